Background: an optimization exercise with open tools, aiming at small area and a short achievable clock period. Do not read the settings as production practice.
RTL that was checked went through simulation tests only; none was proved equivalent to the original.
Order is by start time. A run may have started before the one above it ended, and the first run may already hold edits.
Not every run is shown, and edits may drop behaviour that the tests do not exercise.
Only the layout flow was run in run 2; the RTL was not checked for function there.
Power and IR drop assume default switching activity.

==> run.sh <==
#!/bin/bash
# synth_recipe.tcl (not shown) runs the flow's synth.tcl, then flattens the netlist and writes it again
# the make line also repeats each setting of config.mk as NAME=value (left out here)
make -C /OpenROAD-flow-scripts/flow DESIGN_CONFIG=/design/flow/config.mk WORK_HOME=/design/flow/orfs CLKGATE_MAP_FILE= SYNTH_SCRIPT=/design/flow/synth_recipe.tcl finish
==> config.mk <==
export PLATFORM = sky130hd
export DESIGN_NAME = core
export DESIGN_NICKNAME = core
export VERILOG_FILES = /design/flow/design.v
export SDC_FILE = /design/flow/constraint.sdc
export NUM_CORES = 4
export LEC_CHECK = 0
export CAP_MARGIN = 20
export CORE_MARGIN = 2
export CORE_UTILIZATION = 40
export SLEW_MARGIN = 20
==> constraint.sdc <==
create_clock -name core_clock -period 16.0 [get_ports {clk}]
set_input_delay 3.2000 -clock core_clock [delete_from_list [all_inputs] [get_ports {clk}]]
set_output_delay 3.2000 -clock core_clock [all_outputs]
set_load 0.01 [all_outputs]
==> design.v <==
module alu
  #(
    parameter N = 32
    )
   (
    input logic [N-1:0]  src1, src2,
    input logic [3:0]    op,
    output logic [N-1:0] res,
    output logic [3:0]   flags
    );
   logic                 carry_out;
   logic [N:0]           temp;
   assign temp = src1 - src2;
   logic signed [31:0]   temp1, temp2;
   always_comb begin : alu_results
           temp1 = src1;
           temp2 = src2;
      case (op)
        'b0000 : {carry_out, res} = src1 + src2;
        'b0001 : {carry_out, res} = temp;
        'b0010 : {carry_out, res} = {1'b0, src1} & {1'b0, src2};
        'b0011 : {carry_out, res} = {1'b0, src1} | {1'b0, src2};
        'b0101 : begin
           if(temp1 < temp2) {carry_out, res} = 1;
           else {carry_out, res} = 0;
        end
        'b1001 : begin
           if(src1 < src2) {carry_out, res} = 1;
           else {carry_out, res} = 0;
        end
        'b0100 : {carry_out, res} = {1'b0, src1} ^ {1'b0, src2};
        'b0110 : {carry_out, res} = {1'b0, $signed(src1) >>> src2[4:0]};
        'b0111 : {carry_out, res} = {1'b0, src1 >> src2[4:0]};
        'b1000 : {carry_out, res} = {1'b0, src1 << src2[4:0]};
        default : {carry_out, res} = src1 + src2;
      endcase  
   end
   assign flags[0] = & (~res);
   assign flags[1] = res[N-1];
   assign flags[2] = carry_out && (~op[1]);
   assign flags[3] = (~op[1]) && (temp[N-1] ^ src1[N-1]) && (~(~(op[0] ^ src1[N-1]) ^ src2[N-1]));
endmodule  
module register_file
  # (
     parameter N = 32,
     parameter A = $clog2(N)
     )
   (
    input logic          clk, we3, rst,
    input logic [A-1:0]  addr1, addr2, addr3,
    output logic [N-1:0] rd1, rd2,
    input logic [N-1:0]  wd3,
    output logic [N-1:0] x14
    );
   logic [N-1:0]         regs [0:31];
   always_ff @(posedge clk, posedge rst) begin
      if(rst) begin
         for(integer i = 0; i < 32; i = i + 1) begin
            regs[i] <= 32'b0;
         end
      end
      else if(we3) begin
         regs[addr3] <= wd3;
         regs[0] <= 0;
      end
   end
   assign x14 = regs[14];
   assign rd1 = regs[addr1];
   assign rd2 = regs[addr2];
endmodule  
module core
  (
   input clk, rst,
   output [31:0] imem_addr,
   input [31:0] imem_rdata,
   output [31:0] dmem_addr,
   output [31:0] dmem_wdata,
   output dmem_we,
   input [31:0] dmem_rdata,
   output logic [31:0] io_o,
   output [31:0] test
   );
   localparam N = 32;
   localparam A = 5;
   logic [N-1:0] pc, pc_next, pc_plus_4, pc_target;
   logic [N-1:0] instr;
   logic [A-1:0] ra1, ra2, wa3;
   logic [N-1:0] rd1, rd2, wd3;
   logic [N-1:0] result, immExt;
   logic [N-1:0] srcA, srcB, aluResult;
   logic [3:0]   _flags;
   logic [N-1:0] readData, writeData;
   logic         regWrite, pcSrc, memWrite, aluSrc, zero, branch_, jump, io_s;
   logic [3:0]   aluControl;
   logic [2:0]   immSrc;
   logic [3:0]   resultSrc;
   logic [1:0]   aluOp;
   logic [1:0]   writeSrc;
   logic [6:0]   op;
   logic [2:0]   funct3;
   logic         funct7;
    logic [31:0] io;
   assign imem_addr = pc;
   assign instr = imem_rdata;
   register_file regs(
                      .clk(clk),
                      .rst(rst),
                      .we3(regWrite),
                      .addr1(ra1),
                      .addr2(ra2),
                      .rd1(rd1),
                      .rd2(rd2),
                      .addr3(wa3),
                      .wd3(wd3),
                      .x14(test)
                      );
   alu alu(
           .src1(srcA),
           .src2(srcB),
           .op(aluControl),
           .res(aluResult),
           .flags(_flags)
           );
   assign dmem_addr = aluResult;
   assign dmem_wdata = writeData;
   assign dmem_we = memWrite;
   assign readData = dmem_rdata;
    always_ff @(posedge clk or posedge rst) begin
        if(rst) {io_o} <= 32'b0;
        else io_o <= io;
    end
    always_comb begin
        if(io_s == 1'b1) io = writeData;
        else io = io_o;
    end
   always_ff @(posedge rst or posedge clk) begin  
      if(rst) pc <= 0;
      else begin
         pc <= pc_next;
      end
   end
always @* begin
        pc_plus_4 = pc + 4;
        pc_target = (op[4:2] == 3'b001) ? {aluResult[N-1:1], 1'b0} : pc + immExt;
        pc_next = (pcSrc == 1'b1) ? pc_target : pc_plus_4;
   end
   assign ra1 = instr[19:15];
   assign ra2 = instr[24:20];
   assign wa3 = instr[11:7];
   assign wd3 = result;
   assign srcA = rd1;
   assign srcB = (aluSrc == 1'b1) ? immExt : rd2;
   always_comb begin
      case(writeSrc)
        2'b00: writeData = rd2;
        2'b01: writeData = {16'b0, rd2[15:0]};
        2'b10: writeData = {24'b0, rd2[7:0]};
        default: writeData = rd2;
      endcase  
   end
   always_comb begin
      case(immSrc)
        'b000: immExt = {{20{instr[31]}}, instr[31:20]};
        'b001: immExt = {{20{instr[31]}}, instr[31:25], instr[11:7]};
        'b010: immExt = {{20{instr[31]}}, instr[7], instr[30:25], instr[11:8], 1'b0};
        'b011: immExt = {{12{instr[31]}}, instr[19:12], instr[20], instr[30:21], 1'b0};
        'b100: immExt = {instr[31:12], 12'b0};
        default: immExt = {{20{instr[31]}}, instr[31:20]};
      endcase  
   end
   always_comb begin
      case(resultSrc)
        4'b000 : result = aluResult;
        4'b001 : result = readData;
        4'b010 : result = pc_plus_4;
        4'b011 : result = immExt;
        4'b100 : result = pc_target;
        4'b101 : result = {{16{readData[15]}}, readData[15:0]};
        4'b110 : result = {{24{readData[7]}}, readData[7:0]};
        4'b111 : result = {16'b0, readData[15:0]};
        4'b1000: result = {24'b0, readData[7:0]};
        4'b1001: result = io_o;
        default : result = aluResult;
      endcase  
   end
   assign op = instr[6:0];
   assign funct3 = instr[14:12];
   assign funct7 = instr[30];
   assign zero = _flags[0];
   always_comb begin
        io_s = 1'b0;
      case (op)
        7'b0000011: begin    
           regWrite = 1'b1;
           immSrc = 3'b000;
           aluSrc = 1'b1;
           memWrite = 1'b0;
           case(funct3)
             3'b000: resultSrc = 4'b0110;
             3'b001: resultSrc = 4'b0101;
             3'b010: resultSrc = 4'b0001;
             3'b101: resultSrc = 4'b0111;
             3'b100: resultSrc = 4'b1000;
             default: resultSrc = 4'b0001;
           endcase  
            if(aluResult[31] == 1'b0) begin
              resultSrc = 4'b1001;
           end
           branch_ = 1'b0;
           aluOp = 2'b00;
           jump = 1'b0;
           writeSrc = 2'b00;
        end
        7'b0100011: begin     
           regWrite = 1'b0;
           immSrc = 3'b001;
           aluSrc = 1'b1;
            if(aluResult[31] == 0) begin
              io_s = 1'b1;
              memWrite = 1'b0;
           end
           else begin
              memWrite = 1'b1;
              io_s = 1'b0;
           end
           resultSrc = 4'bxxx;
           branch_ = 1'b0;
           aluOp = 2'b00;
           jump = 1'b0;
           case (funct3)
             3'b000: writeSrc = 2'b10;
             3'b001: writeSrc = 2'b01;
             3'b010: writeSrc = 2'b00;
             default: writeSrc = 2'b00;
           endcase  
        end
        7'b0110011: begin    
           regWrite = 1'b1;
           immSrc = 3'bxxx;
           aluSrc = 1'b0;
           memWrite = 1'b0;
           resultSrc = 4'b000;
           branch_ = 1'b0;
           aluOp = 2'b10;
           jump = 1'b0;
           writeSrc = 2'b00;
        end
        7'b1100011: begin   
           regWrite = 1'b0;
           immSrc = 3'b010;
           aluSrc = 1'b0;
           memWrite = 1'b0;
           resultSrc = 4'bxxx;
           branch_ = 1'b1;
           if(funct3 == 3'b000 || funct3 == 3'b001) aluOp = 2'b01;
           else aluOp = 2'b11;
           jump = 1'b0;
           writeSrc = 2'b00;
        end
        7'b0010011: begin  
           regWrite = 1'b1;
           immSrc = 3'b000;
           aluSrc = 1'b1;
           memWrite = 1'b0;
           resultSrc = 4'b000;
           branch_ = 1'b0;
           aluOp = 2'b10;
           jump = 1'b0;
           writeSrc = 2'b00;
        end
        7'b1101111: begin  
           regWrite = 1'b1;
           immSrc = 3'b011;
           aluSrc = 1'bx;
           memWrite = 1'b0;
           resultSrc = 4'b010;
           branch_ = 1'b0;
           aluOp = 2'bxx;
           jump = 1'b1;
           writeSrc = 2'b00;
        end
        7'b1100111: begin  
           regWrite = 1'b1;
           immSrc = 3'b000;
           aluSrc = 1'b1;
           memWrite = 1'b0;
           resultSrc = 4'b010;
           branch_ = 1'b0;
           aluOp = 2'b00;
           jump = 1'b1;
           writeSrc = 2'b00;
        end
        7'b0110111: begin  
           regWrite = 1'b1;
           immSrc = 3'b100;
           aluSrc = 1'bx;
           memWrite = 1'b0;
           resultSrc = 4'b011;
           branch_ = 1'b0;
           aluOp = 2'bxx;
           jump = 1'b0;
           writeSrc = 2'b00;
        end
        7'b0010111: begin  
           regWrite = 1'b1;
           immSrc = 3'b100;
           aluSrc = 1'bx;
           memWrite = 1'b0;
           resultSrc = 4'b100;
           branch_ = 1'b0;
           aluOp = 2'bxx;
           jump = 1'b0;
           writeSrc = 2'b00;
        end
        default: begin
           regWrite = 1'b0;
           immSrc = 3'bxxx;
           aluSrc = 1'bx;
           memWrite = 1'b0;
           resultSrc = 4'bxxx;
           branch_ = 1'b0;
           aluOp = 2'bxx;
           jump = 1'b0;
           writeSrc = 2'b00;
        end
      endcase  
   end  
   always_comb begin
      case(funct3)
        3'b000: pcSrc = (zero && branch_) || jump;
        3'b001: pcSrc = (~zero && branch_) || jump;
        3'b100: pcSrc = (~zero && branch_) || jump;
        3'b101: pcSrc = (zero && branch_) || jump;
        3'b110: pcSrc = (~zero && branch_) || jump;
        3'b111: pcSrc = (zero && branch_) || jump;
        default: pcSrc =  branch_ || jump;
      endcase  
   end
   always_comb begin
      case (aluOp)
        2'b00: aluControl = 4'b0000;
        2'b01: aluControl = 4'b0001;
        2'b10: begin
           case (funct3)
             3'b000: begin
                if({op[5], funct7} == 2'b11) aluControl = 4'b0001;
                else aluControl = 4'b0000;
             end
             3'b001: aluControl = 4'b1000;
             3'b010: aluControl = 4'b0101;
             3'b011: aluControl = 4'b1001;
             3'b100: aluControl = 4'b0100;
             3'b101: begin
                if(funct7 == 1'b1) aluControl = 4'b0110;
                else aluControl = 4'b0111;
             end
             3'b110: aluControl = 4'b0011;
             3'b111: aluControl = 4'b0010;
             default: aluControl = 4'b0000;
           endcase  
        end  
        2'b11: begin
           case(funct3)
             3'b100: aluControl = 4'b0101;
             3'b101: aluControl = 4'b0101;
             3'b110: aluControl = 4'b1001;
             3'b111: aluControl = 4'b1001;
             default: aluControl = 4'b0001;
           endcase  
        end
        default: aluControl = 4'b0000;
      endcase  
   end  
endmodule  
==> reports/metrics.yaml, run 1 <==
antenna_found_initial: 43
holdPathStages: 2
yosysTopAreaCell: "dfrtp_1"
post_cts_resized: 0
slew_viol_final: 0
maxCapViolations: 0
min_period_ns: 15.42
rsz0062_at_grt: "false"
grt_max_degree: 163
max-vdd-ir-drop_mv: 0.09543
rr_worst_depth: 25
power.leakage_nw: 33.80
endpoint_kind: "primary output"
synthTopCellsByArea: "dfrtp_1, o21ai_0, nand2_1"
finalNonFillerCells: 9905
syn_inst: 7643
clkTransAtPathRegs_ns: 0.06
dieArea_sq_um: 166200
grt_pass1_wl_microns: 556500
wirelength_met1_microns: 145600
cts_tree: "yes"
synthArstFlopShare: 1.000
finalSetupViolCount: 0
p_int_mw: 5.081
vias: 71700
drive_above_1_share: 0.1155
fp-row-count: 148
start_util: 0.4015
vias_per_cell: 7.238
cp_slowest_cell: "clkdlybuf4s50_1"
yosysUniqueCellTypes: 102
place_inst: 9646
clockBufferDepth: 3
synth_area_per_cell_sq_um: 8.530
dieHeight_microns: 407.7
maxUsedRoutingLayer: "met5"
die_w_microns: 407.7
synth_most_common_cell: "nand2_1"
worstSetupStartpointType: "primary input"
root_buffer: "clkbuf_16"
ctsHoldBuffers: 0
status: "timing/DRC/antenna clean"
io_buffer_count: 226
drc: 0
grt_pass1_vias: 66530
ys_seq_elements: 1056
clock_sinks: 1056
worst_ep_arrival_time_ns: 12.22
worstSkewPairLatency_ns: 0.81
finalCritPeriodShare: 0.9639
cp_data_required_time_ns: 12.80
swShare: 0.3674
cts_buffers: 115
met3_length_microns: 56910
final_nets: 7789
cp_top_family: "simple AND/OR/NAND/NOR gates"
path_class: "primary input to primary output"
finClkSkew_ns: 0.07809
grt_overflow: 0
core-area_sq_um: 162400
syn_area_sq_um: 65200
yosysWarnings: 4
antenna_left: 0
wl_per_cell_microns: 41.38
drt_wl_total_microns: 409900
met2WireLength_microns: 165300
hold_viol_final: 0
hpwl_microns: 279600
globalplace.congestion: 1.062
max_slew_margin: 0.09484
powerDensity_nw_per_um2: 107.3
hp-class: "flip-flop to flip-flop"
tightest_slew_ns: 1.356
path_buf_inv: 5
p_comb_frac: 0.273
yosysTopAreaCellShare: 0.4053
io_pins: 227
synthToLayoutAreaGrowth_pct: 14.80
postCtsSetupRepairBufs: 0
cpPeakStageDelay_ns: 1.02
post-place-ws_ns: 1.067
synthTopCellsByCount: "nand2_1, dfrtp_1, o21ai_0"
synth_edf_count: 0
synth-main-ff-cell: "dfrtp_1"
worstSetupPathDepth: 26
drtPass1Iterations: 10
cp_max_fo: 15
worst_slack_ns: 0.5777
drt_iter0_markers: 13340
htree_levels: 3
p_seq_frac: 0.370
switchingPower_mw: 2.951
grt_usage: 0.4766
ys_seq_area_frac: 0.4053
clock.fmax_ghz: 0.06484
clock_power_share: 0.358
cell type report:
cell class	count	area, sq um
multi-input combinational	5745	36360
inverter	126	476.7
timing repair buffer	546	4733
tap	2175	2721
sequential	1056	26430
fill	15910	87550
antenna	39	97.59
clock inverter	55	679.4
clock buffer	163	3349
final timing paths:
path / to / slack [ns] / startpoint
min in group asynchronous: regs.regs[19][3] / 3.03 / rst
worst max-delay path: dmem_addr[30] / 0.58 / imem_rdata[23]
worst min-delay path: regs.regs[3][1] / 0.50 / regs.regs[3][1]
worst max register to register: regs.regs[26][19] / 6.05 / regs.regs[28][1]
worst min register to register: regs.regs[3][1] / 0.50 / regs.regs[3][1]
max in group asynchronous: regs.regs[23][28] / 9.72 / rst
through the flow:
step	hold WS, ns	TNS, ns	cell area (sq um)	util	power [mW]
2_1_floorplan	0.4553	-1860.18	65200	-	4.067
4_1_cts	0.5006	0	74710	0.4600	7.932
3_3_place_gp	0.4795	0	70650	0.4350	5.090
3_5_place_dp	0.4871	0	70680	0.4352	5.095
5_1_grt	0.5307	0	74770	0.4604	8.221
6_report	0.5010	0	74850	0.4609	8.032
metal layers:
layer / global-route usage / vias up
met5: 0.01494 / -
met4: 0.3864 / 30
met3: 0.1876 / 2152
met2: 0.6760 / 6466
met1: 0.5684 / 34790
li1: - / 28260
kinds of logic after synthesis:
logic type                 after synthesis  synth area share
and+or+nand+nor                       2757            0.2082
AOI/OAI and AO/OA                     2497            0.2512
DFF                                   1056            0.4053
buffers and inverters                  842           0.05055
muxes                                  288           0.04946
adders and majority gates              133           0.02587
xor gates and xnor gates                70          0.009404
tightest hold or removal path: stages, from the launching register on:
cell and delay, ns:
dfrtp_1 0.36, nand2_1 0.05, o21ai_0 0.06
power by group through the flow:
stage	Combinational, mW	Sequential, mW	Clock (mW)
after floorplan	1.11	2.95	0
after global placement	2.08	3.01	0
after detailed placement	2.09	3.01	0
after CTS	2.10	2.96	2.88
after global routing	2.27	2.97	2.98
final	2.19	2.97	2.87
registers in the layout, indices dropped and copies added, names as in the netlist:
register,count
io_o,32
pc,32
regs.regs,992
cell usage in the layout, fill, tap and decap left out, types with 121 or more instances in the layout:
cell type,Yosys,final
a22oi_1,478,478
o21ai_0,1053,1037
nand3_1,153,148
and3_1,513,512
inv_1,122,121
a21oi_1,179,174
nor2_1,292,229
buf_4,6,312
clkdlybuf4s50_1,0,220
ha_1,130,130
dfrtp_1,1056,1056
nand2_1,1227,1205
mux2_2,163,163
a2111oi_0,139,138
==> run 2: changes to the inputs <==
==> design.v (replaced) <==
module alu
  (
   input  logic [31:0] a, b,
   input  logic        sub,
   output logic [31:0] s,
   output logic        lt, ltu, eq
   );
   logic [32:0] t;
   assign t   = {1'b0, a} + {1'b0, b ^ {32{sub}}} + {32'b0, sub};
   assign s   = t[31:0];
   assign ltu = ~t[32];
   assign lt  = (a[31] ^ b[31]) ? a[31] : t[31];
   assign eq  = ~|t[31:0];
endmodule
module shifter
  (
   input  logic [31:0] x,
   input  logic [4:0]  n,
   input  logic        left, arith,
   output logic [31:0] y
   );
   logic [31:0] xr, r;
   logic        fill;
   always_comb begin
      for (integer i = 0; i < 32; i = i + 1) xr[i] = left ? x[31-i] : x[i];
   end
   assign fill = arith & ~left & x[31];
   assign r = $signed({fill, xr}) >>> n;
   always_comb begin
      for (integer i = 0; i < 32; i = i + 1) y[i] = left ? r[31-i] : r[i];
   end
endmodule
module register_file
  (
   input  logic        clk, rst, we3,
   input  logic [4:0]  addr1, addr2, addr3,
   output logic [31:0] rd1, rd2,
   input  logic [31:0] wd3,
   output logic [31:0] x14
   );
   logic [31:0] regs [1:31];
   logic [31:1] valid;
   always_ff @(posedge clk) begin
      if (we3) begin
         for (integer i = 1; i < 32; i = i + 1)
           if (i != 14 && addr3 == i[4:0]) regs[i] <= wd3;
      end
   end
   always_ff @(posedge clk, posedge rst) begin
      if (rst) regs[14] <= 32'b0;
      else if (we3 && addr3 == 5'd14) regs[14] <= wd3;
   end
   always_ff @(posedge clk, posedge rst) begin
      if (rst) valid <= '0;
      else if (we3) begin
         for (integer i = 1; i < 32; i = i + 1)
           if (i != 14 && addr3 == i[4:0]) valid[i] <= 1'b1;
      end
   end
   assign x14 = regs[14];
   always_comb begin
      rd1 = 32'b0;
      rd2 = 32'b0;
      for (integer i = 1; i < 32; i = i + 1) begin
         rd1 = rd1 | (regs[i] & {32{addr1 == i[4:0] && (i == 14 || valid[i])}});
         rd2 = rd2 | (regs[i] & {32{addr2 == i[4:0] && (i == 14 || valid[i])}});
      end
   end
endmodule
module core
  (
   input clk, rst,
   output [31:0] imem_addr,
   input [31:0] imem_rdata,
   output [31:0] dmem_addr,
   output [31:0] dmem_wdata,
   output dmem_we,
   input [31:0] dmem_rdata,
   output logic [31:0] io_o,
   output [31:0] test
   );
   logic [31:0] pc;
   logic [31:0] instr;
   assign instr = imem_rdata;
   assign imem_addr = pc;
   logic [6:0] op;
   logic [2:0] f3;
   assign op = instr[6:0];
   assign f3 = instr[14:12];
   logic is_load, is_store, is_r, is_i, is_br, is_jal, is_jalr, is_lui, is_auipc;
   assign is_load  = op == 7'b0000011;
   assign is_store = op == 7'b0100011;
   assign is_r     = op == 7'b0110011;
   assign is_i     = op == 7'b0010011;
   assign is_br    = op == 7'b1100011;
   assign is_jal   = op == 7'b1101111;
   assign is_jalr  = op == 7'b1100111;
   assign is_lui   = op == 7'b0110111;
   assign is_auipc = op == 7'b0010111;
   logic [31:0] immI, immS, immB, immJ, immU, immA, immP;
   assign immI = {{20{instr[31]}}, instr[31:20]};
   assign immS = {{20{instr[31]}}, instr[31:25], instr[11:7]};
   assign immB = {{20{instr[31]}}, instr[7], instr[30:25], instr[11:8], 1'b0};
   assign immJ = {{12{instr[31]}}, instr[19:12], instr[20], instr[30:21], 1'b0};
   assign immU = {instr[31:12], 12'b0};
   assign immA = is_store ? immS : immI;
   assign immP = is_jal ? immJ : (is_br ? immB : immU);
   logic [31:0] rd1, rd2, wd;
   logic        we;
   register_file regs(.clk(clk), .rst(rst), .we3(we),
                      .addr1(instr[19:15]), .addr2(instr[24:20]), .addr3(instr[11:7]),
                      .rd1(rd1), .rd2(rd2), .wd3(wd), .x14(test));
   logic use_imm, sub;
   assign use_imm = ~(is_r | is_br);
   assign sub = is_br | ((is_r | is_i) & ((f3 == 3'b000 & is_r & instr[30]) | f3 == 3'b010 | f3 == 3'b011));
   logic [31:0] opb, sum;
   logic        lt, ltu, eq;
   assign opb = use_imm ? immA : rd2;
   alu alu(.a(rd1), .b(opb), .sub(sub), .s(sum), .lt(lt), .ltu(ltu), .eq(eq));
   logic [31:0] sh;
   shifter shifter(.x(rd1), .n(opb[4:0]), .left(~f3[2]), .arith(instr[30]), .y(sh));
   logic [31:0] wdata;
   assign wdata = (f3 == 3'b000) ? {24'b0, rd2[7:0]} :
                  (f3 == 3'b001) ? {16'b0, rd2[15:0]} : rd2;
   assign dmem_addr  = sum;
   assign dmem_wdata = wdata;
   assign dmem_we    = is_store & sum[31];
   always_ff @(posedge clk or posedge rst) begin
      if (rst) io_o <= 32'b0;
      else if (is_store & ~sum[31]) io_o <= wdata;
   end
   logic [31:0] pc4, pct;
   assign pc4 = pc + 32'd4;
   assign pct = pc + immP;
   logic taken;
   always_comb begin
      case (f3)
        3'b000: taken = eq;
        3'b001: taken = ~eq;
        3'b100: taken = lt;
        3'b101: taken = ~lt;
        3'b110: taken = ltu;
        3'b111: taken = ~ltu;
        default: taken = 1'b1;
      endcase
   end
   always_ff @(posedge clk or posedge rst) begin
      if (rst) pc <= 32'b0;
      else if (is_jalr) pc <= {sum[31:1], 1'b0};
      else if (is_jal | (is_br & taken)) pc <= pct;
      else pc <= pc4;
   end
   logic [31:0] alu_res, ld;
   always_comb begin
      case (f3)
        3'b000: alu_res = sum;
        3'b001: alu_res = sh;
        3'b010: alu_res = {31'b0, lt};
        3'b011: alu_res = {31'b0, ltu};
        3'b100: alu_res = rd1 ^ opb;
        3'b101: alu_res = sh;
        3'b110: alu_res = rd1 | opb;
        default: alu_res = rd1 & opb;
      endcase
   end
   always_comb begin
      if (~sum[31]) ld = io_o;
      else case (f3)
        3'b000: ld = {{24{dmem_rdata[7]}}, dmem_rdata[7:0]};
        3'b001: ld = {{16{dmem_rdata[15]}}, dmem_rdata[15:0]};
        3'b100: ld = {24'b0, dmem_rdata[7:0]};
        3'b101: ld = {16'b0, dmem_rdata[15:0]};
        default: ld = dmem_rdata;
      endcase
   end
   assign we = is_load | is_r | is_i | is_jal | is_jalr | is_lui | is_auipc;
   assign wd = is_load ? ld :
               (is_jal | is_jalr) ? pc4 :
               is_lui ? immU :
               is_auipc ? pct : alu_res;
endmodule
==> run 2 against run 1 <==
Hold slack got worse by 0.0034 ns. Critical path depth shrank 4. First-iteration DRC count grew 2.7%. Combinational power fell by 41%. Cell count is 30% lower. Cell area decreased by 13%. Via count is 25% lower. Register-to-register slack gained 0.22 ns. Synthesized cell count is 38% lower. Wire length fell by 17%. Clock skew decreased by 0.0066 ns. Global-route usage is 1.7 points lower. Critical endpoint is now dmem_addr[21].
==> reports/metrics.yaml, run 2 <==
status: "timing/DRC/antenna clean"
yosysTopAreaCell: "edfxtp_1"
core-area_sq_um: 139400
rsz0062_at_grt: "false"
finalCritPeriodShare: 0.9074
finalPower_mw: 7.243
cp_max_fo: 22
finalHoldWorstSlack_ns: 0.4976
synthArstFlopShare: 0.08832
die_w_microns: 378.4
switchingPower_mw: 2.170
synth_most_common_cell: "edfxtp_1"
grt_overflow: 0
largest_register: "regs.regs"
syn_area_sq_um: 56080
crit_top_cell: "a21o_1"
hold_path.startpoint: "regs.valid[1]"
grt_use_met3: 0.2142
synth-main-ff-cell: "edfxtp_1"
post-place-ws_ns: 1.920
final_area_sq_um: 65170
antenna_left: 0
antenna_found_initial: 46
yosysTopAreaCellShare: 0.5140
postCtsSetupRepairBufs: 0
io_pins: 227
wl_per_cell_microns: 48.59
max-vdd-ir-drop_mv: 0.1016
largest_register_ffs: 960
power.leakage_nw: 23.85
drtPass1Iterations: 13
r2r_start: "regs.valid[4]"
ys_seq_elements: 1053
clock.fmax_ghz: 0.06887
final_nets: 5136
syn_inst: 4763
worstSetupPathDepth: 22
worstSkewPairLatency_ns: 0.81
top_regs: "regs.regs (960), io_o (32), pc (31)"
synth_area_per_cell_sq_um: 11.77
finClkSkew_ns: 0.07151
dieArea_sq_um: 143200
ctsHoldBuffers: 0
clockBufferDepth: 3
yosysWarnings: 68
hold_viol_final: 0
cts_tree: "yes"
finalSetupViolCount: 0
start_util: 0.4024
vias_per_cell: 7.749
cp_slowest_cell: "clkdlybuf4s50_1"
synthTopCellsByArea: "edfxtp_1, a22oi_1, dfrtp_1"
htree_levels: 3
dieHeight_microns: 378.4
p_int_mw: 5.073
grt_max_degree: 59
hp-class: "flip-flop to flip-flop"
worstSetupStartpointType: "primary input"
powerDensity_nw_per_um2: 111.1
yosysUniqueCellTypes: 101
worst_ep_arrival_time_ns: 11.32
drive_above_1_share: 0.1390
cp_top_family: "buffers and inverters"
path_class: "primary input to primary output"
drt_iter0_markers: 13690
synthToLayoutAreaGrowth_pct: 16.20
drt_wl_total_microns: 338500
cts_buffers: 111
endpoint_kind: "primary output"
p_comb_frac: 0.178
cpPeakStageDelay_ns: 1.10
holdPathStages: 1
maxCapViolations: 0
grt_pass1_vias: 49480
multi_input_area_sq_um: 23470
fill_cells: 12570
swShare: 0.2996
min_period_ns: 14.52
clock_sinks: 1053
p_seq_frac: 0.446
root_buffer: "clkbuf_16"
cp-startpoint: "imem_rdata[23]"
clkTransAtPathRegs_ns: 0.06
hpwl_microns: 216900
grt_most_used_layer: "met2"
layout_common_cells: "edfxtp_1, a22oi_1, buf_4"
vias: 53980
grt_usage: 0.4595
seq_area_sq_um: 31150
setup_tns_ns: 0
io_buffer_count: 193
post_cts_resized: 0
slew_viol_final: 0
synthTopCellsByCount: "edfxtp_1, a22oi_1, clkbuf_1"
rr_worst_depth: 25
tightest_slew_ns: 1.327
path_buf_inv: 4
grt_pass1_wl_microns: 442100
grt_util_met2: 0.6374
cp_data_required_time_ns: 12.80
grtUsageMet1: 0.5404
synth_edf_count: 960
ys_seq_area_frac: 0.5555
globalplace.congestion: 1.096
drc: 0
final_common_cell: "edfxtp_1"
fp-row-count: 137
dpl_cell_area_sq_um: 61170
clock_power_share: 0.376
worst_slack_ns: 1.481
max_slew_margin: 0.1154
cp_cell_sequence: "clkdlybuf4s50_1 -> nor3b_1 -> buf_4 -> and2_2 -> buf_4 -> a222oi_1 -> nand3_1 -> nor4_1 -> a21oi_1 -> a21oi_1 -> xnor2_1 -> ha_1 -> a21o_1 -> a21o_1 -> a21o_1 -> nor2b_1 -> nand3_1 -> o21ai_1 -> o21a_2 -> o21bai_1 -> xor2_1 -> clkdlybuf4s50_1"
==> run 2: changes by cell type in the layout (fill, tap and decap cells not counted), sizes merged, moves of 99 or more <==
cell / before / now
nand3: 153 / 252
and3: 513 / 181
nand2: 1228 / 224
edfxtp: 0 / 960
a2111oi: 141 / 39
o21ai: 1057 / 124
mux2: 171 / 32
dfrtp: 1056 / 93
nor2: 292 / 160
==> run 2: layer usage <==
layer | wire length (microns) | vias to the layer above
li1 | - | 19570
met1 | 111100 | 26050
met2 | 134800 | 6356
met3 | 56860 | 1976
met4 | 35070 | 24
met5 | 673 | -
==> run 2: kinds of logic (layout without fill, tap and decap cells) <==
group | Yosys count | after routing | share of synthesized area
flops | 1053 | 1053 | 0.5555
compound gates | 1477 | 1477 | 0.1951
buf+inv | 519 | 759 | 0.03828
mux | 171 | 171 | 0.03799
simple gates | 1300 | 1300 | 0.1263
fa+ha+maj | 128 | 128 | 0.02883
xor+xnor | 114 | 114 | 0.01794
other cells | 1 | 88 | 0.00006687
==> run 2: cell type report <==
class                           count  area share
Sequential cell                  1053      0.4781
Multi-Input combinational cell   3223      0.3602
Tap cell                         1876     0.03602
Inverter                           95    0.005510
Clock buffer                      128     0.04424
Antenna cell                       55    0.002112
Timing Repair Buffer              458     0.06015
Clock inverter                     78     0.01375
==> run 2: power groups by stage <==
stage               Sequential [mW]  Clock (mW)  Combinational, mW
finish                         3.23        2.72               1.29
global route                   3.23        2.82               1.33
CTS                            3.22        2.71               1.24
detailed placement             3.28           0               1.23
global placement               3.28           0               1.23
floorplan                      3.25           0              0.637
==> run 2: worst register-to-register path, cell delays in order (launching register included) <==
cell and delay [ns]:
dfrtp_1 0.43, nor3b_1 0.87, and2_2 1.00, buf_4 0.51, a22o_1 0.20, a221oi_1 0.06
and3_1 0.25, nand3_1 0.49, o21ai_2 0.21, xnor2_1 0.18, ha_1 0.44, o2111ai_1 0.22
a31oi_1 0.38, a22oi_1 0.19, o311a_1 0.41, o31ai_1 0.24, a21oi_1 0.14, o21ai_0 0.68
mux2i_1 0.24, o21ai_0 0.19, a211oi_1 0.64, nand4bb_1 0.43, o221ai_4 0.15, buf_4 0.53
mux2_1 0.43, a21oi_1 0.14
==> run 2: final timing paths <==
check | endpoint | slack, ns
setup / recovery | dmem_addr[21] | 1.48
hold / removal | regs.valid[1] | 0.50
setup reg to reg | pc[2] | 6.27
hold reg to reg | regs.valid[1] | 0.50
max in group asynchronous | regs.valid[8] | 11.78
min in group asynchronous | pc[12] | 2.87
==> run 2: stage by stage <==
| stage | util | instances |
|---|---|---|
| final | 0.4676 | 6966 |
| after global routing | 0.4668 | 6919 |
| after CTS | 0.4660 | 6905 |
| after detailed placement | 0.4389 | 6699 |
| after global placement | 0.4387 | 6697 |
| after floorplan | - | 4795 |
==> run 3: changes to the inputs <==
--- a/design.v
+++ b/design.v
@@ -46,9 +46,10 @@
            if (i != 14 && addr3 == i[4:0]) regs[i] <= wd3;
       end
    end
+   logic [31:0] r14;
    always_ff @(posedge clk, posedge rst) begin
-      if (rst) regs[14] <= 32'b0;
-      else if (we3 && addr3 == 5'd14) regs[14] <= wd3;
+      if (rst) r14 <= 32'b0;
+      else if (we3 && addr3 == 5'd14) r14 <= wd3;
    end
    always_ff @(posedge clk, posedge rst) begin
       if (rst) valid <= '0;
@@ -57,13 +58,19 @@
            if (i != 14 && addr3 == i[4:0]) valid[i] <= 1'b1;
       end
    end
-   assign x14 = regs[14];
+   assign x14 = r14;
    always_comb begin
       rd1 = 32'b0;
       rd2 = 32'b0;
       for (integer i = 1; i < 32; i = i + 1) begin
-         rd1 = rd1 | (regs[i] & {32{addr1 == i[4:0] && (i == 14 || valid[i])}});
-         rd2 = rd2 | (regs[i] & {32{addr2 == i[4:0] && (i == 14 || valid[i])}});
+         if (i == 14) begin
+            rd1 = rd1 | (r14 & {32{addr1 == 5'd14}});
+            rd2 = rd2 | (r14 & {32{addr2 == 5'd14}});
+         end
+         else begin
+            rd1 = rd1 | (regs[i] & {32{addr1 == i[4:0] && valid[i]}});
+            rd2 = rd2 | (regs[i] & {32{addr2 == i[4:0] && valid[i]}});
+         end
       end
    end
 endmodule
@@ -113,21 +120,22 @@
    logic use_imm, sub;
    assign use_imm = ~(is_r | is_br);
    assign sub = is_br | ((is_r | is_i) & ((f3 == 3'b000 & is_r & instr[30]) | f3 == 3'b010 | f3 == 3'b011));
-   logic [31:0] opb, sum;
+   logic [31:0] opb, sum, addr;
    logic        lt, ltu, eq;
-   assign opb = use_imm ? immA : rd2;
+   assign opb = use_imm ? immI : rd2;
    alu alu(.a(rd1), .b(opb), .sub(sub), .s(sum), .lt(lt), .ltu(ltu), .eq(eq));
+   assign addr = rd1 + immA;
    logic [31:0] sh;
    shifter shifter(.x(rd1), .n(opb[4:0]), .left(~f3[2]), .arith(instr[30]), .y(sh));
    logic [31:0] wdata;
    assign wdata = (f3 == 3'b000) ? {24'b0, rd2[7:0]} :
                   (f3 == 3'b001) ? {16'b0, rd2[15:0]} : rd2;
-   assign dmem_addr  = sum;
+   assign dmem_addr  = addr;
    assign dmem_wdata = wdata;
-   assign dmem_we    = is_store & sum[31];
+   assign dmem_we    = is_store & addr[31];
    always_ff @(posedge clk or posedge rst) begin
       if (rst) io_o <= 32'b0;
-      else if (is_store & ~sum[31]) io_o <= wdata;
+      else if (is_store & ~addr[31]) io_o <= wdata;
    end
    logic [31:0] pc4, pct;
    assign pc4 = pc + 32'd4;
@@ -146,7 +154,7 @@
    end
    always_ff @(posedge clk or posedge rst) begin
       if (rst) pc <= 32'b0;
-      else if (is_jalr) pc <= {sum[31:1], 1'b0};
+      else if (is_jalr) pc <= {addr[31:1], 1'b0};
       else if (is_jal | (is_br & taken)) pc <= pct;
       else pc <= pc4;
    end
@@ -164,7 +172,7 @@
       endcase
    end
    always_comb begin
-      if (~sum[31]) ld = io_o;
+      if (~addr[31]) ld = io_o;
       else case (f3)
         3'b000: ld = {{24{dmem_rdata[7]}}, dmem_rdata[7:0]};
         3'b001: ld = {{16{dmem_rdata[15]}}, dmem_rdata[15:0]};
--- a/config.mk
+++ b/config.mk
@@ -8,4 +8,6 @@
 export CAP_MARGIN = 20
 export CORE_MARGIN = 2
 export CORE_UTILIZATION = 40
+export SETUP_SLACK_MARGIN = 5
 export SLEW_MARGIN = 20
+export TNS_END_PERCENT = 10
==> run 3 against run 2 <==
Critical path type unchanged. First-iteration DRC count down 13%. Sequential share of layout area down 2.7 points. Cell area up 8.7%. Core utilization up 1.9 points. Power up 5.7%. Count of clock-buffer cells in the layout up 14. Flip-flop and latch count up 32. Wire length up 1.4%. Clock skew up 0.016 ns. Sequential power up 2%. Register-to-register slack better by 1.6 ns. Largest cell class unchanged. Maximum frequency up 31%.
==> reports/metrics.yaml, run 3 <==
layout.core_utilization: 0.4865
io_pins: 227
synthToLayoutAreaGrowth_pct: 20.75
yosysTopAreaCellShare: 0.4915
clock.fmax_ghz: 0.09053
top_regs: "regs.regs (960), io_o (32), regs.r14 (32)"
largest_register: "regs.regs"
cts_tree: "yes"
swShare: 0.3075
clockBufferDepth: 3
cp_slowest_cell: "a31oi_1"
drive_above_1_share: 0.1804
core-area_sq_um: 145600
cts_buffers: 114
grt_max_degree: 80
switchingPower_mw: 2.355
clkTransAtPathRegs_ns: 0.07
maxCapViolations: 0
crit_path_end: "dmem_wdata[17]"
finalCritPeriodShare: 0.6903
r2r_start: "regs.valid[8]"
max-vdd-ir-drop_mv: 0.08726
dieArea_sq_um: 149700
path_class: "primary input to primary output"
tightest_slew_ns: 1.192
final_nets: 5711
endpoint_kind: "primary output"
layout_common_cells: "edfxtp_1, a22oi_1, nand2_1"
synth_most_common_cell: "edfxtp_1"
cp_max_fo: 33
rsz0062_at_grt: "true"
drt_wl_total_microns: 343100
final_common_cell: "edfxtp_1"
multi_input_area_sq_um: 26420
yosysWarnings: 4
fp-row-count: 140
synthTopCellsByArea: "edfxtp_1, a22oi_1, dfrtp_1"
syn_area_sq_um: 58650
ys_seq_elements: 1085
p_int_mw: 5.303
synth-main-ff-cell: "edfxtp_1"
finClkSkew_ns: 0.08767
synth_compound_area_frac: 0.2009
powerDensity_nw_per_um2: 108.1
setup_tns_ns: 0
rr_endpoint: "regs.r14[29]"
synth_edf_count: 960
yosysUniqueCellTypes: 94
fill_cells: 13100
io_buffer_count: 225
p_seq_frac: 0.433
start_util: 0.4029
worstSkewPairLatency_ns: 0.79
finalSetupViolCount: 0
cp-startpoint: "imem_rdata[23]"
rr_worst_depth: 25
wl_per_cell_microns: 45.63
synth_top_family_by_area: "compound AO/OA/AOI/OAI gates"
synth_area_per_cell_sq_um: 11.44
slew_viol_final: 0
grt_usage: 0.4426
hold_viol_final: 0
clock_sinks: 1085
cpPeakStageDelay_ns: 0.91
grt_pass1_vias: 51990
cp_data_required_time_ns: 12.80
max_slew_margin: 0.2053
drt_iter0_markers: 11920
holdPathStages: 1
min_period_ns: 11.05
muxShareOfSynthArea: 0.04642
synthTopCellsByCount: "edfxtp_1, a22oi_1, nand2_1"
grt_pass1_wl_microns: 455400
hold_path.startpoint: "regs.valid[1]"
synthArstFlopShare: 0.1152
drtPass1Iterations: 20
die_w_microns: 386.9
vias_per_cell: 7.420
hpwl_microns: 218500
htree_levels: 3
clock_power_share: 0.372
power.leakage_nw: 26.52
worstSetupStartpointType: "primary input"
p_comb_frac: 0.196
yosysTopAreaCell: "edfxtp_1"
syn_inst: 5129
globalplace.congestion: 1.055
grt_overflow: 0
cp_cell_sequence: "clkdlybuf4s50_1 -> buf_6 -> nor3b_4 -> and2_2 -> buf_4 -> a222oi_1 -> nand2_1 -> nor3_1 -> a31oi_1 -> clkdlybuf4s50_1"
root_buffer: "clkbuf_16"
worst_ep_arrival_time_ns: 7.85
antenna_left: 0
status: "timing/DRC/antenna clean"
dieHeight_microns: 386.9
ys_seq_area_frac: 0.5448
place_inst: 7133
antenna_found_initial: 23
ctsHoldBuffers: 0
finalNonFillerCells: 7519
seq_area_sq_um: 31960
hp-class: "flip-flop to flip-flop"
ff2ff_setup_slack_ns: 7.86
yosys.area_share.adder: 0.03452
drc: 0
synth_xor_area_frac: 0.02061
crit_top_cell: "clkdlybuf4s50_1"
yosys.area_share.simple: 0.1199
largest_register_ffs: 960
vias: 55790
-- run 3: cell count changes in the layout (fill, tap and decap cells not counted), sizes merged, moves of 40 or more --
cell / before / now
a22oi: 484 / 752
nand4: 115 / 74
a221oi: 76 / 33
nor3: 67 / 121
nand2: 224 / 534
buf: 266 / 375
a22o: 87 / 30
and3: 181 / 115
diode: 55 / 15
nand3: 252 / 129
-- run 3: cell families after synthesis --
kind of cell | count (synthesis)
AO/OA/AOI/OAI | 1620
AND/OR/NAND/NOR | 1427
flip-flops | 1085
buffers and inverters | 474
multiplexers | 224
adder cells (fa/ha/maj) | 160
XOR/XNOR | 138
other | 1
-- run 3: cell type report --
class                   instances  area share
diodes                         15   0.0005300
clock buffers                 142     0.04323
clock inverters                76     0.01299
inverters                     114    0.006148
multi-input cells            3576      0.3730
flip-flops and latches       1085      0.4512
well taps                    1917     0.03387
repair buffers                594     0.07899
-- run 3: stage by stage --
step	power, mW	area [sq um]	worst slack (ns)	hold WS [ns]
after floorplan	4.048	58690	5.001	0.4449
after global placement	4.740	64110	2.091	0.4975
after detailed placement	4.745	64130	1.943	0.4968
after CTS	7.574	70110	4.868	0.5126
after global routing	7.809	70790	4.866	0.5391
final	7.658	70820	4.954	0.5277
-- run 3: power by group through the flow --
| stage | combinational, mW | clock [mW] | sequential [mW] |
|---|---|---|---|
| after detailed placement | 1.38 | 0 | 3.36 |
| final | 1.50 | 2.85 | 3.31 |
| after global routing | 1.55 | 2.95 | 3.31 |
| after global placement | 1.38 | 0 | 3.36 |
| after CTS | 1.42 | 2.85 | 3.31 |
| after floorplan | 0.726 | 0 | 3.32 |
-- run 3: worst min-delay path by stage --
stage | slack, ns | to
after floorplan | 0.44 | regs.valid[1]
after global placement | 0.50 | regs.valid[1]
after detailed placement | 0.50 | regs.valid[1]
after CTS | 0.51 | regs.valid[1]
after global routing | 0.54 | regs.valid[1]
final | 0.53 | regs.valid[1]
-- run 3: what timing repair did --
item / in CTS / in global routing
endpoints found under the setup margin: 619 / 492
endpoints found under the hold margin: 0 / 0
pin swaps: 53 / 41
gates resized for setup: 260 / 92
gates cloned: 7 / 2
buffers inserted: 116 / 26
-- run 3: worst max-delay path: cells and delay by family --
family	cells	cell delay, ns
AO/OA/AOI/OAI	2	1.09
AND/OR/NAND/NOR	4	1.43
buffers and inverters	4	2.03
-- run 3: per-layer routing --
layer,vias up,global-route usage,wire (microns)
met4,32,0.3243,32480
met5,-,0.01595,622
met2,5842,0.6344,140300
met1,27160,0.5466,118600
li1,21080,-,-
met3,1679,0.1603,51060
==> run 4: changes to the inputs <==
==> design.v (replaced) <==
module addr_add
  (
   input  logic [31:0] a, b,
   output logic [31:0] s
   );
   assign s = a + b;
endmodule
module rf_readbit
  (
   input  logic [31:1] d,
   input  logic [31:1] s,
   output logic        y
   );
   logic [15:0] n;
   logic [3:0]  m;
   always_comb begin
      n[0] = ~(d[1] & s[1]);
      for (integer k = 1; k < 16; k = k + 1) n[k] = ~((d[2*k] & s[2*k]) | (d[2*k+1] & s[2*k+1]));
      for (integer j = 0; j < 4; j = j + 1) m[j] = ~&n[4*j +: 4];
   end
   assign y = |m;
endmodule
module rf_read
  (
   input  logic [1023:32] q,
   input  logic [31:1]    sel,
   output logic [31:0]    rd
   );
   for (genvar b = 0; b < 32; b = b + 1) begin : g_bit
      logic [31:1] d;
      for (genvar i = 1; i < 32; i = i + 1) begin : g_d
         assign d[i] = q[32*i + b];
      end
      rf_readbit rb (.d(d), .s(sel), .y(rd[b]));
   end
endmodule
module core
  (
   input clk, rst,
   output [31:0] imem_addr,
   input [31:0] imem_rdata,
   output [31:0] dmem_addr,
   output [31:0] dmem_wdata,
   output dmem_we,
   input [31:0] dmem_rdata,
   output logic [31:0] io_o,
   output [31:0] test
   );
   logic [31:0] pc;
   logic [31:0] instr;
   assign instr = imem_rdata;
   assign imem_addr = pc;
   logic [6:0] op;
   logic [2:0] f3;
   logic [4:0] ra1, ra2, wa;
   assign op = instr[6:0];
   assign f3 = instr[14:12];
   assign ra1 = instr[19:15];
   assign ra2 = instr[24:20];
   assign wa  = instr[11:7];
   logic is_load, is_store, is_r, is_i, is_br, is_jal, is_jalr, is_lui, is_auipc;
   assign is_load  = op == 7'b0000011;
   assign is_store = op == 7'b0100011;
   assign is_r     = op == 7'b0110011;
   assign is_i     = op == 7'b0010011;
   assign is_br    = op == 7'b1100011;
   assign is_jal   = op == 7'b1101111;
   assign is_jalr  = op == 7'b1100111;
   assign is_lui   = op == 7'b0110111;
   assign is_auipc = op == 7'b0010111;
   logic [31:0] immI, immS, immB, immJ, immU, immA, immP;
   assign immI = {{20{instr[31]}}, instr[31:20]};
   assign immS = {{20{instr[31]}}, instr[31:25], instr[11:7]};
   assign immB = {{20{instr[31]}}, instr[7], instr[30:25], instr[11:8], 1'b0};
   assign immJ = {{12{instr[31]}}, instr[19:12], instr[20], instr[30:21], 1'b0};
   assign immU = {instr[31:12], 12'b0};
   assign immA = is_store ? immS : immI;
   assign immP = is_jal ? immJ : (is_br ? immB : immU);
   logic [31:0] regs [1:31];
   logic [31:0] r14;
   logic [31:0] valid;
   logic        we;
   logic [31:0] wd;
   always_ff @(posedge clk) begin
      if (we) begin
         for (integer i = 1; i < 32; i = i + 1)
           if (i != 14 && wa == i[4:0]) regs[i] <= wd;
      end
   end
   always_ff @(posedge clk, posedge rst) begin
      if (rst) r14 <= 32'b0;
      else if (we && wa == 5'd14) r14 <= wd;
   end
   always_ff @(posedge clk, posedge rst) begin
      if (rst) valid <= 32'b0;
      else if (we) begin
         for (integer i = 1; i < 32; i = i + 1)
           if (i != 14 && wa == i[4:0]) valid[i] <= 1'b1;
      end
   end
   assign test = r14;
   logic [1023:0] q;
   logic [31:0]   qvalid;
   always_comb begin
      q = '0;
      qvalid = valid;
      qvalid[0] = 1'b0;
      qvalid[14] = 1'b1;
      for (integer i = 1; i < 32; i = i + 1)
        q[32*i +: 32] = (i == 14) ? r14 : regs[i];
   end
   logic [31:0] rd1, rd2;
   logic [31:1] sel1, sel2;
   always_comb begin
      for (integer i = 1; i < 32; i = i + 1) begin
         sel1[i] = ra1 == i[4:0] && qvalid[i];
         sel2[i] = ra2 == i[4:0] && qvalid[i];
      end
   end
   rf_read rp1 (.q(q[1023:32]), .sel(sel1), .rd(rd1));
   rf_read rp2 (.q(q[1023:32]), .sel(sel2), .rd(rd2));
   logic sub;
   assign sub = is_br | ((is_r | is_i) & ((f3 == 3'b000 & is_r & instr[30]) | f3 == 3'b010 | f3 == 3'b011));
   logic [31:0] opb, sum, addr;
   logic [32:0] t;
   assign opb = (is_r | is_br) ? rd2 : immI;
   assign t   = {1'b0, rd1} + {1'b0, opb ^ {32{sub}}} + {32'b0, sub};
   assign sum = t[31:0];
   logic lt, ltu, eq;
   assign ltu = ~t[32];
   assign lt  = (rd1[31] ^ opb[31]) ? rd1[31] : t[31];
   assign eq  = ~|t[31:0];
   addr_add aa(.a(rd1), .b(immA), .s(addr));
   logic [31:0] shx, shr, sh;
   logic        left, fill;
   assign left = ~f3[2];
   assign fill = instr[30] & ~left & rd1[31];
   always_comb for (integer i = 0; i < 32; i = i + 1) shx[i] = left ? rd1[31-i] : rd1[i];
   assign shr = $signed({fill, shx}) >>> opb[4:0];
   always_comb for (integer i = 0; i < 32; i = i + 1) sh[i] = left ? shr[31-i] : shr[i];
   logic [31:0] wdata;
   assign wdata = (f3 == 3'b000) ? {24'b0, rd2[7:0]} :
                  (f3 == 3'b001) ? {16'b0, rd2[15:0]} : rd2;
   assign dmem_addr  = addr;
   assign dmem_wdata = wdata;
   assign dmem_we    = is_store & addr[31];
   always_ff @(posedge clk or posedge rst) begin
      if (rst) io_o <= 32'b0;
      else if (is_store & ~addr[31]) io_o <= wdata;
   end
   logic [31:0] pc4, pct;
   assign pc4 = pc + 32'd4;
   assign pct = pc + immP;
   logic taken;
   always_comb begin
      case (f3)
        3'b000: taken = eq;
        3'b001: taken = ~eq;
        3'b100: taken = lt;
        3'b101: taken = ~lt;
        3'b110: taken = ltu;
        3'b111: taken = ~ltu;
        default: taken = 1'b1;
      endcase
   end
   always_ff @(posedge clk or posedge rst) begin
      if (rst) pc <= 32'b0;
      else if (is_jalr) pc <= {addr[31:1], 1'b0};
      else if (is_jal | (is_br & taken)) pc <= pct;
      else pc <= pc4;
   end
   logic [31:0] alu_res, ld;
   always_comb begin
      case (f3)
        3'b000: alu_res = sum;
        3'b001: alu_res = sh;
        3'b010: alu_res = {31'b0, lt};
        3'b011: alu_res = {31'b0, ltu};
        3'b100: alu_res = rd1 ^ opb;
        3'b101: alu_res = sh;
        3'b110: alu_res = rd1 | opb;
        default: alu_res = rd1 & opb;
      endcase
   end
   always_comb begin
      if (~addr[31]) ld = io_o;
      else case (f3)
        3'b000: ld = {{24{dmem_rdata[7]}}, dmem_rdata[7:0]};
        3'b001: ld = {{16{dmem_rdata[15]}}, dmem_rdata[15:0]};
        3'b100: ld = {24'b0, dmem_rdata[7:0]};
        3'b101: ld = {16'b0, dmem_rdata[15:0]};
        default: ld = dmem_rdata;
      endcase
   end
   assign we = is_load | is_r | is_i | is_jal | is_jalr | is_lui | is_auipc;
   assign wd = is_load ? ld :
               (is_jal | is_jalr) ? pc4 :
               is_lui ? immU :
               is_auipc ? pct : alu_res;
endmodule
--- a/config.mk
+++ b/config.mk
@@ -10,4 +10,5 @@
 export CORE_UTILIZATION = 40
 export SETUP_SLACK_MARGIN = 5
 export SLEW_MARGIN = 20
+export SYNTH_HIERARCHICAL = 1
 export TNS_END_PERCENT = 10
==> run 4 against run 3 <==
Worst setup slack got worse by 0.19 ns. Still clean on timing, DRC and antenna. Maximum frequency fell by 1.7%. Area after synthesis fell by 0.71%. Non-clock buffer count fell by 98.
==> reports/metrics.yaml, run 4 <==
status: "timing/DRC/antenna clean"
drt_iter0_markers: 8810
drc: 0
vias: 52080
synth-main-ff-cell: "edfxtp_1"
yosys.area_share.simple: 0.1052
synth_top_family_by_area: "compound AO/OA/AOI/OAI gates"
ys_seq_elements: 1085
finalHoldWorstSlack_ns: 0.4907
htree_levels: 3
wl_per_cell_microns: 41.70
hp-class: "flip-flop to flip-flop"
grt_overflow: 0
path_class: "primary input to primary output"
clkTransAtPathRegs_ns: 0.06
syn_area_sq_um: 58230
hold_viol_final: 0
io_pins: 227
worstSetupStartpointType: "primary input"
fill_cells: 12940
met3_length_microns: 36640
drtPass1Iterations: 9
slew_viol_final: 0
synthTopCellsByArea: "edfxtp_1, a22oi_1, dfrtp_1"
yosysTopAreaCellShare: 0.4950
clock.fmax_ghz: 0.08902
switchingPower_mw: 2.388
synthArstFlopShare: 0.1152
yosysTopAreaCell: "edfxtp_1"
maxUsedRoutingLayer: "met5"
start_util: 0.4015
grt_pass1_vias: 48220
seq_area_sq_um: 31960
synthToLayoutAreaGrowth_pct: 20.32
synth_area_per_cell_sq_um: 12.04
grt_max_degree: 82
synthTopCellsByCount: "edfxtp_1, a22oi_1, a21oi_1"
swShare: 0.3128
rsz0062_at_grt: "true"
holdPathStages: 1
globalplace.congestion: 1.054
syn_inst: 4837
dieArea_sq_um: 148600
synth_most_common_cell: "edfxtp_1"
yosys.area_share.adder: 0.03519
cts_tree: "yes"
final_nets: 5475
dieHeight_microns: 385.6
drt_wl_total_microns: 303800
muxShareOfSynthArea: 0.03651
grt_pass1_wl_microns: 408900
top_regs: "regs (960), io_o (32), r14 (32)"
cts_buffers: 115
largest_register_ffs: 960
synth_edf_count: 960
powerDensity_nw_per_um2: 109.0
cp_max_fo: 16
endpoint_kind: "primary output"
ys_seq_area_frac: 0.5488
root_buffer: "clkbuf_16"
maxCapViolations: 0
grt_usage: 0.3994
p_comb_frac: 0.208
p_int_mw: 5.246
synth_xor_area_frac: 0.02076
wirelength_met1_microns: 108300
clock_sinks: 1085
min_period_ns: 11.23
layout.core_utilization: 0.4831
drive_above_1_share: 0.1714
multi_input_area_sq_um: 26460
ctsHoldBuffers: 0
yosysWarnings: 9
final_common_cell: "edfxtp_1"
finClkSkew_ns: 0.08709
max_slew_margin: 0.1298
max-vdd-ir-drop_mv: 0.1092
met2WireLength_microns: 128400
setup_tns_ns: 0
worst_ep_arrival_time_ns: 8.03
yosysUniqueCellTypes: 104
finalSetupViolCount: 0
worstSkewPairLatency_ns: 0.82
antenna_left: 0
io_buffer_count: 225
finalCritPeriodShare: 0.7021
cp_data_required_time_ns: 12.80
die_w_microns: 385.6
core-area_sq_um: 145000
largest_register: "regs"
clock_power_share: 0.360
hpwl_microns: 205700
tightest_slew_ns: 1.305
rr_worst_depth: 21
power.leakage_nw: 24.89
vias_per_cell: 7.149
p_seq_frac: 0.432
antenna_found_initial: 32
clockBufferDepth: 3
fp-row-count: 140
synth_compound_area_frac: 0.2300
layout_common_cells: "edfxtp_1, a22oi_1, a21oi_1, buf_4, nand2_1"
-- run 4: cell count changes after synthesis, moves of 26 or more --
cell and change:
a221oi_2 +61, nand2_1 -321, nand3_1 +63, buf_4 +26, nor3_1 -76, a22o_1 +43, clkbuf_1 -124, buf_1 -31
mux2i_1 -33, or4_1 +68, nand4_1 +93, a222oi_1 -26, o21ai_0 +37, and3_1 -29
-- run 4: final cells by class --
type / instances / share of cell area
sequential: 1085 / 0.4561
multi-input combinational: 3437 / 0.3777
timing repair buffer: 496 / 0.07048
clock buffer: 146 / 0.04316
tap: 1917 / 0.03423
clock inverter: 73 / 0.01154
inverter: 112 / 0.006125
antenna: 19 / 0.0006786
-- run 4: critical path, cell delays in order --
cell	delay [ns]
buf_6	0.14
nor2b_4	0.15
and2_4	0.18
and3_4	0.21
buf_12	0.16
a222oi_1	0.41
nand3_2	0.36
or4_4	0.73
ha_4	0.22
buf_4	0.13
buf_4	0.13
a211oi_1	0.24
o21a_2	0.25
buf_4	0.15
a21oi_1	0.07
o21ai_0	0.16
nand2b_1	0.10
xor2_2	0.38
clkdlybuf4s50_1	0.63
-- run 4: worst paths after layout --
path                                      from           end  slack, ns
max in group asynchronous                  rst      valid[2]      11.64
min in group asynchronous                  rst        r14[5]       3.00
worst min register to register       valid[27]     valid[27]       0.49
worst max-delay path            imem_rdata[19]  dmem_addr[9]       4.77
worst min-delay path                 valid[27]     valid[27]       0.49
worst max register to register        valid[5]        pc[25]       8.36
-- run 4: metrics by stage --
step / cell area, sq um / worst slack, ns / power (mW) / cells
final: 70060 / 4.766 / 7.634 / 7285
after global routing: 70020 / 4.800 / 7.789 / 7268
after CTS: 69710 / 4.868 / 7.566 / 7254
after detailed placement: 64150 / 2.510 / 4.829 / 6988
after global placement: 64090 / 2.650 / 4.833 / 6986
after floorplan: 58230 / 5.014 / 4.045 / 4837
-- run 4: per-layer routing --
layer	up-vias	GRT usage
li1	20890	-
met3	980	0.1221
met4	38	0.3176
met1	26120	0.4895
met2	4050	0.5834
met5	-	0
-- run 4: power groups by stage --
| stage | logic, mW | registers [mW] | clock network, mW |
|---|---|---|---|
| floorplan | 0.713 | 3.33 | 0 |
| detailed placement | 1.47 | 3.35 | 0 |
| global placement | 1.48 | 3.35 | 0 |
| CTS | 1.51 | 3.30 | 2.76 |
| global route | 1.62 | 3.30 | 2.87 |
| finish | 1.59 | 3.30 | 2.75 |
-- run 4: cells by family (layout without fill, tap and decap cells) --
logic type / count (synthesis) / count (layout)
DFF: 1085 / 1085
and+or+nand+nor: 1161 / 1161
AOI/OAI and AO/OA: 1792 / 1792
buffers and inverters: 315 / 827
xor gates and xnor gates: 138 / 138
muxes: 183 / 183
adders and majority gates: 162 / 162
other: 1 / 20
-- run 4: repair_timing --
item,CTS,global route
setup buffers,34,11
gates resized for setup,316,50
pin swaps,71,22
cloned,13,0
endpoints found under the hold margin,0,0
endpoints found under the setup margin,555,341
-- run 4: modules after synthesis (local to each module, per instance), excerpt --
module / flip-flops and latches / times used
core: 1085 / 1
addr_add: 0 / 1
rf_readbit: 0 / 64
==> run 5: changes to the inputs <==
==> flow/run.sh (new file) <==
#!/bin/bash
# The standard layout, with buf_2 cells (instead of the default clkdlybuf4s50_1) as the
# buffers that buffer_ports puts on every input and output port. ORFS's own logs are in
# orfs/logs; make's output is in flow_make.log.
set -euo pipefail
bash standard.sh "BUFFER_PORTS_ARGS=-buffer_cell sky130_fd_sc_hd__buf_2" finish > flow_make.log 2>&1
==> standard.sh (new file) <==
#!/bin/bash
# synth_recipe.tcl (not shown) runs the flow's synth.tcl, then flattens the netlist and writes it again
# the make line also repeats each setting of config.mk as NAME=value (left out here)
make -C /OpenROAD-flow-scripts/flow DESIGN_CONFIG=/design/flow/config.mk WORK_HOME=/design/flow/orfs CLKGATE_MAP_FILE= SYNTH_SCRIPT=/design/flow/synth_recipe.tcl "${@:-finish}"
removed: run.sh
==> run 5 against run 4 <==
Still clean on timing, DRC and antenna. Maximum frequency up 0.13%. Combinational power down 6%. Hold slack worse by 0.0080 ns. Via count barely moved. Cell area decreased by 2.3%. Clock skew down 0.046 ns. Critical path type unchanged. Critical endpoint is now dmem_we. Largest cell class unchanged. Highest routed layer unchanged.
==> reports/metrics.yaml, run 5 <==
final_common_cell: "edfxtp_1"
worst_ep_arrival_time_ns: 8.02
finClkSkew_ns: 0.04158
setup_tns_ns: 0
drt_iter0_markers: 8441
antenna_found_initial: 46
syn_area_sq_um: 58230
clock.fmax_ghz: 0.08914
grt_pass1_vias: 47850
finalPower_mw: 7.637
clkTransAtPathRegs_ns: 0.06
die_w_microns: 385.6
hold_path.startpoint: "valid[28]"
largest_register: "regs"
final_nets: 5437
top_regs: "regs (960), io_o (32), r14 (32)"
power.leakage_nw: 24.85
io_pins: 227
r2r_start: "valid[18]"
drtPass1Iterations: 10
synth_edf_count: 960
holdPathStages: 1
hp-class: "flip-flop to flip-flop"
status: "timing/DRC/antenna clean"
rr_worst_depth: 21
io_buffer_count: 225
core-area_sq_um: 145000
ff2ff_setup_slack_ns: 7.89
grt_pass1_wl_microns: 407800
drc: 0
yosysWarnings: 9
clock_sinks: 1085
ys_seq_area_frac: 0.5488
worstSetupStartpointType: "primary input"
wl_per_cell_microns: 42.17
largest_register_ffs: 960
syn_inst: 4837
dieHeight_microns: 385.6
grt_usage: 0.3990
endpoint_kind: "primary output"
drt_wl_total_microns: 305400
synthTopCellsByArea: "edfxtp_1, a22oi_1, dfrtp_1"
vias_per_cell: 7.190
synthTopCellsByCount: "edfxtp_1, a22oi_1, a21oi_1"
layout.core_utilization: 0.4719
root_buffer: "clkbuf_16"
finalCritPeriodShare: 0.7012
htree_levels: 3
clockBufferDepth: 3
dieArea_sq_um: 148600
max-vdd-ir-drop_mv: 0.1019
cts_tree: "yes"
cp_max_fo: 32
hold_viol_final: 0
max_slew_margin: 0.2137
hpwl_microns: 207200
synth-main-ff-cell: "edfxtp_1"
synthToLayoutAreaGrowth_pct: 17.55
min_to: "valid[28]"
yosysTopAreaCell: "edfxtp_1"
finalSetupViolCount: 0
drive_above_1_share: 0.2053
yosysTopAreaCellShare: 0.4950
grt_overflow: 0
synth_area_per_cell_sq_um: 12.04
ys_seq_elements: 1085
min_period_ns: 11.22
synth_most_common_cell: "edfxtp_1"
layout_common_cells: "edfxtp_1, a22oi_1, a21oi_1"
grt_max_degree: 71
maxCapViolations: 0
tightest_slew_ns: 1.167
rr_endpoint: "pc[16]"
antenna_left: 0
fp-row-count: 140
cts_buffers: 115
start_util: 0.4015
powerDensity_nw_per_um2: 111.6
globalplace.congestion: 1.077
rsz0062_at_grt: "true"
worstSkewPairLatency_ns: 0.78
fill_cells: 13120
synthArstFlopShare: 0.1152
path_class: "primary input to primary output"
vias: 52070
yosysUniqueCellTypes: 104
cp_data_required_time_ns: 12.80
slew_viol_final: 0
[run 5: cell counts after synthesis]
No cell type changed its count.
[run 5: kinds of logic after synthesis]
family,count (synthesis),share of synthesized area
flops,1085,0.5488
buf+inv,315,0.02353
xor+xnor,138,0.02076
compound gates,1792,0.2300
fa+ha+maj,162,0.03519
mux,183,0.03651
simple gates,1161,0.1052
other cells,1,0.00006440
[run 5: worst max-delay path: stages]
cell       delay, ns
buf_6           0.15
nor2b_4         0.16
nor2b_4         0.18
and3_1          0.19
buf_6           0.20
a22oi_1         0.20
nand4_1         0.55
or4_4           0.86
ha_2            0.40
a21oi_1         0.29
a21oi_2         0.11
o21ai_1         0.24
a21oi_4         0.07
o211a_1         0.21
o211ai_1        0.23
bufbuf_16       0.36
and2_1          0.15
buf_2           0.13
[run 5: worst max path at each step]
| stage | startpoint | endpoint | slack, ns | cells after the start |
|---|---|---|---|---|
| after floorplan | imem_rdata[15] | dmem_we | 5.01 | 19 |
| after global placement | imem_rdata[20] | pc[25] | 3.19 | 27 |
| after detailed placement | imem_rdata[20] | pc[25] | 3.06 | 27 |
| after CTS | imem_rdata[15] | dmem_addr[30] | 4.98 | 16 |
| after global routing | imem_rdata[17] | dmem_we | 4.88 | 18 |
| final | imem_rdata[17] | dmem_we | 4.78 | 18 |
[run 5: Yosys stat by module (local to each module, per instance), a selection]
module,flip-flops and latches,copies in the design,cells inside
core,1085,1,3282
rf_readbit,0,64,20
addr_add,0,1,275
[run 5: cell type report]
cell class	count	area, sq um	share of cell area
flip-flops and latches	1085	31960	0.4668
multi-input cells	3438	26400	0.3856
diodes	16	40.04	0.0005849
inverters	112	429.2	0.006270
clock buffers	129	3002	0.04385
clock inverters	88	974.7	0.01424
repair buffers	457	3253	0.04753
well taps	1917	2399	0.03504
[run 5: power breakdown]
part           switching, mW  internal [mW]  total [mW]
clock network           1.21           1.63        2.84
logic                   1.05          0.443        1.49
registers              0.105           3.20        3.31
total                   2.37           5.27        7.64
[run 5: layer usage]
metal | share of wire | GRT usage | vias up
li1 | - | - | 20810
met1 | 0.36 | 0.4955 | 26140
met2 | 0.41 | 0.5723 | 4129
met3 | 0.14 | 0.1387 | 957
met4 | 0.092 | 0.2966 | 38
met5 | 0.00084 | 0 | -
[run 5: stage by stage]
stage | area, sq um | cells | hold slack, ns | setup slack [ns]
final | 68450 | 7242 | 0.4827 | 4.781
after CTS | 68070 | 7219 | 0.4870 | 4.980
after global routing | 68420 | 7228 | 0.5036 | 4.883
after global placement | 62790 | 6964 | 0.4703 | 3.190
after detailed placement | 62850 | 6966 | 0.4626 | 3.061
after floorplan | 58230 | 4837 | 0.4450 | 5.014
[run 5: repair_timing]
item | in CTS | in global routing
endpoints found under the setup margin | 123 | 52
cloned | 6 | 0
resized for setup | 184 | 58
pin swaps | 54 | 33
setup buffers | 30 | 6
hold buffers | 0 | 0
hold endpoints to repair | 0 | 0
==> run 6: changes to the inputs <==
--- a/config.mk
+++ b/config.mk
@@ -8,6 +8,8 @@
 export CAP_MARGIN = 20
 export CORE_MARGIN = 2
 export CORE_UTILIZATION = 40
+export CTS_CLUSTER_DIAMETER = 100
+export CTS_CLUSTER_SIZE = 20
 export SETUP_SLACK_MARGIN = 5
 export SLEW_MARGIN = 20
 export SYNTH_HIERARCHICAL = 1
==> run 6 against run 5 <==
Cell area shrank 2.7%. Combinational power hardly changed. Die area unchanged. Highest routed layer unchanged. Critical endpoint is now dmem_addr[19]. Wire length fell by 0.65%. Critical path type unchanged. Hold slack improved by 0.015 ns. Cell count decreased by 1.2%. Core utilization fell by 1.3 points. Register-to-register slack better by 0.09 ns. Via count shrank 0.63%. Maximum frequency increased by 0.83%. Area after synthesis did not move. Still clean. First-iteration DRC count grew 4.2%.
==> reports/metrics.yaml, run 6 <==
max-vdd-ir-drop_mv: 0.07725
yosysWarnings: 9
rr_worst_depth: 21
yosysTopAreaCell: "edfxtp_1"
synth_most_common_cell: "edfxtp_1"
r2r_start: "valid[5]"
cp_top_family: "simple AND/OR/NAND/NOR gates"
drive_above_1_share: 0.1908
cp_data_required_time_ns: 12.80
ys_seq_elements: 1085
syn_area_sq_um: 58230
status: "timing/DRC/antenna clean"
hold_viol_final: 0
grt_pass1_wl_microns: 404700
hpwl_microns: 207200
synth-main-ff-cell: "edfxtp_1"
slew_viol_final: 0
drt_wl_total_microns: 303400
final_common_cell: "edfxtp_1"
grt_usage: 0.3957
synthTopCellsByArea: "edfxtp_1, a22oi_1, dfrtp_1"
fp-row-count: 140
synthTopCellsByCount: "edfxtp_1, a22oi_1, a21oi_1"
cts_buffers: 68
antenna_found_initial: 48
clock_sinks: 1085
worstSetupStartpointType: "primary input"
yosysTopAreaCellShare: 0.4950
min_period_ns: 11.13
grt_pass1_vias: 47210
path_buf_inv: 3
rr_endpoint: "pc[20]"
finalPower_mw: 6.634
die_w_microns: 385.6
setup_tns_ns: 0
ctsHoldBuffers: 0
drc: 0
clock.fmax_ghz: 0.08988
worstSetupPathDepth: 16
globalplace.congestion: 1.077
cp_cell_sequence: "buf_6 -> nor2b_4 -> nor2b_2 -> and3_4 -> buf_12 -> a22oi_1 -> nand4_1 -> or4_4 -> ha_4 -> nand2_1 -> o21a_2 -> and3_1 -> and2_1 -> o31a_1 -> xnor2_2 -> buf_2"
start_util: 0.4015
cts_tree: "yes"
grt_overflow: 0
vias_per_cell: 7.230
finClkSkew_ns: 0.06089
fill_cells: 13260
hp-class: "flip-flop to flip-flop"
io_buffer_count: 225
antenna_left: 0
synthToLayoutAreaGrowth_pct: 14.41
wl_per_cell_microns: 42.39
ys_seq_area_frac: 0.5488
finalHoldWorstSlack_ns: 0.4973
yosysUniqueCellTypes: 104
finalSetupViolCount: 0
cpPeakStageDelay_ns: 0.83
ff2ff_setup_slack_ns: 7.98
largest_register_ffs: 960
grt_max_degree: 71
dieHeight_microns: 385.6
cp-startpoint: "imem_rdata[16]"
worstSkewPairLatency_ns: 0.73
largest_register: "regs"
cp_slowest_cell: "or4_4"
synthArstFlopShare: 0.1152
finalCritPeriodShare: 0.6954
crit_path_end: "dmem_addr[19]"
cp_max_fo: 16
path_class: "primary input to primary output"
maxCapViolations: 0
htree_levels: 3
synth_area_per_cell_sq_um: 12.04
tightest_slew_ns: 1.253
io_pins: 227
rsz0062_at_grt: "true"
dieArea_sq_um: 148600
syn_inst: 4837
core-area_sq_um: 145000
root_buffer: "clkbuf_16"
vias: 51740
hold_path.startpoint: "valid[1]"
powerDensity_nw_per_um2: 99.58
power.leakage_nw: 23.93
final_nets: 5401
endpoint_kind: "primary output"
layout_common_cells: "edfxtp_1, a22oi_1, a21oi_1"
drtPass1Iterations: 8
top_regs: "regs (960), io_o (32), r14 (32)"
max_slew_margin: 0.1556
worst_ep_arrival_time_ns: 7.93
clkTransAtPathRegs_ns: 0.08
synth_edf_count: 960
clockBufferDepth: 3
drt_iter0_markers: 8795
-- run 6: cell types whose count changed in the layout (fill, tap and decap cells not counted), moves of 9 or more --
cell / before / now
clkbuf_16: 116 / 70
clkinv_2: 28 / 2
buf_4: 194 / 205
diode_2: 16 / 25
clkinvlp_4: 10 / 1
clkbuf_1: 8 / 29
clkinv_1: 23 / 2
bufinv_16: 17 / 0
-- run 6: cells by family (layout without fill, tap and decap cells) --
group,after synthesis,count (layout),share of synthesized area
mux,183,184,0.03651
flops,1085,1085,0.5488
compound gates,1792,1792,0.2300
buf+inv,315,692,0.02353
xor+xnor,138,138,0.02076
fa+ha+maj,162,162,0.03519
other cells,1,26,0.00006440
simple gates,1161,1161,0.1052
-- run 6: repair_timing --
item	4_1_cts	5_1_grt
resized for setup	179	63
pin swaps	55	52
buffers inserted	29	18
cloned	6	0
setup endpoints to repair	124	75
-- run 6: cell type report --
class	count	area, sq um	share of cell area
flip-flops and latches	1085	31960	0.4797
diodes	25	62.56	0.0009390
inverters	112	429.2	0.006442
well taps	1917	2399	0.03600
multi-input cells	3438	26380	0.3960
clock inverters	14	221.5	0.003324
repair buffers	468	3336	0.05007
clock buffers	98	1836	0.02755
-- run 6: how the worst min path moves through the flow --
stage                      endpoint  slack, ns  depth (start not counted)
after floorplan           valid[21]       0.45                          1
after global placement    valid[28]       0.47                          1
after detailed placement   valid[1]       0.46                          1
after CTS                  valid[1]       0.49                          1
after global routing      valid[29]       0.51                          1
final                      valid[1]       0.50                          1
-- run 6: per-module statistics from Yosys, one instance, submodules excluded, excerpt --
module | cells inside | cell area, sq um | copies in the design
core | 3282 | 46340 | 1
addr_add | 275 | 2046 | 1
rf_readbit | 20 | 153.9 | 64
-- run 6: routing by layer --
layer / vias up / share of wire / GRT usage
met2: 4203 / 0.42 / 0.5753
met1: 25920 / 0.36 / 0.4953
li1: 20690 / - / -
met5: - / 0.00069 / 0
met3: 903 / 0.13 / 0.1312
met4: 32 / 0.087 / 0.2778
-- run 6: power breakdown --
part	total (mW)	leakage [nW]	internal, mW	switching, mW
Clock	1.85	0.983	0.826	1.02
Combinational	1.48	12.5	0.443	1.04
Sequential	3.30	10.4	3.20	0.104
-- run 6: metrics by stage --
stage | util | instances | area (sq um) | worst slack [ns]
detailed placement | 0.4333 | 6966 | 62850 | 3.061
global route | 0.4589 | 7133 | 66560 | 4.916
finish | 0.4593 | 7157 | 66620 | 4.874
CTS | 0.4559 | 7113 | 66130 | 4.955
global placement | 0.4329 | 6964 | 62790 | 3.190
floorplan | - | 4837 | 58230 | 5.014
==> run 7: changes to the inputs <==
--- a/design.v
+++ b/design.v
@@ -1,37 +1,38 @@
 module addr_add
   (
-   input  logic [31:0] a, b,
-   output logic [31:0] s
-   );
+   input  logic [127:0] ay,     
+   input  logic [31:0]  b,
+   output logic [31:0]  s
+   );
+   logic [31:0] a;
+   always_comb for (integer i = 0; i < 32; i = i + 1) a[i] = |ay[4*i +: 4];
    assign s = a + b;
 endmodule
 module rf_readbit
   (
    input  logic [31:1] d,
    input  logic [31:1] s,
-   output logic        y
+   output logic [3:0]  y        
    );
    logic [15:0] n;
-   logic [3:0]  m;
    always_comb begin
       n[0] = ~(d[1] & s[1]);
       for (integer k = 1; k < 16; k = k + 1) n[k] = ~((d[2*k] & s[2*k]) | (d[2*k+1] & s[2*k+1]));
-      for (integer j = 0; j < 4; j = j + 1) m[j] = ~&n[4*j +: 4];
-   end
-   assign y = |m;
+      for (integer j = 0; j < 4; j = j + 1) y[j] = ~&n[4*j +: 4];
+   end
 endmodule
 module rf_read
   (
    input  logic [1023:32] q,
    input  logic [31:1]    sel,
-   output logic [31:0]    rd
+   output logic [127:0]   ry      
    );
    for (genvar b = 0; b < 32; b = b + 1) begin : g_bit
       logic [31:1] d;
       for (genvar i = 1; i < 32; i = i + 1) begin : g_d
          assign d[i] = q[32*i + b];
       end
-      rf_readbit rb (.d(d), .s(sel), .y(rd[b]));
+      rf_readbit rb (.d(d), .s(sel), .y(ry[4*b +: 4]));
    end
 endmodule
 module core
@@ -117,8 +118,15 @@
          sel2[i] = ra2 == i[4:0] && qvalid[i];
       end
    end
-   rf_read rp1 (.q(q[1023:32]), .sel(sel1), .rd(rd1));
-   rf_read rp2 (.q(q[1023:32]), .sel(sel2), .rd(rd2));
+   logic [127:0] ry1, ry2;
+   rf_read rp1 (.q(q[1023:32]), .sel(sel1), .ry(ry1));
+   rf_read rp2 (.q(q[1023:32]), .sel(sel2), .ry(ry2));
+   always_comb begin
+      for (integer b = 0; b < 32; b = b + 1) begin
+         rd1[b] = |ry1[4*b +: 4];
+         rd2[b] = |ry2[4*b +: 4];
+      end
+   end
    logic sub;
    assign sub = is_br | ((is_r | is_i) & ((f3 == 3'b000 & is_r & instr[30]) | f3 == 3'b010 | f3 == 3'b011));
    logic [31:0] opb, sum, addr;
@@ -130,7 +138,7 @@
    assign ltu = ~t[32];
    assign lt  = (rd1[31] ^ opb[31]) ? rd1[31] : t[31];
    assign eq  = ~|t[31:0];
-   addr_add aa(.a(rd1), .b(immA), .s(addr));
+   addr_add aa(.ay(ry1), .b(immA), .s(addr));
    logic [31:0] shx, shr, sh;
    logic        left, fill;
    assign left = ~f3[2];
==> run 7 against run 6 <==
Highest routed layer unchanged. Flip-flop and latch count unchanged. Register-to-register slack got worse by 0.08 ns. Sequential share of layout area increased by 1.1 points. Count of clock-buffer cells in the layout decreased by 4. Global-route usage decreased by 1.8 points. Sequential power about the same. Cell area decreased by 2.2%. Still clean on timing, DRC and antenna.
==> reports/metrics.yaml, run 7 <==
max-vdd-ir-drop_mv: 0.1012
status: "timing/DRC/antenna clean"
syn_area_sq_um: 57510
hpwl_microns: 197800
cpPeakStageDelay_ns: 1.30
powerDensity_nw_per_um2: 100.4
wl_per_cell_microns: 40.07
io_buffer_count: 225
final_nets: 5413
grt_overflow: 0
path_buf_inv: 4
clkTransAtPathRegs_ns: 0.09
synthTopCellsByArea: "edfxtp_1, a22oi_1, dfrtp_1"
cp_top_family: "simple AND/OR/NAND/NOR gates"
drive_above_1_share: 0.1707
power.leakage_nw: 23.58
layout_common_cells: "edfxtp_1, a22oi_1, a21oi_1"
synth_area_per_cell_sq_um: 11.92
endpoint_kind: "flip-flop"
holdPathStages: 1
finalCritPeriodShare: 0.6990
r2r_start: "valid[28]"
io_pins: 227
finalSetupViolCount: 0
root_buffer: "clkbuf_16"
drc: 0
synth_most_common_cell: "edfxtp_1"
min_period_ns: 11.18
ctsHoldBuffers: 0
start_util: 0.4018
yosysUniqueCellTypes: 98
ys_seq_elements: 1085
grt_pass1_wl_microns: 384300
synth_edf_count: 960
tightest_slew_ns: 1.359
htree_levels: 3
synth-main-ff-cell: "edfxtp_1"
grtUsageMet1: 0.4799
hold_viol_final: 0
finalHoldWorstSlack_ns: 0.4898
cts_tree: "yes"
grt_most_used_layer: "met2"
globalplace.congestion: 1.082
slew_viol_final: 0
grt_use_met3: 0.1267
antenna_left: 0
antenna_found_initial: 42
yosysWarnings: 10
largest_register_ffs: 960
synthToLayoutAreaGrowth_pct: 13.35
clock.fmax_ghz: 0.08941
clock_sinks: 1085
worstSkewPairLatency_ns: 0.72
drt_iter0_markers: 9029
vias: 50970
synthTopCellsByCount: "edfxtp_1, a22oi_1, a21oi_1"
yosysTopAreaCellShare: 0.5013
min_to: "valid[7]"
fill_cells: 13190
clockBufferDepth: 3
finClkSkew_ns: 0.03740
yosysTopAreaCell: "edfxtp_1"
ys_seq_area_frac: 0.5557
rsz0062_at_grt: "true"
core-area_sq_um: 143100
grt_max_degree: 77
finalPower_mw: 6.546
final_common_cell: "edfxtp_1"
hold_path.startpoint: "valid[7]"
drtPass1Iterations: 14
rr_worst_depth: 24
max_slew_margin: 0.08533
grt_util_met2: 0.5364
worstSetupStartpointType: "primary input"
dieArea_sq_um: 146800
cp_max_fo: 34
maxCapViolations: 0
dieHeight_microns: 383.2
vias_per_cell: 7.134
cp_slowest_cell: "nor4_1"
synthArstFlopShare: 0.1152
grt_pass1_vias: 46010
top_regs: "regs (960), io_o (32), r14 (32)"
worst_ep_arrival_time_ns: 11.82
grt_usage: 0.3772
ff2ff_setup_slack_ns: 7.90
rr_endpoint: "pc[14]"
die_w_microns: 383.2
hp-class: "flip-flop to flip-flop"
cp_data_required_time_ns: 16.63
fp-row-count: 139
drt_wl_total_microns: 286300
setup_tns_ns: 0
cts_buffers: 67
path_class: "primary input to flip-flop"
syn_inst: 4823
largest_register: "regs"
==> run 7: cell count changes in the layout (fill, tap and decap cells not counted), moves of 48 or more <==
cell / delta
a22oi_1: +138
nand3_1: -56
a22o_1: -65
nor2_1: +67
nand4_1: +48
a221oi_2: -65
==> run 7: worst max path at each step <==
| stage | slack, ns | cells after the start | startpoint | end |
|---|---|---|---|---|
| 5_1_grt | 4.97 | 20 | imem_rdata[17] | dmem_addr[30] |
| 3_3_place_gp | 3.97 | 18 | imem_rdata[16] | dmem_we |
| 3_5_place_dp | 4.02 | 18 | imem_rdata[17] | dmem_we |
| 4_1_cts | 4.90 | 16 | imem_rdata[16] | dmem_addr[30] |
| 6_report | 4.82 | 25 | imem_rdata[22] | pc[14] |
| 2_1_floorplan | 5.40 | 17 | imem_rdata[15] | dmem_we |
==> run 7: kinds of logic after synthesis <==
group                    after synthesis  synth area share
XOR/XNOR                             143           0.02178
buffers and inverters                313           0.02380
AO/OA/AOI/OAI                       1757            0.2187
multiplexers                         195           0.03749
flip-flops                          1085            0.5557
AND/OR/NAND/NOR                     1166            0.1067
other                                  1        0.00006521
adder cells (fa/ha/maj)              163           0.03586
==> run 7: final cells by class <==
type,instances,area (sq um),area share
multi-input cells,3425,25050,0.3843
inverters,117,444.2,0.006814
clock buffers,94,1821,0.02793
well taps,1903,2381,0.03653
flip-flops and latches,1085,31960,0.4903
diodes,21,52.55,0.0008062
clock inverters,12,153.9,0.002361
repair buffers,488,3322,0.05096
==> run 7: metrics by stage <==
stage | setup WS (ns) | area (sq um) | utilization | instances
detailed placement | 4.022 | 62060 | 0.4336 | 6950
floorplan | 5.400 | 57510 | - | 4823
CTS | 4.904 | 64650 | 0.4517 | 7096
global route | 4.967 | 65130 | 0.4550 | 7124
finish | 4.816 | 65180 | 0.4554 | 7145
global placement | 3.972 | 62060 | 0.4336 | 6950
==> run 7: timing repair <==
action	4_1_cts	5_1_grt
pin swaps	26	27
resized for setup	66	67
setup buffers	39	27
setup endpoints to repair	55	53
cloned	1	0
hold endpoints to repair	0	0
==> run 7: worst register-to-register path: stages, from the launching register on <==
cell,delay (ns)
dfrtp_1,0.41
and3_1,0.43
buf_4,0.38
a22oi_1,0.19
nand4_1,0.50
nor4_2,0.48
buf_4,0.24
nor2_1,0.08
a21oi_4,0.43
xnor2_1,0.16
ha_1,0.61
nand2_1,0.11
nor3_1,0.43
a21oi_1,0.19
xnor2_1,0.20
a2111o_1,0.41
a2111oi_2,0.27
and4b_1,0.26
o2111ai_1,0.16
nor4b_2,0.60
a31oi_1,0.24
o41ai_4,0.27
buf_6,0.41
mux2_2,0.44
o21ai_0,0.14
==> run 7: Yosys stat by module, one instance, submodules excluded, a selection <==
module	flip-flops and latches	cells	copies in the design
rf_readbit	0	19	64
core	1085	3280	1
addr_add	0	327	1
==> run 7: per-layer routing <==
layer,vias to the layer above,wire length [microns]
li1,20540,-
met4,38,25540
met2,4168,118400
met5,-,266
met3,864,39680
met1,25360,102400
==> run 7: report_power, final <==
| group | switching [mW] | internal, mW |
|---|---|---|
| clock network | 0.992 | 0.812 |
| logic | 1.04 | 0.414 |
| registers | 0.0898 | 3.19 |
| total | 2.12 | 4.42 |
==> run 8: changes to the inputs <==
--- a/design.v
+++ b/design.v
@@ -4,9 +4,35 @@
    input  logic [31:0]  b,
    output logic [31:0]  s
    );
-   logic [31:0] a;
+   logic [31:0] a, g0, p0;
    always_comb for (integer i = 0; i < 32; i = i + 1) a[i] = |ay[4*i +: 4];
-   assign s = a + b;
+   assign g0 = a & b;
+   assign p0 = a ^ b;
+   logic [31:0] g [0:5];
+   logic [31:0] p [0:5];
+   assign g[0] = g0;
+   assign p[0] = p0;
+   for (genvar k = 0; k < 5; k = k + 1) begin : g_lvl
+      for (genvar i = 0; i < 32; i = i + 1) begin : g_bit
+         if (i >= (1 << k)) begin : g_dot
+            ks_dot d (.gh(g[k][i]), .ph(p[k][i]), .gl(g[k][i - (1 << k)]), .pl(p[k][i - (1 << k)]),
+                      .go(g[k+1][i]), .po(p[k+1][i]));
+         end
+         else begin : g_pass
+            assign g[k+1][i] = g[k][i];
+            assign p[k+1][i] = p[k][i];
+         end
+      end
+   end
+   assign s = p0 ^ {g[5][30:0], 1'b0};
+endmodule
+module ks_dot
+  (
+   input  logic gh, ph, gl, pl,
+   output logic go, po
+   );
+   assign go = gh | (ph & gl);
+   assign po = ph & pl;
 endmodule
 module rf_readbit
   (
==> run 8 against run 7 <==
Combinational power is 25% lower. Clock skew is 0.0028 ns lower. Area after synthesis is 1.0% higher. Clock power is 6% higher. Sequential share of layout area is 0.19 points lower. Non-clock buffer count is 44 lower. Hold slack worse by 0.0068 ns. Highest routed layer unchanged.
==> reports/metrics.yaml, run 8 <==
path_class: "primary input to primary output"
drtPass1Iterations: 7
rsz0062_at_grt: "true"
seq_area_sq_um: 31960
clock_sinks: 1085
synthToLayoutAreaGrowth_pct: 12.61
drc: 0
switchingPower_mw: 1.883
worst_ep_arrival_time_ns: 7.98
powerDensity_nw_per_um2: 94.99
finalNonFillerCells: 7215
grt_max_degree: 65
clkTransAtPathRegs_ns: 0.08
cts_tree: "yes"
finClkSkew_ns: 0.03456
syn_inst: 4927
setup_tns_ns: 0
finalHoldWorstSlack_ns: 0.4830
tightest_slew_ns: 1.297
power.leakage_nw: 24.22
place_inst: 7035
yosysWarnings: 14
vias_per_cell: 7.213
hp-class: "flip-flop to flip-flop"
worstSetupStartpointType: "primary input"
top_regs: "regs (960), io_o (32), r14 (32)"
antenna_left: 0
die_w_microns: 385.1
clock_power_share: 0.307
p_seq_frac: 0.518
globalplace.congestion: 1.080
finalPower_mw: 6.215
vias: 52040
layout.core_utilization: 0.4549
synth_area_per_cell_sq_um: 11.79
swShare: 0.3029
io_buffer_count: 225
grt_usage: 0.3929
root_buffer: "clkbuf_16"
htree_levels: 3
start_util: 0.4040
syn_area_sq_um: 58100
worst_slack_ns: 4.820
max-vdd-ir-drop_mv: 0.09188
dieHeight_microns: 385.1
drive_above_1_share: 0.1478
grt_pass1_vias: 47450
worstSkewPairLatency_ns: 0.73
multi_input_area_sq_um: 25580
cp_max_fo: 32
dieArea_sq_um: 148300
maxCapViolations: 0
slew_viol_final: 0
clock.fmax_ghz: 0.08945
largest_register: "regs"
endpoint_kind: "primary output"
final_nets: 5469
drt_iter0_markers: 8421
p_int_mw: 4.333
status: "timing/DRC/antenna clean"
cp_data_required_time_ns: 12.80
grt_overflow: 0
cts_buffers: 68
dpl_cell_area_sq_um: 62660
final_area_sq_um: 65430
core-area_sq_um: 143800
finalCritPeriodShare: 0.6987
post-place-ws_ns: 4.113
fp-row-count: 139
p_comb_frac: 0.175
max_slew_margin: 0.1271
grt_pass1_wl_microns: 400700
layout_common_cells: "edfxtp_1, a22oi_1, a21oi_1"
largest_register_ffs: 960
hpwl_microns: 211700
io_pins: 227
final_common_cell: "edfxtp_1"
hold_viol_final: 0
clockBufferDepth: 3
antenna_found_initial: 43
min_period_ns: 11.18
drt_wl_total_microns: 299700
wl_per_cell_microns: 41.53
finalSetupViolCount: 0
fill_cells: 13300
run 8: final timing paths:
kind | end | slack [ns] | cells after the start | startpoint
worst min register to register | valid[16] | 0.48 | 1 | valid[16]
max in group asynchronous | io_o[29] | 11.75 | 3 | rst
worst max register to register | pc[7] | 7.93 | 22 | valid[12]
worst max-delay path | dmem_we | 4.82 | 18 | imem_rdata[15]
worst min-delay path | valid[16] | 0.48 | 1 | valid[16]
min in group asynchronous | pc[29] | 2.59 | 2 | rst
run 8: power by group through the flow:
stage | Combinational, mW | Clock, mW | Sequential [mW]
floorplan | 0.512 | 0 | 3.25
finish | 1.09 | 1.91 | 3.22
detailed placement | 1.02 | 0 | 3.28
global route | 1.11 | 2.01 | 3.22
global placement | 1.01 | 0 | 3.28
CTS | 1.03 | 1.92 | 3.21
run 8: critical path: stages:
cell	delay, ns
buf_2	0.32
nor3b_1	0.20
and3_1	0.22
buf_4	0.29
a22oi_1	0.31
nand4_1	0.46
or4_1	0.62
ha_1	0.36
a21o_1	0.20
a21o_1	0.21
a21o_1	0.21
a21o_1	0.19
a21o_1	0.19
xor2_1	0.16
xnor2_2	0.27
buf_12	0.21
and2_1	0.15
buf_2	0.13
run 8: cell type report:
type                    instances  area share
clock inverters                15    0.004341
multi-input cells            3537      0.3909
inverters                     108    0.006272
flip-flops and latches       1085      0.4884
well taps                    1903     0.03639
diodes                         27    0.001033
clock buffers                  96     0.02842
repair buffers                444     0.04427
run 8: timing repair:
item / CTS / global route
pin swaps: 28 / 11
resized for setup: 22 / 24
setup endpoints to repair: 35 / 44
setup buffers: 32 / 7
cloned: 1 / 0
hold buffers: 0 / 0
run 8: per-layer routing:
metal,track usage,vias up,routed length [microns],share of wire
li1,-,20880,-,-
met1,0.4890,26090,107200,0.36
met2,0.5692,4102,125600,0.42
met3,0.1238,933,38710,0.13
met4,0.2980,32,27950,0.093
met5,0,-,241,0.00080

==> what the ideal ports hide <==
No port has a modelled driver above. Below, the same layouts with a new extraction and two added sets of constraints. Step 1, drivers: a clkbuf_16 drives clk and a buf_2 each remaining input, both assumed. Step 2 also shifts input and output timing later by t, the mid clock arrival at the registers, as if the neighbouring blocks saw the same clock. Three values: ideal ports, drivers, drivers and shift; two values: the first two.
run	shift t [ns]	setup WS [ns]	latest minus earliest clock arrival (ns)
run 1	0.862	0.578 / 0.552 / 0.552	0.078 / 0.078
run 2	0.855	1.481 / 1.457 / 1.457	0.071 / 0.071
run 3	0.830	4.954 / 4.871 / 4.364	0.088 / 0.088
run 4	0.859	4.766 / 4.685 / 4.298	0.087 / 0.087
run 5	0.848	4.781 / 4.692 / 4.335	0.042 / 0.042
run 6	0.783	4.874 / 4.796 / 4.370	0.061 / 0.061
run 7	0.783	4.816 / 4.865 / 4.082	0.037 / 0.038
run 8	0.793	4.820 / 4.794 / 4.138	0.035 / 0.034
After both steps setup and hold are still met in every run listed. The setup slack of run 7, which loses most, moves by +0.049 ns with the drivers and by -0.734 ns with both steps.
